Source: an optimization exercise on an open RTL-to-GDS flow (aim: small area and a short achievable clock period). Production flows keep margins and buffers that such runs may drop.
In this exercise RTL edits were held to simulation tests only and were not proved equivalent to the original.
Order is by start time. A run may have started before the one above it ended, and the first run may already hold edits.
Not every run is shown, and edits may drop behaviour that the tests do not exercise.
Power figures rest on the tool's default switching activity, not on a simulated workload.

===== flow/run.sh =====
#!/bin/bash
# synth_recipe.tcl (not shown) runs the flow's synth.tcl, then flattens the netlist and writes it again
# the make line also repeats each setting of config.mk as NAME=value (left out here)
make -C /OpenROAD-flow-scripts/flow DESIGN_CONFIG=/design/flow/config.mk WORK_HOME=/design/flow/orfs CLKGATE_MAP_FILE= SYNTH_SCRIPT=/design/flow/synth_recipe.tcl finish

===== flow/constraint.sdc =====
create_clock -name core_clock -period 7.0 [get_ports {clk}]
set_input_delay 1.4000 -clock core_clock [delete_from_list [all_inputs] [get_ports {clk}]]
set_output_delay 1.4000 -clock core_clock [all_outputs]
set_load 0.01 [all_outputs]

===== flow/design.v =====
module PCAdder(newv, old);
   input [31:0] old;
   output [31:0] newv;
   assign newv = old + 4;
endmodule  
module PCMux(res, a, b, sel);
   input [31:0] a, b;
   input	sel;
   output [31:0] res;
   assign res = (sel) ? a:b;
endmodule  
module AddrGenerator(adr_branch,
                    Add_in,
                    Add_out,
                    Ins_address,
                    PCSrc);
    input [31:0] adr_branch;
    input [31:0] Add_in;
    input PCSrc;
    output [31:0] Ins_address;
    output [31:0] Add_out;
    wire [31:0] Add_out_temp;
    PCMux pcMux(Ins_address, Add_out_temp, adr_branch, ~PCSrc);
    PCAdder pcAdder(Add_out_temp, Add_in);
    assign Add_out = Add_out_temp;
endmodule  
module PCReg(
        pcOut,
        pc,
        ihit,
        clk,
        rstn);
   input [31:0] pc;
   input clk, rstn;
   input ihit;    
   output reg [31:0] pcOut;
   always @(posedge clk) begin
      if (!rstn)
         pcOut <= 0;
      else if (ihit)
         pcOut <= pc;
   end
endmodule  
`timescale 1ns / 1ps
module InsCache(clk,
                rstn,
                iaddr,
                imem_in,
                ohit,
                oins);
   input clk, rstn;
   input [31:0] iaddr;
   input [127:0] imem_in;
   output reg ohit;
   output reg [31:0] oins;
   reg [127:0] data[3:0];
   reg [25:0]  tag[3:0];
   reg [3:0]   valid;
   reg [1:0]   counter;
   wire [1:0]   idx = iaddr[5:4];
   wire         lookup = valid[idx] && (tag[idx] == iaddr[31:6]);
   wire [127:0] line = lookup ? data[idx] : imem_in;
   always @(*) begin
      ohit = lookup || (counter == 2'd3);
      case (iaddr[3:2])
         2'b00 : oins = line[31:0];
         2'b01 : oins = line[63:32];
         2'b10 : oins = line[95:64];
         default : oins = line[127:96];
      endcase
   end
   always @(posedge clk) begin
      if (!rstn) begin
         valid <= 4'b0;
         counter <= 2'd0;
      end else if (!lookup) begin
         if (counter == 2'd3) begin
            valid[idx] <= 1'b1;
            counter <= 2'd0;
         end else
            counter <= counter + 2'd1;
      end
   end
   always @(posedge clk) begin
      if (rstn && !lookup && counter == 2'd3) begin
         data[idx] <= imem_in;
         tag[idx] <= iaddr[31:6];
      end
   end
endmodule  
module InsFetch(
               iSIG_PCSrc,
               imem_in,
               iaddr4branch,
               iupdatepc,
               obranch_adder,
               oins,
               ocacheHit,
               oi_addr,
               clk,
               rstn);
   input iSIG_PCSrc;
   input [127:0] imem_in;
   input [31:0] iaddr4branch;
   input iupdatepc;
   output [31:0] oins, obranch_adder;
   output [31:0] oi_addr;
   output ocacheHit;
   input clk, rstn;
   wire [31:0] pcOut;
   wire [31:0] pc;
   assign oi_addr = pcOut;
   PCReg pcReg(pcOut, pc, iupdatepc, clk, rstn);
   InsCache insCache(.clk(clk),
                  .rstn(rstn),
                  .iaddr(pcOut),   
                  .imem_in(imem_in),  
                  .ohit(ocacheHit),  
                  .oins(oins));  
   AddrGenerator addrGenerator(.adr_branch(iaddr4branch),  
                               .Add_in(pcOut),  
                               .Add_out(obranch_adder),  
                               .Ins_address(pc),  
                               .PCSrc(iSIG_PCSrc));
endmodule  
`timescale 1ns / 1ps
module IFID(Adder_in,
                   Instruction_in,
                   Adder_out,
                   Instruction_out,
                   hit,
                   clk,
                   rstn);
   input [31:0] Adder_in;
   input [31:0] Instruction_in;
   input hit, clk, rstn;
   output reg [31:0] Adder_out;
   output reg [31:0] Instruction_out;
   always @(posedge clk) begin
      if (!rstn) begin
         Instruction_out <= 0;
         Adder_out <= 0;
      end else if (hit) begin
         Adder_out <= Adder_in;
         Instruction_out <= Instruction_in;
      end
   end
endmodule  
`timescale 1ns / 1ps
module ControlUnit(opcode,
               RegDst,
               Branch,
               MemRead,
               MemtoReg,
               ALUOp,
               MemWrite,
               ALUSrc,
               RegWrite);
   input [5:0] opcode;
   output reg RegDst,
              MemRead,
              MemtoReg,
              MemWrite,
              ALUSrc,
              Branch,
              RegWrite;
   output reg [1:0] ALUOp;
   always @(*) begin
      ALUOp = 2'b00; RegWrite = 0; RegDst = 0; Branch = 0;
      MemWrite = 0; MemRead = 0; MemtoReg = 0; ALUSrc = 0;
      if(opcode == 6'h00) begin  
         ALUOp[1] = 1; RegWrite = 1 ;RegDst = 1;
         ALUOp[0] = 0; Branch = 0; MemWrite = 0;
         MemRead = 0; MemtoReg = 0; ALUSrc = 0;
      end
      else if(opcode == 6'b100011) begin  
         RegDst = 0; MemWrite = 0; Branch = 0;
         ALUOp = 0;
         ALUSrc = 1; MemtoReg = 1; RegWrite = 1;
         MemRead = 1;
      end
      else if(opcode == 6'b101011) begin  
         MemtoReg = 1'b0; RegDst = 1'b0;
         ALUSrc = 1; MemWrite = 1;
         RegWrite = 0; MemRead = 0; Branch = 0;
         ALUOp = 0;
      end
      else if(opcode == 6'b000100) begin  
         MemtoReg = 1'b0; RegDst = 1'b0;
         RegWrite = 0; MemRead = 0; MemWrite = 0;
         ALUOp[1] = 0; ALUSrc = 0;
         Branch = 1; ALUOp[0] = 1;
      end
   end
endmodule  
`timescale 1ns / 1ps
module RegFile(rs,
                rt,
                rd,
                writedata,
                A,
                B,
                regwrite,
                clk,
                rstn);
   input [4:0] rs, rt, rd;
   input [31:0] writedata;
   input regwrite;
   input clk, rstn;
   output [31:0] A, B;
   reg [31:0] content[31:0];
   integer i;
   wire wr = regwrite && (rd != 5'd0);
   assign A = (wr && rd == rs) ? writedata : content[rs];
   assign B = (wr && rd == rt) ? writedata : content[rt];
   always @(posedge clk) begin
      if (!rstn) begin
         for (i = 0; i < 32; i = i + 1)
            content[i] <= i;
      end else if (wr)
         content[rd] <= writedata;
   end
endmodule  
`timescale 1ns / 1ps
module SignExtend(in,
                  out);
    input [15:0] in;
    output [31:0] out;
    wire [15:0] sgn = (in[15]) ? 16'hFFFF:16'h0000;
    assign out = {sgn , in};
endmodule  
module InsDecode(
               clk,
               rstn,
               iins,
               iSig_RegWrite,
               iWriteReg,
               iWriteData2Reg,
               i_temp_npc,
               oSig_WB,
               oSig_MEM,
               oSig_EX,
               oRegFileRead1,
               oRegFileRead2,
               oSignExtended,
               oins2016,
               oins1511,
               o_temp_npc
               );
   input [31:0] iins;
   input iSig_RegWrite;
   input [4:0] iWriteReg;
   input [31:0] iWriteData2Reg;
   input [31:0] i_temp_npc;
   output [1:0] oSig_WB;
   output [2:0] oSig_MEM;
   output [3:0] oSig_EX;
   output [31:0] oRegFileRead1, oRegFileRead2;
   output [31:0] oSignExtended;
   output [4:0] oins2016, oins1511;
   output [31:0] o_temp_npc;
   input clk, rstn;
   assign o_temp_npc = i_temp_npc;
   assign oins2016 = iins[20:16];
   assign oins1511 = iins[15:11];
   ControlUnit controlUnit(.opcode(iins[31:26]),
                           .RegDst(oSig_EX[0]),
                           .Branch(oSig_MEM[0]),
                           .MemRead(oSig_MEM[2]),
                           .MemtoReg(oSig_WB[1]),
                           .ALUOp(oSig_EX[3:2]),
                           .MemWrite(oSig_MEM[1]),
                           .ALUSrc(oSig_EX[1]),
                           .RegWrite(oSig_WB[0]));
   RegFile regFile(.rs(iins[25:21]),
                   .rt(iins[20:16]),
                   .rd(iWriteReg),
                   .writedata(iWriteData2Reg),
                   .A(oRegFileRead1),
                   .B(oRegFileRead2),
                   .regwrite(iSig_RegWrite),
                   .clk(clk),
                   .rstn(rstn));
   SignExtend signExtend(.in(iins[15:0]),
                        .out(oSignExtended));
endmodule  
`timescale 1ns / 1ps
module IDEX(i_ctlwb,
            i_ctlmem,
            i_ctlexec,
            inpc,
            iread_dat_1,
            iread_dat_2,
            isgn_extended,
            iins_20_16,
            iins_15_11,
            o_ctlwb,
            o_ctlmem,
            o_ctlexec,
            onpc,
            oread_dat_1,
            oread_dat_2,
            osgn_extended,
            oins_20_16,
            oins_15_11,
            clk,
            rstn,
            hit
   );
   input [1:0] i_ctlwb;
   input [2:0] i_ctlmem;
   input [3:0] i_ctlexec;
   input [31:0] inpc,
                iread_dat_1,
                iread_dat_2,
                isgn_extended;
   input [4:0] iins_20_16,
               iins_15_11;
   output reg [1:0] o_ctlwb;
   output reg [2:0] o_ctlmem;
   output reg [3:0] o_ctlexec;
   output reg [31:0] onpc,
                     oread_dat_1,
                     oread_dat_2,
                     osgn_extended;
   output reg [4:0] oins_20_16,
                    oins_15_11;
   input clk, hit, rstn;
   always @(posedge clk) begin
      if (!rstn) begin
         o_ctlwb <= 0;
         o_ctlmem <= 0;
         o_ctlexec <= 0;
         onpc <= 0;
         oread_dat_1 <= 0;
         oread_dat_2 <= 0;
         osgn_extended <= 0;
         oins_20_16 <= 0;
         oins_15_11 <= 0;
      end else if (hit) begin
         o_ctlwb <= i_ctlwb;
         o_ctlmem <= i_ctlmem;
         o_ctlexec <= i_ctlexec;
         onpc <= inpc;
         oread_dat_1 <= iread_dat_1;
         oread_dat_2 <= iread_dat_2;
         osgn_extended <= isgn_extended;
         oins_20_16 <= iins_20_16;
         oins_15_11 <= iins_15_11;
      end
   end
endmodule  
`timescale 1ns / 1ps
module ALUctrlUnit(ifunct,
                   iALUOp,
                   oALUctrl);
    input [5:0] ifunct;
    input [1:0] iALUOp;
    output reg [2:0] oALUctrl;
    always @(iALUOp or ifunct) begin
        if (iALUOp == 2'b00)
            oALUctrl = 3'b010;
        else if (iALUOp == 2'b01)
            oALUctrl = 3'b110;
        else if (iALUOp == 2'b10)
            case (ifunct)
                6'b100000: oALUctrl = 3'b010;
                6'b100010: oALUctrl = 3'b110;
                6'b100100: oALUctrl = 3'b000;
                6'b100101: oALUctrl = 3'b001;
                6'b101010: oALUctrl = 3'b111;
                default:   oALUctrl = 3'b010;  
            endcase
        else
            oALUctrl = 3'b010;
    end
endmodule  
`timescale 1ns / 1ps
module ALUexec(iA,
               iB,
               iALUctrl,
               res,
               zero);
   input [31:0] iA, iB;
   input [2:0] iALUctrl;
   output zero;
   output reg [31:0] res;
   assign zero = ~|(iA ^ iB);
   always @(*) begin
      case(iALUctrl)
         3'b010: res = iA + iB;
         3'b110: res = iA - iB;
         3'b000: res = iA & iB;
         3'b001: res = iA | iB;
         3'b111: res = (iA < iB) ? 32'h1:32'h0;   
         default: res = 32'h0;
      endcase
   end
endmodule  
`timescale 1ns / 1ps
module AdderBranch(pc,
                   imm32,
                   pcAddResult);
   input [31:0] pc, imm32;
   output [31:0] pcAddResult;
   assign pcAddResult = pc + imm32;
endmodule  
`timescale 1ns / 1ps
module AdderShift(in,
                  out);
    input [31:0] in;
    output [31:0] out;
    assign out = in<<2;
endmodule  
`timescale 1ns / 1ps
module MuxALUSrc(B,
                 imm32,
                 ALUSrc,
                 toAdder);
    input [31:0] B, imm32;
    input ALUSrc;
    output [31:0] toAdder;
    assign toAdder = (ALUSrc) ? imm32:B;
endmodule  
`timescale 1ns / 1ps
module MuxRegDest(rt,
                  rd,
                  RegDest,
                  rw);
    input [4:0] rt, rd;
    input RegDest;
    output [4:0] rw;
    assign rw = (RegDest) ? rd:rt;
endmodule  
module Execute(iSig_RegDst,
               iSig_ALUOp,
               iSig_ALUSrc,
               iadder_branch_result,
               iregfile_read_1,
               iregfile_read_2,
               iimm,
               iins2016,
               iins1511,
               o_adder_branch_result,
               oALU_zero,
               oALU_result,
               oreg_write_reg
               );
   input iSig_RegDst;
   input [1:0] iSig_ALUOp;
   input iSig_ALUSrc;
   input [31:0] iadder_branch_result;
   input [31:0] iregfile_read_1, iregfile_read_2;
   input [31:0] iimm;
   input [4:0] iins2016, iins1511;
   output [31:0] o_adder_branch_result;
   output oALU_zero;
   output [31:0] oALU_result;
   output [4:0] oreg_write_reg;
   wire [31:0] alu_operand_2;
   wire [2:0] alu_ctrl;
   wire [31:0] imm_shifted;
   MuxRegDest muxRegDest(.rt(iins2016),
                         .rd(iins1511),
                         .RegDest(iSig_RegDst),
                         .rw(oreg_write_reg));
   MuxALUSrc muxALUSrc(
                       .B(iregfile_read_2),
                       .imm32(iimm),
                       .ALUSrc(iSig_ALUSrc),
                       .toAdder(alu_operand_2));
   ALUctrlUnit aLUctrlUnit(
                           .ifunct(iimm[5:0]),
                           .iALUOp(iSig_ALUOp),
                           .oALUctrl(alu_ctrl));
   ALUexec aLUexec(.iA(iregfile_read_1),
                   .iB(alu_operand_2),
                   .iALUctrl(alu_ctrl),
                   .res(oALU_result),
                   .zero(oALU_zero));
   AdderShift adderShift(.in(iimm), .out(imm_shifted));
   AdderBranch  adderBranch(.pc(iadder_branch_result),
                            .imm32(imm_shifted),
                            .pcAddResult(o_adder_branch_result));
endmodule  
`timescale 1ns / 1ps
module EXMEM(i_ctlwb,
            i_ctlmem,
            iadder_output,
            ialu_zero,
            ialu_output,
            iread_dat_2,
            imux_out,
            o_ctlwb,
            o_ctlmem,
            oadder_output,
            oalu_zero,
            oalu_output,
            oread_dat_2,
            omux_out,
            clk,
            rstn,
            hit
   );
   input [1:0] i_ctlwb;
   input [2:0] i_ctlmem;
   input ialu_zero;
   input [31:0] iadder_output,
                ialu_output,
                iread_dat_2;
   input [4:0] imux_out;
   output reg [1:0] o_ctlwb;
   output reg [2:0] o_ctlmem;
   output reg oalu_zero;
   output reg [31:0] oadder_output,
                oalu_output,
                oread_dat_2;
   output reg [4:0] omux_out;
   input clk, hit, rstn;
   always @(posedge clk) begin
      if (!rstn) begin
         o_ctlwb <= 0;
         o_ctlmem <= 0;
         oalu_zero <= 0;
         oadder_output <= 0;
         oalu_output <= 0;
         oread_dat_2 <= 0;
         omux_out <= 0;
      end else if (hit) begin
         o_ctlwb <= i_ctlwb;
         o_ctlmem <= i_ctlmem;
         oalu_zero <= ialu_zero;
         oadder_output <= iadder_output;
         oalu_output <= ialu_output;
         oread_dat_2 <= iread_dat_2;
         omux_out <= imux_out;
      end
   end
endmodule  
`timescale 1ns / 1ps
module DataCache(clk,
                 rstn,
                 iaddr,
                 idata_write,
                 ohit,
                 omem_addr,
                 imem_in,
                 omem_write_data,
                 odata_read,
                 iSigMemRead,
                 iSigMemWrite);
   input clk, rstn;
   input [31:0] iaddr;   
   input [31:0] idata_write;   
   input [127:0] imem_in;   
   input iSigMemRead, iSigMemWrite;   
   output reg ohit;   
   output [31:0] omem_addr;   
   output [31:0] omem_write_data;   
   output reg [31:0] odata_read;   
   reg [127:0] data[3:0];
   reg [25:0]  tag[3:0];
   reg [3:0]   valid;
   reg [1:0]   counter;
   wire [1:0]   idx = iaddr[5:4];
   wire         lookup = valid[idx] && (tag[idx] == iaddr[31:6]);
   wire [127:0] line = lookup ? data[idx] : imem_in;
   wire         fill = iSigMemRead && !lookup && (counter == 2'd3);
   assign omem_addr = iaddr;
   assign omem_write_data = idata_write;
   always @(*) begin
      ohit = !iSigMemRead || lookup || (counter == 2'd3);
      case (iaddr[3:2])
         2'b00 : odata_read = line[31:0];
         2'b01 : odata_read = line[63:32];
         2'b10 : odata_read = line[95:64];
         default : odata_read = line[127:96];
      endcase
   end
   always @(posedge clk) begin
      if (!rstn) begin
         valid <= 4'b0;
         counter <= 2'd0;
      end else if (iSigMemRead && !lookup) begin
         if (counter == 2'd3) begin
            valid[idx] <= 1'b1;
            counter <= 2'd0;
         end else
            counter <= counter + 2'd1;
      end
   end
   always @(posedge clk) begin
      if (rstn) begin
         if (fill) begin
            data[idx] <= imem_in;
            tag[idx] <= iaddr[31:6];
         end else if (iSigMemWrite && lookup) begin
            case (iaddr[3:2])
               2'b00 : data[idx][31:0]   <= idata_write;
               2'b01 : data[idx][63:32]  <= idata_write;
               2'b10 : data[idx][95:64]  <= idata_write;
               default : data[idx][127:96] <= idata_write;
            endcase
         end
      end
   end
endmodule  
module MemoryStage(
                   clk,
                   rstn,
                   iSig_MemWrite,
                   iSig_branch,
                   iSig_MemRead,
                   iALUzero,
                   iALUresult,
                   iregfile_read_data2,
                   iread_from_ram,  
                   oMemReadData,
                   ocacheHit,
                   oram_addr_wdata,  
                   oram_data_wdata,  
                   oSig_PCSrc
                  );
   input clk, rstn;
   input iSig_branch;
   input iSig_MemWrite, iSig_MemRead;
   input iALUzero;
   input [31:0] iALUresult;
   input [31:0] iregfile_read_data2;
   input [127:0] iread_from_ram;
   output [31:0] oMemReadData;
   output [31:0] oram_addr_wdata, oram_data_wdata;
   output oSig_PCSrc;
   output ocacheHit;
   DataCache dcache(
            .clk(clk),
            .rstn(rstn),
            .iaddr(iALUresult),
            .idata_write(iregfile_read_data2),
            .ohit(ocacheHit),   
            .omem_addr(oram_addr_wdata),
            .imem_in(iread_from_ram),  
            .omem_write_data(oram_data_wdata),  
            .odata_read(oMemReadData),
            .iSigMemRead(iSig_MemRead),
            .iSigMemWrite(iSig_MemWrite));
   assign oSig_PCSrc = iSig_branch & iALUzero;
endmodule  
`timescale 1ns / 1ps
module MEMWB(i_ctlwb,
            iread_data_mem,
            ialu_result,
            ireg_write,
            o_ctlwb,
            oread_data_mem,
            oalu_result,
            oreg_write,
            clk,
            rstn,
            hit
   );
   input [1:0] i_ctlwb;
   input [31:0] iread_data_mem,
                ialu_result;
   input [4:0] ireg_write;
   output reg [1:0] o_ctlwb;
   output reg [31:0] oread_data_mem,
                oalu_result;
   output reg [4:0] oreg_write;
   input clk, hit, rstn;
   always @(posedge clk) begin
      if (!rstn) begin
         o_ctlwb <= 0;
         oread_data_mem <= 0;
         oalu_result <= 0;
         oreg_write <= 0;
      end else if (hit) begin
         o_ctlwb <= i_ctlwb;
         oread_data_mem <= iread_data_mem;
         oalu_result <= ialu_result;
         oreg_write <= ireg_write;
      end
   end
endmodule  
`timescale 1ns / 1ps
module DataBranch(MemRead,
                  Addr,
                  SigMemToReg,
                  Write2Reg);
   input SigMemToReg;
   input [31:0] MemRead, Addr;
   output [31:0] Write2Reg;
   assign Write2Reg = (SigMemToReg) ? MemRead : Addr;
endmodule  
module WriteBack(
                  iSig_MemtoReg,
                  iread_from_ram,
                  ialu_result,
                  odata2write2regfile
                  );
   input iSig_MemtoReg;
   input [31:0] iread_from_ram, ialu_result;
   output [31:0] odata2write2regfile;
   DataBranch dataBranch(.MemRead(iread_from_ram),
               .Addr(ialu_result),
               .SigMemToReg(iSig_MemtoReg),
               .Write2Reg(odata2write2regfile));
endmodule  
`timescale 1ns / 1ps
module CPUMIPS(clk,
               rstn,
               ii_miss_data,
               id_miss_data,
               oi_addr,
               od_addr,
               od_write_data,
               od_SIG_write
               );
   input clk, rstn;
   input [127:0] ii_miss_data, id_miss_data;
   output [31:0] od_addr, oi_addr;
   output [31:0] od_write_data;
   output od_SIG_write;
   wire [31:0] fetch_Adder_PC_output;
   wire [31:0] fetch_instruction;
   wire [31:0] decode_instruction;
   wire [1:0] decode_SIGS_WB;
   wire [2:0] decode_SIGS_MEM;
   wire [3:0] decode_SIGS_EXEC;
   wire [31:0] decode_regfile_data1, decode_regfile_data2;
   wire [31:0] decode_imm;
   wire [4:0] decode_ins2016, decode_ins1511;
   wire [31:0] decode_npc, decode_temp_npc;
   wire [31:0] exec_npc;
   wire [31:0] exec_regfile_read1, exec_regfile_read2;
   wire [31:0] exec_imm32;
   wire [4:0] exec_ins2016, exec_ins1511;
   wire [3:0] exec_SIGS_EXEC;
   wire [1:0] exec_SIGS_WB;
   wire [2:0] exec_SIGS_MEM;
   wire [31:0] exec_pc_adder_result;
   wire exec_ALUzero;
   wire [31:0] exec_ALU_result;
   wire [4:0] exec_mux_regdest;
   wire [1:0] memstg_SIGS_WB;
   wire [2:0] memstg_SIGS_MEM;
   wire memstg_ALUzero;
   wire [31:0] memstg_ALU_result;
   wire [31:0] memstg_addrs_output;
   wire [31:0] memstg_regfile_read2;
   wire [4:0] memstg_mux_regdest;
   wire memstg_SIG_PCSrc;
   wire [31:0] memstg_MemReadData;
   wire [1:0] wb_SIGS_WB;
   wire [31:0] wb_ram_data, wb_ALU_result;
   wire [31:0] wb_muxoutput;
   wire [4:0] wb_regwrite;
   wire advance, inscache_hit, datacache_hit;
   assign advance = inscache_hit & datacache_hit;
   InsFetch insFetchStage(
               .iSIG_PCSrc(memstg_SIG_PCSrc),   
               .imem_in(ii_miss_data),   
               .iaddr4branch(memstg_addrs_output),   
               .iupdatepc(advance),
               .obranch_adder(fetch_Adder_PC_output),   
               .oins(fetch_instruction),
               .ocacheHit(inscache_hit),
               .oi_addr(oi_addr),
               .clk(clk),
               .rstn(rstn));
   IFID pipl_ifid(
               .Adder_in(fetch_Adder_PC_output),
               .Instruction_in(fetch_instruction),
               .Adder_out(decode_npc),
               .Instruction_out(decode_instruction),
               .hit(advance),
               .clk(clk),
               .rstn(rstn));
   InsDecode insDecodeStage(
               .clk(clk),
               .rstn(rstn),
               .iins(decode_instruction),
               .iSig_RegWrite(wb_SIGS_WB[0]),
               .iWriteReg(wb_regwrite),
               .iWriteData2Reg(wb_muxoutput),
               .i_temp_npc(decode_npc),
               .oSig_WB(decode_SIGS_WB),
               .oSig_MEM(decode_SIGS_MEM),
               .oSig_EX(decode_SIGS_EXEC),
               .oRegFileRead1(decode_regfile_data1),
               .oRegFileRead2(decode_regfile_data2),
               .oSignExtended(decode_imm),
               .oins2016(decode_ins2016),
               .oins1511(decode_ins1511),
               .o_temp_npc(decode_temp_npc)
               );
   IDEX pipl_idex(
               .i_ctlwb(decode_SIGS_WB),
               .i_ctlmem(decode_SIGS_MEM),
               .i_ctlexec(decode_SIGS_EXEC),
               .inpc(decode_temp_npc),
               .iread_dat_1(decode_regfile_data1),
               .iread_dat_2(decode_regfile_data2),
               .isgn_extended(decode_imm),
               .iins_20_16(decode_ins2016),
               .iins_15_11(decode_ins1511),
               .o_ctlwb(exec_SIGS_WB),
               .o_ctlmem(exec_SIGS_MEM),
               .o_ctlexec(exec_SIGS_EXEC),
               .onpc(exec_npc),
               .oread_dat_1(exec_regfile_read1),
               .oread_dat_2(exec_regfile_read2),
               .osgn_extended(exec_imm32),
               .oins_20_16(exec_ins2016),
               .oins_15_11(exec_ins1511),
               .clk(clk),
               .rstn(rstn),
               .hit(advance)
               );
   Execute executeStage(
               .iSig_RegDst(exec_SIGS_EXEC[0]),
               .iSig_ALUOp(exec_SIGS_EXEC[3:2]),
               .iSig_ALUSrc(exec_SIGS_EXEC[1]),
               .iadder_branch_result(exec_npc),
               .iregfile_read_1(exec_regfile_read1),
               .iregfile_read_2(exec_regfile_read2),
               .iimm(exec_imm32),
               .iins2016(exec_ins2016),
               .iins1511(exec_ins1511),
               .o_adder_branch_result(exec_pc_adder_result),
               .oALU_zero(exec_ALUzero),
               .oALU_result(exec_ALU_result),
               .oreg_write_reg(exec_mux_regdest)
               );
   EXMEM pipl_exmem(
               .i_ctlwb(exec_SIGS_WB),
               .i_ctlmem(exec_SIGS_MEM),
               .iadder_output(exec_pc_adder_result),
               .ialu_zero(exec_ALUzero),
               .ialu_output(exec_ALU_result),
               .iread_dat_2(exec_regfile_read2),
               .imux_out(exec_mux_regdest),
               .o_ctlwb(memstg_SIGS_WB),
               .o_ctlmem(memstg_SIGS_MEM),
               .oadder_output(memstg_addrs_output),
               .oalu_zero(memstg_ALUzero),
               .oalu_output(memstg_ALU_result),
               .oread_dat_2(memstg_regfile_read2),
               .omux_out(memstg_mux_regdest),
               .clk(clk),
               .rstn(rstn),
               .hit(advance)
               );
   MemoryStage memoryStage(
               .clk(clk),
               .rstn(rstn),
               .iSig_branch(memstg_SIGS_MEM[0]),
               .iSig_MemWrite(memstg_SIGS_MEM[1]),
               .iSig_MemRead(memstg_SIGS_MEM[2]),
               .iALUzero(memstg_ALUzero),
               .iALUresult(memstg_ALU_result),
               .iregfile_read_data2(memstg_regfile_read2),
               .iread_from_ram(id_miss_data),  
               .oMemReadData(memstg_MemReadData),
               .ocacheHit(datacache_hit),
               .oram_addr_wdata(od_addr),  
               .oram_data_wdata(od_write_data),  
               .oSig_PCSrc(memstg_SIG_PCSrc)
               );
   assign od_SIG_write = memstg_SIGS_MEM[1];  
   MEMWB pipl_memwb(
               .i_ctlwb(memstg_SIGS_WB),
               .iread_data_mem(memstg_MemReadData),
               .ialu_result(memstg_ALU_result),
               .ireg_write(memstg_mux_regdest),
               .o_ctlwb(wb_SIGS_WB),
               .oread_data_mem(wb_ram_data),
               .oalu_result(wb_ALU_result),
               .oreg_write(wb_regwrite),
               .clk(clk),
               .rstn(rstn),
               .hit(advance)
               );
   WriteBack writeBackStage(
               .iSig_MemtoReg(wb_SIGS_WB[1]),
               .iread_from_ram(wb_ram_data),
               .ialu_result(wb_ALU_result),
               .odata2write2regfile(wb_muxoutput)
               );
endmodule  

===== flow/config.mk =====
export PLATFORM = sky130hd
export DESIGN_NAME = CPUMIPS
export DESIGN_NICKNAME = CPUMIPS
export VERILOG_FILES = /design/flow/design.v
export SDC_FILE = /design/flow/constraint.sdc
export NUM_CORES = 4
export LEC_CHECK = 0
export CAP_MARGIN = 20
export CORE_MARGIN = 2
export CORE_UTILIZATION = 45
export PLACE_DENSITY = 0.6
export SLEW_MARGIN = 20

==> summary.md, run 1 <==
| Metric | Value |
|---|---|
| Outcome | complete, no violations |
| Gr usage total | 0.274 |
| Placed inst area | 0.133 mm^2 |
| Worst-Margin Slew | 1.14 ns |
| Clk sink count | 2668 |
| Max reg flops | 1024 |
| IO Port Bufs | 354 |
| Number of global-route vias before repair | 79000 |
| CP required | 7.50 ns |
| Area share of the largest cell type after synthesis | 0.544 |
| Vias | 78900 |
| Critical path fanouts, max | 33 |
| Skew final | 0.0462 ns |
| Hold buffer count at cts | 0 |
| Commonest non-fill, non-tap cell in the layout | edfxtp_1 |
| Pwr/cell area | 254 mW/mm^2 |
| Hold slack | 0.444 ns |
| Most frequent cells in the layout | edfxtp_1, nor2_1, mux4_2 |
| Crit start category | flop |
| Synth top area cells | edfxtp_1, mux4_2, dfxtp_1 |
| LEAKAGE | 44.8 nW |
| Post-layout util | 0.518 |
| Final wirelength | 388000 um |
| Die W | 530 um |
| Fillcell total | 22900 |
| Post-Syn Area per Cell | 14.6 um^2 |
| Post-CTS Resized | 0 |
| Initial DRC Count | 9151 |
| First-pass GRT wire length | 558000 um |
| Final hold viol count | 0 |
| Sequential area share after synthesis | 0.610 |
| Crit end category | flop |
| Root Driver | clkbuf_16 |
| Vias/cell | 6.21 |
| Core ar. | 0.276 mm^2 |
| Postcts setup bufs | 0 |
| Routability congestion estimate | 0.919 |
| Total CTS buffers | 295 |
| Number of flops mapped to enable cells by yosys | 2256 |
| Synth-to-Final Area Change | 14.8% |
| Critical Path AT | 5.98 ns |
| Remaining antenna violation count | 0 |
| TritonRoute pass-1 iters | 8 |
| Residual DRC count | 0 |
| Global route total overflow | 0 |
| Crit-path cells | mux4_2 > xor2_1 > nor4_1 > nand4_1 > a2111oi_2 > nand4b_1 > or2_1 > nor3_4 > buf_4 > nor2_1 > nor2_4 |
| Final-stage net count | 9149 |
| Synthesized cell area | 0.125 mm^2 |
| Final setup viols | 0 |
| Clock Path Buffers | 4 |
| H-tree depth | 5 |
| Largest net degree at the start of global routing | 146 |
| F_max | 182 MHz |
| Largest stage delay on the critical path | 0.93 ns |
| Post-layout minimum cycle time | 5.48 ns |
| Synth Instances | 8553 |
| Total power | 36.2 mW |
| Cell taking the most area after synthesis | edfxtp_1 |
| Worst skew pair latency | 0.92 ns |
| Slowest cell on the critical path | nor2_4 |
| Die height | 530 um |
| Most flop-heavy register | insDecodeStage.regFile.content |
| Std-Cell Rows | 193 |
| Unrepaired setup endpoints after global routing | false |
| CTS tree | done |
| Crit Path Class | reg2reg |
| Initial Util | 0.451 |
| Distinct cells, synth | 76 |
| Final period util | 0.783 |
| Hold Path Class | reg2reg |
| Share of post-route cells with drive strength above 1 | 0.221 |
| Number of top-level pins | 355 |
| Average wire per standard cell | 30.6 um |
| Async S/R FF share, synth | 0 |
| Most used flip-flop cell after synthesis | edfxtp_1 |
| Die ar. | 0.281 mm^2 |
| Post-DP HPWL | 240000 um |
| Fin area | 0.143 mm^2 |
| Antenna violations before repair | 19 |
| Max Slew Vio Count | 0 |
| Setup tns final | 0 ns |
| Yosys reg bits | 2668 |
| Top Registers | insDecodeStage.regFile.content x1024, insFetchStage.insCache.data x512, memoryStage.dcache.data x512 |
| Slew headroom | 0.237 |
| Max-Cap Viols | 0 |
| Clk pin slew, worst setup/hold paths | 0.06 ns |
| VDD IR max | 200 uV |
| Synth warn | 11 |
==> path summary, 6_finish.rpt <==
path,endpoint,startpoint,cells past startpoint,slack [ns]
setup / recovery,memoryStage.dcache.data[0][106],flop,11,1.52
hold reg to reg,pipl_idex.onpc[26],pipl_ifid.Adder_out[26],2,0.44
hold / removal,pipl_idex.onpc[26],pipl_ifid.Adder_out[26],2,0.44
setup reg to reg,memoryStage.dcache.data[0][106],flop,11,1.52
==> layer usage <==
metal,vias up,GRT usage,part of all wire
met5,-,0,0.000026
met4,2,0.0983,0.038
met3,749,0.0534,0.092
met2,3908,0.444,0.48
met1,41000,0.368,0.39
li1,33300,-,-
==> cells by family after synthesis <==
kind of cell    share of synthesized area
xor+xnor                          0.00900
other cells                     0.0000301
buf+inv                            0.0278
mux                                 0.209
fa+ha+maj                          0.0146
simple gates                       0.0746
flops                               0.610
compound gates                     0.0545
==> power breakdown <==
| part | total, mW | internal, mW | switching [mW] |
|---|---|---|---|
| clock | 15.5 | 9.01 | 6.53 |
| sequential | 17.8 | 17.5 | 0.286 |
| combinational | 2.94 | 1.25 | 1.69 |
==> critical path, delay by kind of cell (launching register included) <==
| kind | cells | cell delay (ns) |
|---|---|---|
| simple gates | 7 | 2.79 |
| flops | 1 | 0.61 |
| mux | 1 | 0.59 |
| buf+inv | 1 | 0.49 |
| compound gates | 1 | 0.41 |
| xor+xnor | 1 | 0.16 |
==> through the flow <==
stage | worst slack, ns | std cells
finish | 1.52 | 12700
floorplan | 0.0751 | 8584
detailed placement | 1.50 | 12100
global placement | 1.39 | 12100
global route | 1.18 | 12700
CTS | 1.45 | 12700
==> cell usage after synthesis, types with 33 or more instances <==
cell,n
inv_1,155
a211oi_1,104
a21oi_1,473
a31oi_1,52
mux4_2,993
dfxtp_1,412
nand2_1,798
o2111ai_1,35
clkbuf_1,548
xnor2_1,84
edfxtp_1,2256
nand3_1,100
xor2_1,44
buf_2,76
mux2_2,169
o21ai_0,183
mux2i_1,132
a222oi_1,33
buf_1,90
nor2_1,1183
ha_1,140
nor3_1,81
a22oi_1,37
==> area by class of cell <==
class	instances	area [um^2]	area share
inverter	158	601	0.00420
timing repair buffer	592	6100	0.0427
clock buffer	381	8090	0.0566
tap	3705	4640	0.0324
antenna	11	27.5	0.000193
sequential	2668	76000	0.532
clock inverter	153	1470	0.0103
multi-input combinational	5033	46000	0.322
==> run 2, diff against run 1 <==
==> flow/design.v (replaced) <==
`timescale 1ns / 1ps
module CPUMIPS(clk,
               rstn,
               ii_miss_data,
               id_miss_data,
               oi_addr,
               od_addr,
               od_write_data,
               od_SIG_write
               );
   input clk, rstn;
   input [127:0] ii_miss_data, id_miss_data;
   output [31:0] od_addr, oi_addr;
   output [31:0] od_write_data;
   output od_SIG_write;
   integer i;
   reg [31:2]  pc;                  
   reg [25:0]  itag [0:3];
   reg [3:0]   ivalid;
   reg [1:0]   icnt;
   reg [31:0]  ifid_ins;
   reg [31:2]  ifid_npc;
   reg [31:0]  idex_a;              
   reg [31:0]  idex_b;              
   reg [31:0]  idex_opb;            
   reg [31:2]  idex_target;         
   reg [4:0]   idex_dest;
   reg         idex_inv, idex_and, idex_or, idex_slt;
   reg         idex_wen, idex_rd, idex_wr, idex_br;
   reg [31:0]  exmem_alu;
   reg [31:0]  exmem_b;
   reg [31:2]  exmem_target;
   reg [4:0]   exmem_dest;
   reg         exmem_take, exmem_wen, exmem_rd, exmem_wr;
   reg [127:0] ddata [0:3];
   reg [25:0]  dtag [0:3];
   reg [3:0]   dvalid;
   reg [1:0]   dcnt;
   reg [31:0]  memwb_data;
   reg [4:0]   memwb_dest;
   reg         memwb_wen;
   reg [31:0]  rf [1:31];
   reg [31:1]  rf_set;
   assign oi_addr = {pc, 2'b00};
   wire [1:0]  iidx = pc[5:4];
   reg  [3:0]  imatch;
   always @(*)
      for (i = 0; i < 4; i = i + 1)
         imatch[i] = ivalid[i] & (itag[i] == pc[31:6]);
   wire        ilookup = imatch[iidx];
   wire        ilast = (icnt == 2'd3);
   wire        ihit = ilookup | ilast;
   reg  [31:0] fetch_ins;
   always @(*)
      case (pc[3:2])
         2'b00: fetch_ins = ii_miss_data[31:0];
         2'b01: fetch_ins = ii_miss_data[63:32];
         2'b10: fetch_ins = ii_miss_data[95:64];
         default: fetch_ins = ii_miss_data[127:96];
      endcase
   always @(posedge clk) begin
      if (!rstn) begin
         ivalid <= 4'b0;
         icnt <= 2'd0;
      end else if (!ilookup) begin
         if (ilast) begin
            ivalid[iidx] <= 1'b1;
            icnt <= 2'd0;
         end else
            icnt <= icnt + 2'd1;
      end
   end
   always @(posedge clk)
      if (!ilookup && ilast)
         itag[iidx] <= pc[31:6];
   wire [1:0]  didx = exmem_alu[5:4];
   reg  [3:0]  dmatch;
   always @(*)
      for (i = 0; i < 4; i = i + 1)
         dmatch[i] = dvalid[i] & (dtag[i] == exmem_alu[31:6]);
   wire        dlookup = dmatch[didx];
   wire        dlast = (dcnt == 2'd3);
   wire        dhit = !exmem_rd | dlookup | dlast;
   wire        dfill = exmem_rd & !dlookup & dlast;
   wire        advance = ihit & dhit;
   wire [5:0]  op = ifid_ins[31:26];
   wire [4:0]  rs = ifid_ins[25:21];
   wire [4:0]  rt = ifid_ins[20:16];
   wire [4:0]  rd = ifid_ins[15:11];
   wire [5:0]  funct = ifid_ins[5:0];
   wire [15:0] imm = ifid_ins[15:0];
   wire        is_r   = (op == 6'h00);
   wire        is_lw  = (op == 6'h23);
   wire        is_sw  = (op == 6'h2b);
   wire        is_beq = (op == 6'h04);
   wire        f_sub = (funct == 6'h22);
   wire        f_and = (funct == 6'h24);
   wire        f_or  = (funct == 6'h25);
   wire        f_slt = (funct == 6'h2a);
   wire        d_inv = is_beq | (is_r & (f_sub | f_slt));
   wire [4:0]  d_dest = is_r ? rd : rt;
   wire        d_wen = (is_r | is_lw) & (d_dest != 5'd0);
   wire [31:0] rfx [0:31];
   wire [31:0] rf_setx = {rf_set, 1'b0};
   genvar g;
   generate
      assign rfx[0] = 32'd0;
      for (g = 1; g < 32; g = g + 1) begin : rfv
         assign rfx[g] = rf[g];
      end
   endgenerate
   wire [31:0] rf_a = (memwb_wen && memwb_dest == rs) ? memwb_data
                    : rf_setx[rs] ? rfx[rs] : {27'd0, rs};
   wire [31:0] rf_b = (memwb_wen && memwb_dest == rt) ? memwb_data
                    : rf_setx[rt] ? rfx[rt] : {27'd0, rt};
   wire [31:0] sext = {{16{imm[15]}}, imm};
   wire [31:0] d_opb = (is_lw | is_sw) ? sext : (d_inv ? ~rf_b : rf_b);
   wire [31:2] d_target = ifid_npc + sext[29:0];
   wire [32:0] ex_sum = {1'b0, idex_a} + {1'b0, idex_opb} + {32'd0, idex_inv};
   wire        ex_arith = !(idex_and | idex_or | idex_slt);
   wire [31:0] ex_res = ({32{ex_arith}} & ex_sum[31:0])
                      | ({32{idex_and}} & (idex_a & idex_opb))
                      | ({32{idex_or}}  & (idex_a | idex_opb))
                      | {31'd0, idex_slt & !ex_sum[32]};
   wire        ex_take = idex_br & (idex_a == idex_b);
   assign od_addr = exmem_alu;
   assign od_write_data = exmem_b;
   assign od_SIG_write = exmem_wr;
   wire [1:0]  dword = exmem_alu[3:2];
   wire [127:0] dline = ddata[didx];
   reg  [31:0] cache_word, mem_word;
   always @(*) begin
      case (dword)
         2'b00: begin cache_word = dline[31:0];   mem_word = id_miss_data[31:0];   end
         2'b01: begin cache_word = dline[63:32];  mem_word = id_miss_data[63:32];  end
         2'b10: begin cache_word = dline[95:64];  mem_word = id_miss_data[95:64];  end
         default: begin cache_word = dline[127:96]; mem_word = id_miss_data[127:96]; end
      endcase
   end
   wire [31:0] load_word = dlookup ? cache_word : mem_word;
   wire [31:0] m_wb = exmem_rd ? load_word : exmem_alu;
   always @(posedge clk) begin
      if (!rstn) begin
         dvalid <= 4'b0;
         dcnt <= 2'd0;
      end else if (exmem_rd && !dlookup) begin
         if (dlast) begin
            dvalid[didx] <= 1'b1;
            dcnt <= 2'd0;
         end else
            dcnt <= dcnt + 2'd1;
      end
   end
   wire        dstore = exmem_wr & dlookup;
   wire [127:0] dwdata = dfill ? id_miss_data : {4{exmem_b}};
   always @(posedge clk)
      for (i = 0; i < 4; i = i + 1) begin
         if (dfill && didx == i)
            dtag[i] <= exmem_alu[31:6];
         if ((dfill || (dstore && dword == 2'd0)) && didx == i)
            ddata[i][31:0] <= dwdata[31:0];
         if ((dfill || (dstore && dword == 2'd1)) && didx == i)
            ddata[i][63:32] <= dwdata[63:32];
         if ((dfill || (dstore && dword == 2'd2)) && didx == i)
            ddata[i][95:64] <= dwdata[95:64];
         if ((dfill || (dstore && dword == 2'd3)) && didx == i)
            ddata[i][127:96] <= dwdata[127:96];
      end
   always @(posedge clk)
      for (i = 1; i < 32; i = i + 1)
         if (memwb_wen && memwb_dest == i)
            rf[i] <= memwb_data;
   always @(posedge clk)
      for (i = 1; i < 32; i = i + 1)
         if (!rstn)
            rf_set[i] <= 1'b0;
         else if (memwb_wen && memwb_dest == i)
            rf_set[i] <= 1'b1;
   always @(posedge clk) begin
      if (!rstn)
         pc <= 30'd0;
      else if (advance)
         pc <= exmem_take ? exmem_target : pc + 30'd1;
   end
   always @(posedge clk) begin
      if (!rstn)
         ifid_ins <= 32'd0;
      else if (advance)
         ifid_ins <= fetch_ins;
      if (advance)
         ifid_npc <= pc + 30'd1;
   end
   always @(posedge clk) begin
      if (!rstn) begin
         idex_a <= 32'd0;
         idex_b <= 32'd0;
         idex_opb <= 32'd0;
         idex_inv <= 1'b0;
         idex_and <= 1'b0;
         idex_or <= 1'b0;
         idex_slt <= 1'b0;
         idex_wen <= 1'b0;
         idex_rd <= 1'b0;
         idex_wr <= 1'b0;
         idex_br <= 1'b0;
      end else if (advance) begin
         idex_a <= rf_a;
         idex_b <= rf_b;
         idex_opb <= d_opb;
         idex_inv <= d_inv;
         idex_and <= is_r & f_and;
         idex_or <= is_r & f_or;
         idex_slt <= is_r & f_slt;
         idex_wen <= d_wen;
         idex_rd <= is_lw;
         idex_wr <= is_sw;
         idex_br <= is_beq;
      end
      if (advance) begin
         idex_target <= d_target;
         idex_dest <= d_dest;
      end
   end
   always @(posedge clk) begin
      if (!rstn) begin
         exmem_alu <= 32'd0;
         exmem_b <= 32'd0;
         exmem_take <= 1'b0;
         exmem_wen <= 1'b0;
         exmem_rd <= 1'b0;
         exmem_wr <= 1'b0;
      end else if (advance) begin
         exmem_alu <= ex_res;
         exmem_b <= idex_b;
         exmem_take <= ex_take;
         exmem_wen <= idex_wen;
         exmem_rd <= idex_rd;
         exmem_wr <= idex_wr;
      end
      if (advance) begin
         exmem_target <= idex_target;
         exmem_dest <= idex_dest;
      end
   end
   always @(posedge clk) begin
      if (!rstn)
         memwb_wen <= 1'b0;
      else if (advance)
         memwb_wen <= exmem_wen;
      if (advance) begin
         memwb_data <= m_wb;
         memwb_dest <= exmem_dest;
      end
   end
endmodule
==> run 2 against run 1 <==
Via count fell by 7.2%. Synthesized area fell by 24%. Combinational power fell by 43%. Sequential cell count fell by 541. Die area fell by 24%. Clock power fell by 23%. Sequential power fell by 21%. Critical path type unchanged. Highest routed layer unchanged.
==> summary.md, run 2 <==
| Metric | Value |
|---|---|
| Post-CTS Resized | 0 (unchanged) |
| Final hold viol count | 0 (unchanged) |
| Outcome | complete, no violations (unchanged) |
| Combinational share of power | 0.061 (was 0.081) |
| Root Driver | clkbuf_16 (unchanged) |
| Placed Cells | 10100 (was 12100) |
| H-tree depth | 4 (was 5) |
| Final wirelength | 387000 um (was 388000 um) |
| Top Registers | rf x992, ddata x512 (was insDecodeStage.regFile.content x1024, insFetchStage.insCache.data x512, memoryStage.dcache.data x512) |
| Pint | 21.2 mW (was 27.7 mW) |
| Synthesized cell area | 0.0944 mm^2 (was 0.125 mm^2) |
| Dpl ws | 2.10 ns (was 1.50 ns) |
| Max-Cap Viols | 0 (unchanged) |
| Vias | 73200 (was 78900) |
| Hold buffer count at cts | 0 (unchanged) |
| Clk pin slew, worst setup/hold paths | 0.06 ns (about the same) |
| Most flop-heavy register | rf (was insDecodeStage.regFile.content) |
| Commonest non-fill, non-tap cell in the layout | edfxtp_1 (unchanged) |
| R2R depth | 9 (was 11) |
| Hold Path Class | reg2reg (unchanged) |
| F_max | 198 MHz (was 182 MHz) |
| Post-Syn Area per Cell | 12.9 um^2 (was 14.6 um^2) |
| Share of post-route cells with drive strength above 1 | 0.110 (was 0.221) |
| CP required | 7.82 ns (was 7.50 ns) |
| Std-Cell Rows | 168 (was 193) |
| Most numerous cell in the Yosys netlist | edfxtp_1 (unchanged) |
| Max Slew Vio Count | 0 (unchanged) |
| Post-DP HPWL | 229000 um (was 240000 um) |
| Synth warn | 4 (was 11) |
| Critical path fanouts, max | 109 (was 33) |
| Clock group share of total power | 0.431 (was 0.429) |
| Yosys reg bits | 2127 (was 2668) |
| Multi-input logic area | 0.0315 mm^2 (was 0.0460 mm^2) |
| Area share of the largest cell type after synthesis | 0.588 (was 0.544) |
| Worst-Margin Slew | 1.31 ns (was 1.14 ns) |
| Die height | 462 um (was 530 um) |
| Gr usage total | 0.353 (was 0.274) |
| Vias/cell | 6.93 (was 6.21) |
| Remaining antenna violation count | 0 (unchanged) |
| Finished Layout Cells | 10600 (was 12700) |
| Post-layout minimum cycle time | 5.04 ns (was 5.48 ns) |
| Number of flops mapped to enable cells by yosys | 1849 (was 2256) |
| Average wire per standard cell | 36.7 um (was 30.6 um) |
| Pwr/cell area | 253 mW/mm^2 (was 254 mW/mm^2) |
| Postcts setup bufs | 0 (unchanged) |
| Net Sw Power | 6.43 mW (was 8.50 mW) |
| FF/Latch Area | 0.0611 mm^2 (was 0.0760 mm^2) |
| Reg2Reg Setup Slack | 1.96 ns (was 1.52 ns) |
| Crit Path Class | reg2reg (unchanged) |
| Hold Startpoint | idex_target[24] (was pipl_ifid.Adder_out[26]) |
| Final-stage net count | 7922 (was 9149) |
| Number of top-level pins | 355 (unchanged) |
| Worst Hold Path Cells | 0 (was 2) |
| Critical Path AT | 5.86 ns (was 5.98 ns) |
| CTS tree | done (unchanged) |
| Unrepaired setup endpoints after global routing | false (unchanged) |
| Clock Path Buffers | 3 (was 4) |
| Antenna violations before repair | 26 (was 19) |
| Max reg flops | 992 (was 1024) |
| TritonRoute pass-1 iters | 15 (was 8) |
| Total CTS buffers | 215 (was 295) |
| Worst r2r src | pc[8] |
| IO Port Bufs | 352 (was 354) |
| Cell taking the most area after synthesis | edfxtp_1 (unchanged) |
| Sw Ratio | 0.233 (was 0.234) |
| Worst skew pair latency | 0.91 ns (was 0.92 ns) |
| Initial Util | 0.451 (about the same) |
| Synth top cells by count | edfxtp_1, nand2_1, a22oi_1 (was edfxtp_1, nor2_1, mux4_2) |
| Synth top area cells | edfxtp_1, dfxtp_1, a22oi_1 (was edfxtp_1, mux4_2, dfxtp_1) |
| Number of global-route vias before repair | 68300 (was 79000) |
| Crit start category | flop (unchanged) |
| Worst Hold End | exmem_target[24] (was pipl_idex.onpc[26]) |
| Largest net degree at the start of global routing | 182 (was 146) |
| Fillcell total | 17600 (was 22900) |
| VDD IR max | 281 uV (was 200 uV) |
| Final period util | 0.720 (was 0.783) |
| Clk sink count | 2127 (was 2668) |
| Setup slack after layout | 1.96 ns (was 1.52 ns) |
| Residual DRC count | 0 (unchanged) |
| Part of the power in registers | 0.508 (was 0.490) |
| Synth-to-Final Area Change | 15.5% (was 14.8%) |
| Distinct cells, synth | 94 (was 76) |
| Setup tns final | 0 ns (unchanged) |
| LEAKAGE | 36.7 nW (was 44.8 nW) |
| Slew headroom | 0.116 (was 0.237) |
| First-pass GRT wire length | 529000 um (was 558000 um) |
| Core ar. | 0.209 mm^2 (was 0.276 mm^2) |
| Most used flip-flop cell after synthesis | edfxtp_1 (unchanged) |
| Initial DRC Count | 14800 (was 9151) |
| End of the worst register-to-register path | idex_opb[24] (was memoryStage.dcache.data[0][106]) |
| Crit end category | flop (unchanged) |
| Async S/R FF share, synth | 0 (unchanged) |
| Synth Instances | 7317 (was 8553) |
| Most frequent cells in the layout | edfxtp_1, nand2_1, a22oi_1 (was edfxtp_1, nor2_1, mux4_2) |
| Final setup viols | 0 (unchanged) |
| Skew final | 0.0778 ns (was 0.0462 ns) |
| Sequential area share after synthesis | 0.647 (was 0.610) |
| Routability congestion estimate | 0.983 (was 0.919) |
| Placed inst area | 0.102 mm^2 (was 0.133 mm^2) |
| Die ar. | 0.213 mm^2 (was 0.281 mm^2) |
| Global route total overflow | 0 (unchanged) |
| Fin area | 0.109 mm^2 (was 0.143 mm^2) |
| Die W | 462 um (was 530 um) |
[run 2: final cells by class]
cell class	count	area share
flip-flops and latches	2127	0.560
multi-input cells	4552	0.289
clock buffers	264	0.0522
repair buffers	570	0.0491
well taps	2805	0.0322
clock inverters	137	0.0138
inverters	96	0.00342
diodes	11	0.000252
[run 2: worst max-delay path, cell delays in order (launching register included)]
cell	delay, ns
dfxtp_1	0.88
xor2_1	0.16
nor4_1	0.54
nand4_1	0.23
and4b_1	0.34
a32o_4	0.52
inv_8	0.53
nand2_1	0.51
nor2_2	0.91
a22o_1	0.24
[run 2: worst max-delay path by stage]
stage / start / end / slack [ns] / depth (start not counted)
after floorplan: pc[9] / exmem_dest[0] / 2.66 / 12
after global placement: pc[8] / idex_opb[22] / 2.26 / 9
after detailed placement: pc[8] / idex_opb[21] / 2.10 / 9
after CTS: pc[8] / idex_opb[24] / 2.09 / 9
after global routing: pc[4] / idex_opb[17] / 1.75 / 10
final: pc[8] / idex_opb[24] / 1.96 / 9
[run 2: stage by stage]
| step | hold slack [ns] | power [mW] | util |
|---|---|---|---|
| 2_1_floorplan | 0.400 | 15.1 | - |
| 3_3_place_gp | 0.401 | 15.9 | 0.485 |
| 3_5_place_dp | 0.405 | 15.9 | 0.486 |
| 4_1_cts | 0.418 | 27.6 | 0.521 |
| 5_1_grt | 0.422 | 28.2 | 0.521 |
| 6_report | 0.417 | 27.6 | 0.521 |
[run 2: cell families after synthesis]
logic type | count (synthesis) | synth area share
mux | 288 | 0.0419
simple gates | 1925 | 0.0955
compound gates | 1914 | 0.144
other cells | 1 | 0.0000397
flops | 2127 | 0.647
fa+ha+maj | 102 | 0.0138
buf+inv | 639 | 0.0285
xor+xnor | 321 | 0.0298
[run 2: power groups by stage]
| stage | Combinational [mW] | Sequential, mW | Clock (mW) |
|---|---|---|---|
| after CTS | 1.61 | 14.0 | 11.9 |
| after detailed placement | 1.60 | 14.3 | 0 |
| after global placement | 1.58 | 14.3 | 0 |
| final | 1.69 | 14.0 | 11.9 |
| after global routing | 1.76 | 14.0 | 12.4 |
| after floorplan | 0.894 | 14.2 | 0 |
[run 2: per-layer routing]
layer | up-vias | global-route usage | routed length [um]
met4 | 26 | 0.197 | 28200
met1 | 35700 | 0.469 | 141000
met2 | 6707 | 0.499 | 158000
met3 | 1727 | 0.130 | 59700
met5 | - | 0.00249 | 251
li1 | 29100 | - | -
==> run 3, diff against run 2 <==
--- a/flow/design.v
+++ b/flow/design.v
@@ -37,17 +37,11 @@
    reg [3:0]   dvalid;
    reg [1:0]   dcnt;
-   reg [31:0]  memwb_data;
-   reg [4:0]   memwb_dest;
-   reg         memwb_wen;
    reg [31:0]  rf [1:31];
    reg [31:1]  rf_set;
    assign oi_addr = {pc, 2'b00};
    wire [1:0]  iidx = pc[5:4];
-   reg  [3:0]  imatch;
-   always @(*)
-      for (i = 0; i < 4; i = i + 1)
-         imatch[i] = ivalid[i] & (itag[i] == pc[31:6]);
-   wire        ilookup = imatch[iidx];
+   reg         ilookup;
    wire        ilast = (icnt == 2'd3);
+   wire        ifill = !ilookup && ilast;
    wire        ihit = ilookup | ilast;
    reg  [31:0] fetch_ins;
@@ -72,12 +66,8 @@
    end
    always @(posedge clk)
-      if (!ilookup && ilast)
+      if (ifill)
          itag[iidx] <= pc[31:6];
    wire [1:0]  didx = exmem_alu[5:4];
-   reg  [3:0]  dmatch;
-   always @(*)
-      for (i = 0; i < 4; i = i + 1)
-         dmatch[i] = dvalid[i] & (dtag[i] == exmem_alu[31:6]);
-   wire        dlookup = dmatch[didx];
+   reg         dlookup;
    wire        dlast = (dcnt == 2'd3);
    wire        dhit = !exmem_rd | dlookup | dlast;
@@ -110,8 +100,6 @@
       end
    endgenerate
-   wire [31:0] rf_a = (memwb_wen && memwb_dest == rs) ? memwb_data
-                    : rf_setx[rs] ? rfx[rs] : {27'd0, rs};
-   wire [31:0] rf_b = (memwb_wen && memwb_dest == rt) ? memwb_data
-                    : rf_setx[rt] ? rfx[rt] : {27'd0, rt};
+   wire [31:0] rf_a = rf_setx[rs] ? rfx[rs] : {27'd0, rs};
+   wire [31:0] rf_b = rf_setx[rt] ? rfx[rt] : {27'd0, rt};
    wire [31:0] sext = {{16{imm[15]}}, imm};
    wire [31:0] d_opb = (is_lw | is_sw) ? sext : (d_inv ? ~rf_b : rf_b);
@@ -153,5 +141,5 @@
    end
    wire        dstore = exmem_wr & dlookup;
-   wire [127:0] dwdata = dfill ? id_miss_data : {4{exmem_b}};
+   wire [127:0] dwdata = exmem_rd ? id_miss_data : {4{exmem_b}};
    always @(posedge clk)
       for (i = 0; i < 4; i = i + 1) begin
@@ -167,19 +155,49 @@
             ddata[i][127:96] <= dwdata[127:96];
       end
+   wire        rf_we = advance & exmem_wen;
    always @(posedge clk)
       for (i = 1; i < 32; i = i + 1)
-         if (memwb_wen && memwb_dest == i)
-            rf[i] <= memwb_data;
+         if (rf_we && exmem_dest == i)
+            rf[i] <= m_wb;
    always @(posedge clk)
       for (i = 1; i < 32; i = i + 1)
          if (!rstn)
             rf_set[i] <= 1'b0;
-         else if (memwb_wen && memwb_dest == i)
+         else if (rf_we && exmem_dest == i)
             rf_set[i] <= 1'b1;
+   wire [31:2] pc_inc = pc + 30'd1;
+   reg  [3:0]  ieq_inc, ieq_tgt;
+   always @(*)
+      for (i = 0; i < 4; i = i + 1) begin
+         ieq_inc[i] = ivalid[i] & (itag[i] == pc_inc[31:6]);
+         ieq_tgt[i] = ivalid[i] & (itag[i] == exmem_target[31:6]);
+      end
+   wire        im_inc = (ifill && pc_inc[5:4] == iidx) ? (pc_inc[31:6] == pc[31:6])
+                                                       : ieq_inc[pc_inc[5:4]];
+   wire        im_tgt = (ifill && exmem_target[5:4] == iidx) ? (exmem_target[31:6] == pc[31:6])
+                                                             : ieq_tgt[exmem_target[5:4]];
+   wire        ilookup_next = !advance ? ihit : (exmem_take ? im_tgt : im_inc);
+   wire [31:0] nd = ex_sum[31:0];
+   reg  [3:0]  deq;
+   always @(*)
+      for (i = 0; i < 4; i = i + 1)
+         deq[i] = dvalid[i] & (dtag[i] == nd[31:6]);
+   wire        dm_sum = (dfill && nd[5:4] == didx) ? (nd[31:6] == exmem_alu[31:6])
+                                                   : deq[nd[5:4]];
+   wire        dlookup_next = !advance ? (dlookup | dfill) : dm_sum;
+   always @(posedge clk) begin
+      if (!rstn) begin
+         ilookup <= 1'b0;
+         dlookup <= 1'b0;
+      end else begin
+         ilookup <= ilookup_next;
+         dlookup <= dlookup_next;
+      end
+   end
    always @(posedge clk) begin
       if (!rstn)
          pc <= 30'd0;
       else if (advance)
-         pc <= exmem_take ? exmem_target : pc + 30'd1;
+         pc <= exmem_take ? exmem_target : pc_inc;
    end
    always @(posedge clk) begin
@@ -189,5 +207,5 @@
          ifid_ins <= fetch_ins;
       if (advance)
-         ifid_npc <= pc + 30'd1;
+         ifid_npc <= pc_inc;
    end
    always @(posedge clk) begin
@@ -243,13 +261,3 @@
       end
    end
-   always @(posedge clk) begin
-      if (!rstn)
-         memwb_wen <= 1'b0;
-      else if (advance)
-         memwb_wen <= exmem_wen;
-      if (advance) begin
-         memwb_data <= m_wb;
-         memwb_dest <= exmem_dest;
-      end
-   end
 endmodule
--- a/flow/config.mk
+++ b/flow/config.mk
@@ -10,3 +10,4 @@
 export CORE_UTILIZATION = 45
 export PLACE_DENSITY = 0.6
+export SETUP_SLACK_MARGIN = 4.0
 export SLEW_MARGIN = 20
==> run 3 against run 2 <==
Clock skew down 0.023 ns. Core utilization up 5.8 points. Synthesized cell count up 2.9%. Critical endpoint is now dlookup. Count of clock-buffer cells in the layout down 21. Routed wire length up 16%. Clock power up 3%. Combinational power up 76%. Via count up 10%. Hold slack worse by 0.024 ns. Setup slack better by 0.64 ns.
==> summary.md, run 3 <==
| Metric | Value |
|---|---|
| Outcome | complete, no violations (unchanged) |
| First-pass GRT wire length | 600000 um (was 529000 um) |
| Core ar. | 0.212 mm^2 (was 0.209 mm^2) |
| Worst-Margin Slew | 1.06 ns (was 1.31 ns) |
| Unrepaired setup endpoints after global routing | true (was false) |
| VDD IR max | 299 uV (was 281 uV) |
| Reg2Reg Setup Slack | 2.60 ns (was 1.96 ns) |
| CP Buf/Inv Count | 4 (was 1) |
| CP required | 7.82 ns (about the same) |
| Slowest cell on the critical path | or4_1 (was nor2_2) |
| Final wirelength | 450000 um (was 387000 um) |
| Total CTS buffers | 215 (unchanged) |
| Synth top cells by count | edfxtp_1, nand2_1, clkbuf_1 (was edfxtp_1, nand2_1, a22oi_1) |
| Largest family of logic cells by synthesized area | compound AO/OA/AOI/OAI gates (unchanged) |
| Final hold viol count | 0 (unchanged) |
| Antenna violations before repair | 29 (was 26) |
| Hold buffer count at cts | 0 (unchanged) |
| Synth Area in Compound Gates | 0.151 (was 0.144) |
| Multiplexer share of the synthesized area | 0.0354 (was 0.0419) |
| Critical path fanouts, max | 6 (was 109) |
| Commonest non-fill, non-tap cell in the layout | edfxtp_1 (unchanged) |
| Max reg flops | 992 (unchanged) |
| Share of post-route cells with drive strength above 1 | 0.238 (was 0.110) |
| Max-Cap Viols | 0 (unchanged) |
| Most flop-heavy register | rf (unchanged) |
| Post-DP HPWL | 254000 um (was 229000 um) |
| Yosys reg bits | 2091 (was 2127) |
| Root Driver | clkbuf_16 (unchanged) |
| Max Slew Vio Count | 0 (unchanged) |
| Post-Synth XOR/XNOR Area | 0.0465 (was 0.0298) |
| Initial Util | 0.451 (about the same) |
| Area share of the largest cell type after synthesis | 0.570 (was 0.588) |
| Remaining antenna violation count | 0 (unchanged) |
| Global route total overflow | 0 (unchanged) |
| Die height | 465 um (was 462 um) |
| Delay-heaviest family, CP | simple AND/OR/NAND/NOR gates (unchanged) |
| Most frequent cells in the layout | edfxtp_1, nand2_1, buf_4 (was edfxtp_1, nand2_1, a22oi_1) |
| Post-Syn Area per Cell | 12.7 um^2 (was 12.9 um^2) |
| Gr usage total | 0.395 (was 0.353) |
| Final-stage net count | 8753 (was 7922) |
| H-tree depth | 4 (unchanged) |
| Crit-path cells | fa_2 > buf_4 > buf_6 > a211oi_4 > o211ai_1 > buf_4 > a31oi_4 > buf_12 > o21ai_4 > xor2_4 > xor2_1 > or4_1 > or4_4 > or4_4 > o41ai_4 > o31a_1 (was xor2_1 > nor4_1 > nand4_1 > and4b_1 > a32o_4 > inv_8 > nand2_1 > nor2_2 > a22o_1) |
| Synth-to-Final Area Change | 28.4% (was 15.5%) |
| Sequential area share after synthesis | 0.628 (was 0.647) |
| Crit Path Class | reg2reg (unchanged) |
| F_max | 227 MHz (was 198 MHz) |
| Std-Cell Rows | 169 (was 168) |
| Die ar. | 0.216 mm^2 (was 0.213 mm^2) |
| Largest net degree at the start of global routing | 146 (was 182) |
| Most numerous cell in the Yosys netlist | edfxtp_1 (unchanged) |
| Number of global-route vias before repair | 75500 (was 68300) |
| Distinct cells, synth | 92 (was 94) |
| Clock Path Buffers | 3 (unchanged) |
| Largest stage delay on the critical path | 0.53 ns (was 0.91 ns) |
| Top Registers | rf x992, ddata x512 (unchanged) |
| LEAKAGE | 42.5 nW (was 36.7 nW) |
| Residual DRC count | 0 (unchanged) |
| Cell taking the most area after synthesis | edfxtp_1 (unchanged) |
| Synthesized cell area | 0.0955 mm^2 (was 0.0944 mm^2) |
| Hold Path Class | reg2reg (unchanged) |
| Adder-Cell Fraction of Synth Area | 0.0136 (was 0.0138) |
| Average wire per standard cell | 39.4 um (was 36.7 um) |
| Vias | 80700 (was 73200) |
| Clk sink count | 2091 (was 2127) |
| Slew headroom | 0.289 (was 0.116) |
| Vias/cell | 7.07 (was 6.93) |
| Final setup viols | 0 (unchanged) |
| Most used flip-flop cell after synthesis | edfxtp_1 (unchanged) |
| Pwr/cell area | 238 mW/mm^2 (was 253 mW/mm^2) |
| Post-layout minimum cycle time | 4.40 ns (was 5.04 ns) |
| Synth top area cells | edfxtp_1, dfxtp_1, a22oi_1 (unchanged) |
| Critical Path AT | 5.22 ns (was 5.86 ns) |
| Die W | 465 um (was 462 um) |
| Synth warn | 4 (unchanged) |
| Worst skew pair latency | 0.91 ns (about the same) |
| Skew final | 0.0546 ns (was 0.0778 ns) |
| Routability congestion estimate | 0.995 (was 0.983) |
| Setup tns final | 0 ns (unchanged) |
| Number of top-level pins | 355 (unchanged) |
| Number of flops mapped to enable cells by yosys | 1812 (was 1849) |
| IO Port Bufs | 352 (unchanged) |
| Clk pin slew, worst setup/hold paths | 0.06 ns (about the same) |
| Simple-gate share of the synthesized area | 0.0969 (was 0.0955) |
| Final period util | 0.629 (was 0.720) |
| TritonRoute pass-1 iters | 14 (was 15) |
| Async S/R FF share, synth | 0 (unchanged) |
| Synth Instances | 7528 (was 7317) |
| Initial DRC Count | 16300 (was 14800) |
| Crit start category | flop (unchanged) |
| Crit end category | flop (unchanged) |
| CTS tree | done (unchanged) |
| Post-layout util | 0.580 (was 0.521) |
==> run 3: changes by cell type after synthesis, sizes merged, moves of 84 or more <==
cell	before	now
buf	206	95
a22o	117	267
nor3	61	184
nand3	251	165
a22oi	654	384
and3	138	47
xnor2	132	256
nand4	77	161
a221oi	100	287
a21oi	366	195
clkbuf	337	433
==> run 3: logic make-up (layout without fill, tap and decap cells) <==
group                      count (synthesis)  count (layout)
adders and majority gates                102             102
muxes                                    234             234
xor gates and xnor gates                 502             502
other                                      1              22
buffers and inverters                    701            1742
and+or+nand+nor                         1982            1984
DFF                                     2091            2091
AOI/OAI and AO/OA                       1915            1927
==> run 3: power breakdown <==
group          internal [mW]  total (mW)  switching (mW)
clock network           7.03        12.3            5.28
logic                   1.11        2.98            1.87
registers               13.7        13.9           0.142
==> run 3: path summary, 6_finish.rpt <==
check | from | end | cells past startpoint
worst min-delay path | idex_target[10] | exmem_target[10] | 0
worst min register to register | idex_target[10] | exmem_target[10] | 0
worst max register to register | idex_a[0] | dlookup | 16
worst max-delay path | idex_a[0] | dlookup | 16
==> run 3: repair_timing <==
| action | CTS | global route |
|---|---|---|
| pin swaps | 231 | 310 |
| setup buffers | 378 | 170 |
| resized for setup | 999 | 437 |
| cloned | 32 | 23 |
| endpoints found under the setup margin | 2874 | 1333 |
==> run 3: routing by layer <==
layer | vias to the layer above | part of all wire | global-route usage
li1 | 31200 | - | -
met4 | 39 | 0.083 | 0.241
met5 | - | 0.0015 | 0.00936
met3 | 2309 | 0.16 | 0.164
met2 | 7562 | 0.42 | 0.577
met1 | 39600 | 0.34 | 0.485
==> run 3: area by class of cell <==
cell class,count,area [um^2]
timing repair inverter,2,17.5
clock buffer,243,5560
antenna,20,50.0
inverter,173,682
timing repair buffer,1159,13000
fill,16500,89000
tap,2821,3530
multi-input combinational,4751,37500
clock inverter,165,2010
sequential,2091,60400
==> run 3: stage by stage <==
stage               setup slack (ns)  std cells  hold slack, ns  area [um^2]  power (mW)
floorplan                       3.18       7529           0.400        96100        15.3
global placement                1.85      10400           0.401       104000        16.3
detailed placement              2.05      10400           0.405       104000        16.4
CTS                             2.75      11200           0.395       119000        28.8
global route                    2.50      11400           0.411       123000        29.8
finish                          2.60      11400           0.393       123000        29.2
==> run 4, diff against run 3 <==
--- a/flow/design.v
+++ b/flow/design.v
@@ -1,2 +1,34 @@
+`timescale 1ns / 1ps
+module pfx_add #(parameter W = 32) (a, b, cin, s, cout, co);
+   input  [W-1:0] a, b;
+   input          cin;
+   output [W-1:0] s;
+   output         cout;
+   output [W-1:0] co;               
+   localparam L = 5;                 
+   wire [W-1:0]         p = a ^ b;
+   wire [W-1:0]         g = a & b;
+   wire [(L+1)*W-1:0]   gg, pp;
+   assign gg[W-1:0] = {g[W-1:1], g[0] | (p[0] & cin)};
+   assign pp[W-1:0] = p;
+   genvar l, i;
+   generate
+      for (l = 0; l < L; l = l + 1) begin : lv
+         for (i = 0; i < W; i = i + 1) begin : bt
+            if (i >= (1 << l)) begin : m
+               assign gg[(l+1)*W + i] = gg[l*W + i] | (pp[l*W + i] & gg[l*W + i - (1 << l)]);
+               assign pp[(l+1)*W + i] = pp[l*W + i] & pp[l*W + i - (1 << l)];
+            end else begin : c
+               assign gg[(l+1)*W + i] = gg[l*W + i];
+               assign pp[(l+1)*W + i] = pp[l*W + i];
+            end
+         end
+      end
+   endgenerate
+   wire [W-1:0] carry = gg[L*W +: W];    
+   assign s = p ^ {carry[W-2:0], cin};
+   assign cout = carry[W-1];
+   assign co = carry;
+endmodule
 `timescale 1ns / 1ps
 module CPUMIPS(clk,
@@ -104,6 +136,9 @@
    wire [31:0] sext = {{16{imm[15]}}, imm};
    wire [31:0] d_opb = (is_lw | is_sw) ? sext : (d_inv ? ~rf_b : rf_b);
-   wire [31:2] d_target = ifid_npc + sext[29:0];
-   wire [32:0] ex_sum = {1'b0, idex_a} + {1'b0, idex_opb} + {32'd0, idex_inv};
+   wire [31:2] d_target;
+   pfx_add #(30) target_add(.a(ifid_npc), .b(sext[29:0]), .cin(1'b0), .s(d_target), .cout(), .co());
+   wire [32:0] ex_sum;
+   wire [31:0] ex_co;
+   pfx_add #(32) alu_add(.a(idex_a), .b(idex_opb), .cin(idex_inv), .s(ex_sum[31:0]), .cout(ex_sum[32]), .co(ex_co));
    wire        ex_arith = !(idex_and | idex_or | idex_slt);
    wire [31:0] ex_res = ({32{ex_arith}} & ex_sum[31:0])
@@ -166,23 +201,39 @@
          else if (rf_we && exmem_dest == i)
             rf_set[i] <= 1'b1;
-   wire [31:2] pc_inc = pc + 30'd1;
-   reg  [3:0]  ieq_inc, ieq_tgt;
+   wire [31:2] pc_inc;
+   pfx_add #(30) pc_add(.a(pc), .b(30'd0), .cin(1'b1), .s(pc_inc), .cout(), .co());
+   reg  [3:0]  ieq_pc, ieq_tgt;
    always @(*)
       for (i = 0; i < 4; i = i + 1) begin
-         ieq_inc[i] = ivalid[i] & (itag[i] == pc_inc[31:6]);
+         ieq_pc[i] = ivalid[i] & (itag[i] == pc[31:6]);
          ieq_tgt[i] = ivalid[i] & (itag[i] == exmem_target[31:6]);
       end
-   wire        im_inc = (ifill && pc_inc[5:4] == iidx) ? (pc_inc[31:6] == pc[31:6])
-                                                       : ieq_inc[pc_inc[5:4]];
+   wire        pc_wrap = &pc[5:2];
+   wire        ieq_wrap = ivalid[0] & (itag[0] == pc_inc[31:6]);
+   wire        im_inc = pc_wrap ? ieq_wrap
+                      : ((ifill && pc[3:2] != 2'd3) | ieq_pc[pc_inc[5:4]]);
    wire        im_tgt = (ifill && exmem_target[5:4] == iidx) ? (exmem_target[31:6] == pc[31:6])
                                                              : ieq_tgt[exmem_target[5:4]];
    wire        ilookup_next = !advance ? ihit : (exmem_take ? im_tgt : im_inc);
    wire [31:0] nd = ex_sum[31:0];
+   wire [31:0] nd_p = idex_a ^ idex_opb;
+   wire [31:0] nd_g = idex_a & idex_opb;
+   wire [31:0] nd_o = idex_a | idex_opb;
+   wire        nd_c6 = ex_co[5];
+   function automatic sum_eq(input [31:6] k, input [31:6] p, input [31:6] g,
+                             input [31:6] o, input c6);
+      integer j;
+      begin
+         sum_eq = (p[6] ^ k[6]) == c6;
+         for (j = 7; j < 32; j = j + 1)
+            sum_eq = sum_eq & ((p[j] ^ k[j]) == (k[j-1] ? g[j-1] : o[j-1]));
+      end
+   endfunction
    reg  [3:0]  deq;
    always @(*)
       for (i = 0; i < 4; i = i + 1)
-         deq[i] = dvalid[i] & (dtag[i] == nd[31:6]);
-   wire        dm_sum = (dfill && nd[5:4] == didx) ? (nd[31:6] == exmem_alu[31:6])
-                                                   : deq[nd[5:4]];
+         deq[i] = dvalid[i] & sum_eq(dtag[i], nd_p[31:6], nd_g[31:6], nd_o[31:6], nd_c6);
+   wire        deq_fill = sum_eq(exmem_alu[31:6], nd_p[31:6], nd_g[31:6], nd_o[31:6], nd_c6);
+   wire        dm_sum = (dfill && nd[5:4] == didx) ? deq_fill : deq[nd[5:4]];
    wire        dlookup_next = !advance ? (dlookup | dfill) : dm_sum;
    always @(posedge clk) begin
--- a/flow/config.mk
+++ b/flow/config.mk
@@ -8,6 +8,6 @@
 export CAP_MARGIN = 20
 export CORE_MARGIN = 2
-export CORE_UTILIZATION = 45
-export PLACE_DENSITY = 0.6
+export CORE_UTILIZATION = 35
+export PLACE_DENSITY = 0.45
 export SETUP_SLACK_MARGIN = 4.0
 export SLEW_MARGIN = 20
==> run 4 against run 3 <==
Still clean. Hold slack improved by 0.021 ns. Cell count is 14% higher. Routed wire length rose by 19%. Largest power group unchanged.
==> summary.md, run 4 <==
| Metric | Value |
|---|---|
| Met1 GRT Util | 0.460 (was 0.485) |
| Most flop-heavy register | rf (unchanged) |
| Average wire per standard cell | 41.1 um (was 39.4 um) |
| Share of post-route cells with drive strength above 1 | 0.235 (was 0.238) |
| Placed inst area | 0.107 mm^2 (was 0.104 mm^2) |
| First-pass GRT wire length | 698000 um (was 600000 um) |
| Slew headroom | 0.124 (was 0.289) |
| Most frequent cells in the layout | edfxtp_1, nand2_1, a22oi_1 (was edfxtp_1, nand2_1, buf_4) |
| Multi-input logic area | 0.0393 mm^2 (was 0.0375 mm^2) |
| Global route total overflow | 0 (unchanged) |
| Root Driver | clkbuf_16 (unchanged) |
| Clk pin slew, worst setup/hold paths | 0.06 ns (about the same) |
| Clock Path Buffers | 4 (was 3) |
| Placed Cells | 11900 (was 10400) |
| Met2 Use GR | 0.526 (was 0.577) |
| Critical path fanouts, max | 17 (was 6) |
| Synthesized cell area | 0.0981 mm^2 (was 0.0955 mm^2) |
| Die W | 533 um (was 465 um) |
| Global routing's busiest layer | met2 (unchanged) |
| Dpl ws | 2.09 ns (was 2.05 ns) |
| TritonRoute pass-1 iters | 10 (was 14) |
| Top Registers | rf x992, ddata x512 (unchanged) |
| Synth top cells by count | edfxtp_1, nand2_1, a22oi_1 (was edfxtp_1, nand2_1, clkbuf_1) |
| Vias | 84200 (was 80700) |
| Sw Ratio | 0.256 (was 0.250) |
| Final setup viols | 0 (unchanged) |
| Critical Path AT | 4.30 ns (was 5.22 ns) |
| Setup crit start | ifid_ins[23] (was idex_a[0]) |
| Pwr/cell area | 236 mW/mm^2 (was 238 mW/mm^2) |
| Worst r2r src | ifid_ins[23] (was idex_a[0]) |
| Routability congestion estimate | 0.950 (was 0.995) |
| End of the worst register-to-register path | idex_a[20] (was dlookup) |
| Worst-Margin Slew | 1.31 ns (was 1.06 ns) |
| Post-layout minimum cycle time | 3.44 ns (was 4.40 ns) |
| CP Buf/Inv Count | 3 (was 4) |
| Clock group share of total power | 0.423 (was 0.422) |
| Clk sink count | 2091 (unchanged) |
| Die ar. | 0.284 mm^2 (was 0.216 mm^2) |
| Crit end category | flop (unchanged) |
| Max reg flops | 992 (unchanged) |
| Crit Path Class | reg2reg (unchanged) |
| Hold Startpoint | idex_target[7] (was idex_target[10]) |
| CP required | 7.86 ns (was 7.82 ns) |
| Cell taking the most area after synthesis | edfxtp_1 (unchanged) |
| Setup slack after layout | 3.56 ns (was 2.60 ns) |
| Slowest cell on the critical path | a21oi_1 (was or4_1) |
| Worst Hold End | exmem_target[7] (was exmem_target[10]) |
| Combinational share of power | 0.118 (was 0.102) |
| IO Port Bufs | 352 (unchanged) |
| Antenna violations before repair | 31 (was 29) |
| Number of flops mapped to enable cells by yosys | 1812 (unchanged) |
| Vias/cell | 6.46 (was 7.07) |
| Delay-heaviest family, CP | buffers and inverters (was simple AND/OR/NAND/NOR gates) |
| Final period util | 0.492 (was 0.629) |
| Initial DRC Count | 14900 (was 16300) |
| F_max | 290 MHz (was 227 MHz) |
| Std-Cell Rows | 194 (was 169) |
| Skew final | 0.0817 ns (was 0.0546 ns) |
| R2R depth | 11 (was 16) |
| Worst Hold Path Cells | 0 (unchanged) |
| Synth top area cells | edfxtp_1, a22oi_1, dfxtp_1 (was edfxtp_1, dfxtp_1, a22oi_1) |
| Most used flip-flop cell after synthesis | edfxtp_1 (unchanged) |
| Initial Util | 0.351 (was 0.451) |
| Most numerous cell in the Yosys netlist | edfxtp_1 (unchanged) |
| Synth-to-Final Area Change | 30.4% (was 28.4%) |
| Met3 Use GR | 0.107 (was 0.164) |
| Number of global-route vias before repair | 78900 (was 75500) |
| Area share of the largest cell type after synthesis | 0.555 (was 0.570) |
| Fin area | 0.128 mm^2 (was 0.123 mm^2) |
| Finished Layout Cells | 13000 (was 11400) |
| Synth warn | 4 (unchanged) |
| FF/Latch Area | 0.0604 mm^2 (about the same) |
| Net Sw Power | 7.73 mW (was 7.29 mW) |
| Gr usage total | 0.357 (was 0.395) |
| Sequential area share after synthesis | 0.612 (was 0.628) |
| Fillcell total | 25300 (was 16500) |
| Final-stage net count | 9441 (was 8753) |
| Post-Syn Area per Cell | 12.1 um^2 (was 12.7 um^2) |
| Commonest non-fill, non-tap cell in the layout | edfxtp_1 (unchanged) |
| CTS tree | done (unchanged) |
| Remaining antenna violation count | 0 (unchanged) |
| VDD IR max | 212 uV (was 299 uV) |
| Hold buffer count at cts | 0 (unchanged) |
| Crit start category | flop (unchanged) |
| Largest net degree at the start of global routing | 146 (unchanged) |
| Unrepaired setup endpoints after global routing | true (unchanged) |
| Reg2Reg Setup Slack | 3.56 ns (was 2.60 ns) |
| H-tree depth | 4 (unchanged) |
| Post-DP HPWL | 301000 um (was 254000 um) |
| Max Slew Vio Count | 0 (unchanged) |
| Yosys reg bits | 2091 (unchanged) |
| Synth Instances | 8102 (was 7528) |
| Hold Path Class | reg2reg (unchanged) |
| Crit-path cells | buf_4 > nand3_2 > nor2_4 > buf_4 > buf_6 > a22oi_1 > nand2_1 > nor4_1 > a21oi_1 > nand2_2 > a21oi_1 (was fa_2 > buf_4 > buf_6 > a211oi_4 > o211ai_1 > buf_4 > a31oi_4 > buf_12 > o21ai_4 > xor2_4 > xor2_1 > or4_1 > or4_4 > or4_4 > o41ai_4 > o31a_1) |
| Hold slack | 0.413 ns (was 0.393 ns) |
| Residual DRC count | 0 (unchanged) |
| Part of the power in registers | 0.459 (was 0.476) |
| LEAKAGE | 44.3 nW (was 42.5 nW) |
| Core ar. | 0.279 mm^2 (was 0.212 mm^2) |
| Max-Cap Viols | 0 (unchanged) |
| Outcome | complete, no violations (unchanged) |
| Die height | 533 um (was 465 um) |
| Levels on crit path | 11 (was 16) |
| Setup tns final | 0 ns (unchanged) |
| Total CTS buffers | 234 (was 215) |
| Number of top-level pins | 355 (unchanged) |
| Worst skew pair latency | 0.96 ns (was 0.91 ns) |
| Final wirelength | 535000 um (was 450000 um) |
| Largest stage delay on the critical path | 0.60 ns (was 0.53 ns) |
| Async S/R FF share, synth | 0 (unchanged) |
| Distinct cells, synth | 85 (was 92) |
| Final hold viol count | 0 (unchanged) |
| Pint | 22.5 mW (was 21.9 mW) |
==> run 4: cells by family (layout without fill, tap and decap cells) <==
logic type,Yosys count,after routing,share of synthesized area
and+or+nand+nor,2357,2367,0.114
DFF,2091,2091,0.612
AOI/OAI and AO/OA,2034,2046,0.147
buffers and inverters,724,1881,0.0290
xor gates and xnor gates,540,540,0.0484
muxes,253,253,0.0365
adders and majority gates,102,102,0.0132
other,1,23,0.0000382
==> run 4: power groups by stage <==
stage               Sequential, mW  Combinational [mW]  Clock (mW)
floorplan                     14.1                1.35           0
global placement              14.2                2.36           0
detailed placement            14.2                2.37           0
CTS                           13.9                3.16        12.9
global route                  13.9                3.65        13.3
finish                        13.9                3.55        12.8
==> run 4: area by class of cell <==
type / instances / area share
inverter: 153 / 0.00496
multi-input combinational: 5310 / 0.308
clock buffer: 320 / 0.0509
sequential: 2091 / 0.472
clock inverter: 117 / 0.00992
timing repair inverter: 3 / 0.000264
tap: 3724 / 0.0364
timing repair buffer: 1288 / 0.117
antenna: 21 / 0.000411
==> run 4: worst max path at each step <==
stage	slack, ns	to
2_1_floorplan	3.36	ddata[1][0]
3_3_place_gp	1.81	idex_opb[10]
3_5_place_dp	2.09	idex_a[0]
4_1_cts	3.76	idex_a[20]
5_1_grt	3.68	rf[14][14]
6_report	3.56	idex_a[20]
==> run 4: timing repair <==
action / in CTS / in global routing
pin swaps: 251 / 152
endpoints found under the setup margin: 2816 / 1359
setup buffers: 489 / 129
resized for setup: 1264 / 361
gates cloned: 59 / 25
==> run 4: through the flow <==
step                power [mW]  utilization
floorplan                 15.4            -
global placement          16.6        0.384
detailed placement        16.6        0.384
CTS                       29.9        0.446
global route              30.9        0.458
finish                    30.2        0.458
==> run 4: layer usage <==
metal / up-vias / routed length (um)
met5: - / 237
met4: 26 / 43000
met3: 1939 / 66500
met2: 6699 / 226000
met1: 42400 / 199000
li1: 33200 / -

afterwards: timing with drivers on the ports:
No port has a modelled driver above. Below, the same layouts with a new extraction and two added sets of constraints.
Step 1 assumes that a clkbuf_16 drives the clock port and a buf_2 every other input.
Step 2 also shifts input and output timing later by t, the mid clock arrival at the registers, as if the neighbouring blocks saw the same clock.
Three values: ideal ports, drivers, drivers and shift; two values: the first two.
| run | t (ns) | setup WS [ns] | worst setup path at the end |
|---|---|---|---|
| run 1 | 0.986 | 1.520 / 1.520 / 1.520 | register to register |
| run 2 | 0.972 | 1.959 / 1.959 / 1.959 | register to register |
| run 3 | 0.974 | 2.600 / 2.600 / 2.600 | register to register |
| run 4 | 1.026 | 3.557 / 3.557 / 2.814 | input to register |
After both steps setup and hold are still met in every run listed. For run 4, which loses most, drivers alone change the setup slack by 0.000 ns; drivers and shift together by -0.743 ns.
